What follows belongs to an exercise in optimizing a design on an open flow for small area; a production flow would make more cautious choices. RTL that was checked went through simulation tests only; none was proved equivalent to the original. The runs stand in the order in which they began. Some may have run side by side, so a run need not build on the results above it, and the first need not be the original design. Some runs may be left out. An edit can pass the tests and still lose a function that they never use. Function not checked in runs 7 to 9: the RTL went through the layout flow alone. Power and IR drop assume default switching activity.

`flow/design.v`:
```
`timescale 1ns / 1ps
module clock_generator
    #(
        parameter half = 'd4
    )
    (
    input clk_in,
    input rst,
    output tick
    );
    localparam w = (half > 1) ? $clog2(half) : 1;
    reg [w-1:0] counter;
    reg clk_out;
    always @(posedge clk_in) begin
        if (rst) begin
            clk_out <= 1'b0;
            counter <= 'd0;
        end else if (counter == half - 'd1) begin
            clk_out <= ~clk_out;
            counter <= 'd0;
        end else begin
            counter <= counter + 'd1;
        end
    end
    assign tick = (counter == half - 'd1) && !clk_out;
endmodule
`timescale 1ns / 1ps
module frame_clock_gen
    #(
        parameter count = 'd128
    )
    (
        input clk_in,
        input rst,
        output tick
    );
    localparam w = ((count >> 1) > 1) ? $clog2(count >> 1) : 1;
    reg [w-1:0] counter;
    reg clk_r;
    always @(posedge clk_in) begin
        if (rst) begin
            clk_r <= 1'b1;
            counter <= 'd0;
        end else if (counter == ((count >> 1) - 'd1)) begin
            clk_r <= ~clk_r;
            counter <= 'd0;
        end else begin
            counter <= counter + 'd1;
        end
    end
    assign tick = (counter == ((count >> 1) - 'd1)) && !clk_r;
endmodule
`timescale 1ns / 1ps
module debouncer (
    input clk,
    input rst,
    input en,
    input switch_input,
    output reg button_press
);
	reg sync_0, sync_1;
	always @(posedge clk) begin
		if (rst) begin
			sync_0 <= 1'b0;
			sync_1 <= 1'b0;
		end else if (en) begin
			sync_0 <= switch_input;
			sync_1 <= sync_0;
		end
	end
	reg [3:0] count;
	wire finished = &count; 
	always @(posedge clk) begin
		if (rst) begin
			count <= 'd0;
			button_press <= 1'b0;
		end else if (en) begin
			if (sync_1) begin
				count <= count + 'd1;
			end else begin
				count <= 'd0;
				button_press <= 1'b0;
			end
			if (finished) begin
				button_press <= 1'b1;
			end
		end
	end
endmodule
`timescale 1ns / 1ps
module button_sync(
    input clk,
    input rst,
    input en_in,
    input en_out,
    input [3:0] buttons_in,   
    output reg [3:0] buttons_out  
);
    reg [3:0] btn_request; 
    reg [3:0] sync_ack_1, sync_ack_2; 
    reg [3:0] btn_ack; 
    reg [3:0] btn_latched; 
    always @(posedge clk) begin
        if (rst) begin
            btn_request <= 4'b0000;
        end else if (en_in) begin
            if (buttons_in & ~btn_request) begin
                btn_request <= buttons_in; 
            end else if (sync_ack_2) begin
                btn_request <= 4'b0000;  
            end
        end
    end
    always @(posedge clk) begin
        if (rst) begin
            btn_latched <= 4'b0000;
        end else if (en_out) begin
            btn_latched <= btn_request; 
        end
    end
    always @(posedge clk) begin
        if (rst) begin
            buttons_out <= 4'b0000;
            btn_ack <= 4'b0000;
        end else if (en_out) begin
            buttons_out <= btn_latched & ~btn_ack; 
            btn_ack <= btn_latched; 
        end
    end
    always @(posedge clk) begin
        if (rst) begin
            sync_ack_1 <= 4'b0000;
            sync_ack_2 <= 4'b0000;
        end else if (en_in) begin
            sync_ack_1 <= btn_ack;
            sync_ack_2 <= sync_ack_1;
        end
    end
endmodule
`timescale 1ns / 1ps
module frame_gen
#(
	parameter width = 'd800,
	parameter height = 'd600, 
	parameter ball_size = 'd5,
	parameter paddle_length = 'd30, 
	parameter paddle_width = 'd5,
	parameter fph = 'd56, 
	parameter sph = 'd120,
	parameter bph = 'd64,
	parameter fpv = 'd37,
	parameter spv = 'd6,
	parameter bpv = 'd23
	)(
	input clk, 
	input rst,
	input [9:0] ball_x,
	input [9:0] ball_y,
	input [9:0] paddle_r,
	input [9:0] paddle_l,
	output [2:0] red,
	output [2:0] green,
	output [1:0] blue,
	output HS,
	output VS
);
	reg [11:0] ih;
	reg [9:0] iv;
	wire left_paddle, right_paddle, ball, border;
	always @(posedge clk) begin
		if (rst) begin
			ih <= width + fph;
			iv <= height + fpv;
		end else if (ih >= (width + fph + sph + bph - 'd1)) begin
			if (iv >= (height + fpv + spv + bpv - 'd1)) begin
				iv <= 'd0;
			end else begin
				iv <= iv + 'd1;
			end
			ih <= 'd0;
		end else begin
			ih <= ih + 'd1;
		end
	end
	assign red = {3{((ih < width) && (iv < height) && (ball || left_paddle || right_paddle || border))}};
	assign green = {3{((ih < width) && (iv < height) && (ball || left_paddle || right_paddle || border))}};
	assign blue = {2{((ih < width) && (iv < height) && (ball || left_paddle || right_paddle || border))}};
	assign VS = !((iv >= (height + fpv)) && (iv < (height + fpv + spv)));
	assign HS = !((ih >= (width + fph)) && (ih < (width + fph + sph)));
	assign ball = (((iv >= ball_y) && (iv <= (ball_y + ball_size))) &&
					  ((ih >= ball_x) && (ih <= (ball_x + ball_size))));
	assign left_paddle = (((iv >= paddle_l) && (iv <= (paddle_l + paddle_length))) &&
								((ih >= 'd0) && (ih <= (paddle_width - 'd1))));
	assign right_paddle = (((iv >= paddle_r) && (iv <= (paddle_r + paddle_length))) &&
								 ((ih >= (width - paddle_width - 'd1)) && (ih <= (width - 'd1))));
	assign border = (((ih <= 'd0) || (ih == (width - 'd1)) || (iv <= 'd0) || (iv == (height - 'd1))));
endmodule
`timescale 1ns / 1ps
module pong 
	#(
	  parameter width = 'd800,
	  parameter height = 'd600, 
	  parameter ball_size = 'd10,
	  parameter paddle_length = 'd30, 
	  parameter paddle_width = 'd10,
	  parameter paddle_travel = 'd10,
	  parameter front_porch_h = 'd56, 
	  parameter sync_pulse_h = 'd120,
	  parameter back_porch_h = 'd64,
	  parameter front_porch_v = 'd37,
	  parameter sync_pulse_v = 'd6,
	  parameter back_porch_v = 'd23,
	  parameter debounce_half = 'd4,
	  parameter frame_count = 'd128
	)
	(
	  input clk,
	  input rst,
	  input sw_r_u,
	  input sw_r_d,
	  input sw_l_u,
	  input sw_l_d,
	  output reg [9:0] ball_x, 
	  output reg [9:0] ball_y,
	  output reg [9:0] paddle_r, 
	  output reg [9:0] paddle_l,
	  output [2:0] Red,
	  output [2:0] Green,
	  output [1:0] Blue,
	  output HS,
	  output VS
	);
	localparam up_l = 2'b00, dw_l = 2'b01, dw_r = 2'b10, up_r = 2'b11;
	reg [1:0] ball_dir;
	wire frm_clk, clk_debounce;
	wire collision_paddle, collision_side; 
	wire [3:0] buttons_out;
	wire sw_0, sw_1, sw_2, sw_3;
	always @(posedge clk) begin
		if (rst) begin
			paddle_r <= (height >> 1);
			paddle_l <= (height >> 1);
		end else if (frm_clk) begin
		if ((buttons_out[0]) && ((paddle_r <= (height - paddle_length - 'd2)))) begin
			if ((paddle_r + paddle_travel) > (height - paddle_length - 'd1)) begin
				paddle_r <= (height - paddle_length - 'd1);
			end else begin
				paddle_r <= paddle_r + paddle_travel;
			end
		end else if ((buttons_out[1]) && (paddle_r >= 'd1)) begin
			if (paddle_r < paddle_travel) begin
				paddle_r <= 'd0;
			end else begin
				paddle_r <= paddle_r - paddle_travel;
			end
		end
		if ((buttons_out[2]) && (paddle_l <= (height - paddle_length - 'd2))) begin
			if ((paddle_l + paddle_travel) > (height - paddle_length - 'd1)) begin
				paddle_l <= (height - paddle_length - 'd1);
			end else begin
				paddle_l <= paddle_l + paddle_travel;
			end
		end else if ((buttons_out[3]) && (paddle_l >= 'd1)) begin
			if (paddle_l < paddle_travel) begin
				paddle_l <= 'd0;
			end else begin
				paddle_l <= paddle_l - paddle_travel;
			end
		end
		end
	end
	always @(posedge clk) begin
		if (rst) begin
			ball_x <= (width >> 1);
			ball_y <= (height >> 1);
			ball_dir <= 'd2;
		end else if (frm_clk) begin
		if(collision_paddle) begin
			case (ball_dir)
				up_l: begin
					ball_dir <= up_r;
					ball_x <= ball_x + 'd1;
					ball_y <= ball_y - 'd2;
				end
				up_r: begin
					ball_dir <= up_l;
					ball_x <= ball_x - 'd1;
					ball_y <= ball_y - 'd2;
				end
				dw_l: begin
					ball_dir <= dw_r;
					ball_x <= ball_x + 'd1;
					ball_y <= ball_y + 'd2;
				end
				dw_r: begin
					ball_dir <= dw_l;
					ball_x <= ball_x - 'd1;
					ball_y <= ball_y + 'd2;
				end
			endcase
		end else if (collision_side) begin
			case (ball_dir)
				up_l: begin
					ball_dir <= dw_l;
					ball_x <= ball_x - 'd1;
					ball_y <= ball_y + 'd2;
				end
				up_r: begin
					ball_dir <= dw_r;
					ball_x <= ball_x + 'd1;
					ball_y <= ball_y + 'd2;
				end
				dw_l: begin
					ball_dir <= up_l;
					ball_x <= ball_x - 'd1;
					ball_y <= ball_y - 'd2;
				end
				dw_r: begin
					ball_dir <= up_r;
					ball_x <= ball_x + 'd1;
					ball_y <= ball_y - 'd2;
				end
			endcase
		end
		else begin 
			case (ball_dir)
				up_l: begin
					 ball_x <= ball_x - 'd1;
					 ball_y <= ball_y - 'd2;
				end
				dw_l: begin
					 ball_x <= ball_x - 'd1;
					 ball_y <= ball_y + 'd2;
				end
				dw_r: begin
					 ball_x <= ball_x + 'd1;
					 ball_y <= ball_y + 'd2;
				end
				up_r: begin
					 ball_x <= ball_x + 'd1;
					 ball_y <= ball_y - 'd2;
				end
			endcase
		end
		if ((ball_x == 'd0) || (ball_x > (width - ball_size + 'd2))) begin
			ball_x <= width >> 1;
			ball_y <= height >> 1;
			ball_dir <= up_r;
		end
		end
	end
   assign collision_paddle =  ((
								(ball_x == paddle_width - 'd1) && 
                        (ball_y <= (paddle_l + paddle_length)) &&
                        ((ball_y + ball_size) >= paddle_l) &&
								((ball_dir == up_l) || (ball_dir == dw_l))
                        ) || (
                        ((ball_x + ball_size) == (width - paddle_width - 'd1)) && 
                        (ball_y <= (paddle_r + paddle_length)) &&
                        ((ball_y + ball_size) >= paddle_r) &&
								((ball_dir == up_r) || (ball_dir == dw_r))));
	assign collision_side = ((
                        (ball_y <= 'd1) && ((ball_dir == up_r) || (ball_dir == up_l))
                        ) || (
                        (ball_y >= (height - ball_size - 'd1)) && ((ball_dir == dw_r) || (ball_dir == dw_l))));
	frame_clock_gen
	#(
		.count(frame_count)
	)
	frame_clk
	(
		.clk_in(clk),
		.rst(rst),
		.tick(frm_clk)
	);
	clock_generator
	#(
		.half(debounce_half)
	)
	clk_deb
	(
		.clk_in(clk),
		.rst(rst),
		.tick(clk_debounce)
	);
	debouncer d0
	(
		.clk(clk),
		.rst(rst),
		.en(clk_debounce),
		.switch_input(sw_r_u),
		.button_press(sw_0)
	);
	debouncer d1
	(
		.clk(clk),
		.rst(rst),
		.en(clk_debounce),
		.switch_input(sw_r_d),
		.button_press(sw_1)
	);
	debouncer d2
	(
		.clk(clk),
		.rst(rst),
		.en(clk_debounce),
		.switch_input(sw_l_u),
		.button_press(sw_2)
	);
	debouncer d3
	(
		.clk(clk),
		.rst(rst),
		.en(clk_debounce),
		.switch_input(sw_l_d),
		.button_press(sw_3)
	);
	button_sync btn_sync(
		.clk(clk),
		.rst(rst),
		.en_in(clk_debounce),
		.en_out(frm_clk),
		.buttons_in({sw_0, sw_1, sw_2, sw_3}),
		.buttons_out(buttons_out)
	);
	frame_gen
   #(
		.width(width),
		.height(height), 
		.ball_size(ball_size),
		.paddle_length(paddle_length), 
		.paddle_width(paddle_width),
		.fph(front_porch_h), 
		.sph(sync_pulse_h),
		.bph(back_porch_h),
		.fpv(front_porch_v),
		.spv(sync_pulse_v),
		.bpv(back_porch_v)
	) 
	frm 
	(
		.clk(clk), 
		.rst(rst),
		.ball_x(ball_x), 
		.ball_y(ball_y),
		.paddle_r(paddle_r),
		.paddle_l(paddle_l), 
		.red(Red),
		.green(Green),
		.blue(Blue),
		.HS(HS),
		.VS(VS)
	);
endmodule
```
`flow/run.sh`:
```
#!/bin/bash
# synth_recipe.tcl (not shown) runs the flow's synth.tcl, then flattens the netlist and writes it again
# the make line also repeats each setting of config.mk as NAME=value (left out here)
make -C /OpenROAD-flow-scripts/flow DESIGN_CONFIG=/design/flow/config.mk WORK_HOME=/design/flow/orfs CLKGATE_MAP_FILE= SYNTH_SCRIPT=/design/flow/synth_recipe.tcl finish
```
`flow/config.mk`:
```
export PLATFORM = sky130hd
export DESIGN_NAME = pong
export DESIGN_NICKNAME = pong
export VERILOG_FILES = /design/flow/design.v
export SDC_FILE = /design/flow/constraint.sdc
export NUM_CORES = 4
export LEC_CHECK = 0
export CAP_MARGIN = 20
export CORE_MARGIN = 2
export CORE_UTILIZATION = 40
export SLEW_MARGIN = 20
```
`flow/constraint.sdc`:
```
create_clock -name core_clock -period 20.0 [get_ports {clk}]
set_input_delay 4.0000 -clock core_clock [delete_from_list [all_inputs] [get_ports {clk}]]
set_output_delay 4.0000 -clock core_clock [all_outputs]
set_load 0.01 [all_outputs]
```
==> metrics.yaml, run 1 <==
global_routing:
  antenna_found_initial: 0
  grt_pass1_wl_um: 49000
  first_global_vias: 9406
  grt_overflow_total: 0
  grt_usage_pct: 21.5
  grt_max_degree: 74
timing:
  clock.fmax_mhz: 109
  drv_slew: 0
  rsz0062_at_grt: "no"
  hold_viol_final: 0
  setup_viol: 0
  period_share_pct: 46.0
  setup_tns_ns: 0
  finalClockSkew_ns: 0.0125
  min_period_ns: 9.20
  tightest_slew_ns: 1.08
  slew_headroom_pct: 27.7
clocking:
  clock_path_buffers: 2
  tritoncts: "done"
  clkTransAtPathRegs_ns: 0.07
  clock-root-buffer: "clkbuf_16"
  cts_resized: 0
  cts_max_level: 4
  cts_sinks: 125
  postCtsSetupRepairBufs: 0
  cts_inserted_buffers: 17
  insertion_delay_ns: 0.44
  hold_buffers: 0
worst_setup_path:
  cp.arrival_ns: 5.20
  crit_type: "register to output pin"
  startpoint_type: "register"
  max_stage_delay_ns: 0.66
  cp_cell_sequence: "inv_1 > ha_1 > xor2_1 > inv_1 > ha_1 > a21o_1 > maj3_1 > maj3_1 > maj3_1 > o21ai_0 > a21oi_1 > a211o_1 > a31oi_1 > clkdlybuf4s50_1"
  cp_top_family: "adder cells"
  worstPathRequired_ns: 16.00
  worstRegToRegCells: 16
  path_depth: 14
  crit_top_cell: "maj3_1"
  worstSetupEndpointType: "output pin"
  reg2reg_slack_ns: 15.40
  crit_buf_inv: 3
  cpMaxStageDelayCell: "clkdlybuf4s50_1"
  cp_max_fo: 13
logic_synthesis:
  syn_area_um2: 10500
  synth.distinct_cells: 84
  synth_warnings: 6
  postSynthAreaPerCell_um2: 7.61
  synth_seq_cells: 125
  yosysTopAreaCellShare_pct: 23.9
  ys_top_cells_by_area: "dfxtp_1, ha_1, nand2_1"
  synthArstFlopShare_pct: 0
  yosysSeqAreaShare_pct: 23.9
  synth_edf_count: 0
  yosys.area.top_type: "dfxtp_1"
  synth_flop_cell: "dfxtp_1"
  syn_inst: 1376
route:
  drc: 0
  wirelength_um: 29600
  vias_per_cell: 5.80
  drt_iter0_drc: 786
  drtAntennaViolNets: 0
  vias: 9996
  wl_per_cell_um: 17.2
  drtPass1Iterations: 5
final_layout:
  fin_nets: 1505
  antennaDiodeCount: 0
  areaGrowthSynthToFinish_pct: 12.3
  layout_common_cells: "nand2_1, nor2_1, dfxtp_1"
  layout_commonest_cell: "nand2_1"
  drive_gt1_share_pct: 4.54
  post-route-cell-area_um2: 11700
floorplan:
  die-width_um: 166
  core-area_um2: 25800
  die_h_um: 166
  start_util_pct: 40.5
  fp-row-count: 59
  ioPinCount: 56
  dieArea_um2: 27500
pwr:
  leakagePower_uw: 0.00445
  power_density_nw_per_um2: 56.0
  peakVddDrop_v: 0.0000369
placed_design:
  place_area_um2: 11100
  port_buffers: 54
  gp_congestion: 0.906
  post-dp-hpwl_um: 21100
run_status:
  run_status: "finished clean"
worst_hold_path:
  hold_class: "register to register"
  whs_path_depth: 1
run:
  drv_cap: 0
layer usage:
layer	track usage [%]	vias to the layer above	wire, um	share of wire, %
met5	0	-	0	0
met1	29.4	4680	14000	47
met4	7.52	0	743	2.5
met3	3.41	53	1630	5.5
met2	34.4	308	13200	45
li1	-	4955	-	-
registers in the layout, indices dropped and copies added, names as in the netlist, 4 cells and up:
name and flops:
btn_sync.sync_ack_2 4, d3.count 4, d2.count 4, paddle_r 10
d0.count 4, ball_y 9, frame_clk.counter 6, paddle_l 10
btn_sync.sync_ack_1 4, d1.count 4, btn_sync.btn_request 4, frm.ih 12
btn_sync.btn_latched 4, btn_sync.buttons_out 4, ball_x 10, frm.iv 10
btn_sync.btn_ack 4
final timing paths:
path | startpoint | endpoint
hold / removal | clk_deb.counter[0] | clk_deb.counter[0]
setup reg to reg | paddle_r[1] | ball_y[5]
hold reg to reg | clk_deb.counter[0] | clk_deb.counter[0]
setup / recovery | paddle_r[1] | Red[2]
worst reg2reg max path, cell delays in order (launching register included):
cell and delay (ns):
dfxtp_1 0.65, inv_1 0.24, ha_1 0.30, nor3b_1 0.19, nor2_1 0.13, nand2_1 0.08, xnor2_1 0.16, ha_1 0.31
nand2_1 0.07, a21o_1 0.17, a32oi_1 0.31, mux2i_1 0.23, o21a_1 0.29, o31ai_1 0.74, nand4_1 0.24, a311o_1 0.35
o21ai_0 0.07
area by class of cell:
| type | count | area (um^2) |
|---|---|---|
| inverter | 69 | 259 |
| clock inverter | 15 | 194 |
| multi-input combinational | 1100 | 7340 |
| tap | 335 | 419 |
| clock buffer | 17 | 425 |
| sequential | 125 | 2500 |
| timing repair buffer | 63 | 606 |
| fill | 2612 | 14100 |
logic make-up (layout without fill, tap and decap cells):
logic type,count (synthesis),count (layout),share of synthesized area (%)
and+or+nand+nor,493,493,22.3
adders and majority gates,129,129,15.3
buffers and inverters,152,164,5.98
AOI/OAI and AO/OA,394,394,25.3
DFF,125,125,23.9
xor gates and xnor gates,70,70,5.99
other,1,2,0.0358
muxes,12,12,1.17
Yosys cell counts, types with 7 or more instances:
cell type  count
nand2_1      147
nor2_1       132
dfxtp_1      125
ha_1         123
a21oi_1      109
o21ai_0       84
inv_1         65
clkbuf_1      63
nand3_1       54
xnor2_1       50
nor3_1        39
a21o_1        35
nand4_1       28
nand2b_1      20
xor2_1        19
a211oi_1      14
o21a_1        14
nor2b_1       12
o21bai_1      12
a31oi_1       11
a211o_1       10
mux2i_1       10
buf_4          9
nor4_1         9
o22ai_1        9
a22oi_1        8
a311oi_1       8
or3_1          8
and3_1         7
o31ai_1        7
power breakdown:
part	internal (uW)	switching, uW	total (uW)
combinational	29.2	36.7	66.0
clock	181	147	327
sequential	254	10.8	265
total	463	194	658
metrics by stage:
stage / util (%) / setup WS [ns] / hold slack [ns] / total power (uW) / instances
4_1_cts: 45.5 / 10.77 / 0.433 / 665 / 1724
3_5_place_dp: 43.1 / 11.25 / 0.420 / 336 / 1692
6_report: 45.5 / 10.80 / 0.433 / 658 / 1724
2_1_floorplan: - / 12.01 / 0.404 / 315 / 1377
3_3_place_gp: 43.1 / 11.37 / 0.418 / 334 / 1692
5_1_grt: 45.5 / 10.54 / 0.443 / 685 / 1724
==> run 2: changes to the inputs <==
==> flow/design.v (replaced) <==
`timescale 1ns / 1ps
module debouncer (
    input clk,
    input rst,
    input en,
    input switch_input,
    output reg button_press
);
	reg sync_0, sync_1;
	reg [3:0] count;
	always @(posedge clk) begin
		if (rst) begin
			sync_0 <= 1'b0;
			sync_1 <= 1'b0;
			count <= 4'd0;
			button_press <= 1'b0;
		end else if (en) begin
			sync_0 <= switch_input;
			sync_1 <= sync_0;
			count <= sync_1 ? count + 4'd1 : 4'd0;
			button_press <= (&count) | (sync_1 & button_press);
		end
	end
endmodule
`timescale 1ns / 1ps
module button_sync(
    input clk,
    input rst,
    input en_in,
    input en_out,
    input early,
    input [3:0] buttons_in,
    output reg [3:0] buttons_out
);
    reg [3:0] btn_request;
    reg [3:0] btn_ack;
    reg [3:0] btn_latched;
    reg ack_prev;
    wire ack_seen = early ? ack_prev : |btn_ack;
    always @(posedge clk) begin
        if (rst) begin
            btn_request <= 4'b0000;
        end else if (en_in) begin
            if (|(buttons_in & ~btn_request))
                btn_request <= buttons_in;
            else if (ack_seen)
                btn_request <= 4'b0000;
        end
    end
    always @(posedge clk) begin
        if (rst) begin
            btn_latched <= 4'b0000;
            buttons_out <= 4'b0000;
            btn_ack <= 4'b0000;
            ack_prev <= 1'b0;
        end else if (en_out) begin
            btn_latched <= btn_request;
            buttons_out <= btn_latched & ~btn_ack;
            btn_ack <= btn_latched;
            ack_prev <= |btn_ack;
        end
    end
endmodule
`timescale 1ns / 1ps
module frame_gen (
	input [10:0] ih,
	input [9:0] iv,
	input [9:0] ball_x,
	input [9:0] ball_y,
	input [9:0] paddle_r,
	input [9:0] paddle_l,
	output lit,
	output HS,
	output VS
);
	wire vis = (ih < 11'd800) && (iv < 10'd600);
	wire [9:0] pad = ih[9] ? paddle_r : paddle_l;
	wire [10:0] dp = {1'b0, iv} - {1'b0, pad};
	wire pad_row = !dp[10] && (dp[9:0] <= 10'd30);
	wire pad_col = (ih <= 11'd9) || (ih >= 11'd789);
	wire [10:0] dby = {1'b0, iv} - {1'b0, ball_y};
	wire [11:0] dbx = {1'b0, ih} - {2'b0, ball_x};
	wire ball = !dby[10] && (dby[9:0] <= 10'd10) && !dbx[11] && (dbx[10:0] <= 11'd10);
	wire border = (ih == 11'd0) || (ih == 11'd799) || (iv == 10'd0) || (iv == 10'd599);
	assign lit = vis && (ball || (pad_row && pad_col) || border);
	assign VS = !((iv >= 10'd637) && (iv < 10'd643));
	assign HS = !((ih >= 11'd856) && (ih < 11'd976));
endmodule
`timescale 1ns / 1ps
module pong (
	input clk,
	input rst,
	input sw_r_u,
	input sw_r_d,
	input sw_l_u,
	input sw_l_d,
	output reg [9:0] ball_x,
	output [9:0] ball_y,
	output reg [9:0] paddle_r,
	output reg [9:0] paddle_l,
	output [2:0] Red,
	output [2:0] Green,
	output [1:0] Blue,
	output HS,
	output VS
);
	reg [10:0] ih;
	reg [9:0] iv;
	reg [2:0] tq;
	wire line_end = ih[10] & (&ih[3:0]);                   
	wire frame_end = iv[9] & iv[7] & iv[4] & iv[3] & iv[0];  
	wire t15 = (ih[3:0] == 4'b0111);                         
	always @(posedge clk) begin
		if (rst) begin
			ih <= 11'd856;
			iv <= 10'd637;
			tq <= 3'd0;
		end else begin
			if (line_end) begin
				ih <= 11'd0;
				iv <= frame_end ? 10'd0 : iv + 10'd1;
			end else begin
				ih <= ih + 11'd1;
			end
			if (t15)
				tq <= tq + 3'd1;
		end
	end
	wire deb_tick = (ih[2:0] == 3'd3);    
	wire frm_tick = t15 & (&tq);          
	wire sw_0, sw_1, sw_2, sw_3;
	wire [3:0] buttons_out;
	debouncer d0 (.clk(clk), .rst(rst), .en(deb_tick), .switch_input(sw_r_u), .button_press(sw_0));
	debouncer d1 (.clk(clk), .rst(rst), .en(deb_tick), .switch_input(sw_r_d), .button_press(sw_1));
	debouncer d2 (.clk(clk), .rst(rst), .en(deb_tick), .switch_input(sw_l_u), .button_press(sw_2));
	debouncer d3 (.clk(clk), .rst(rst), .en(deb_tick), .switch_input(sw_l_d), .button_press(sw_3));
	button_sync btn_sync (
		.clk(clk), .rst(rst),
		.en_in(deb_tick), .en_out(frm_tick), .early(tq == 3'd0),
		.buttons_in({sw_0, sw_1, sw_2, sw_3}),
		.buttons_out(buttons_out)
	);
	wire r_up = buttons_out[0] && (paddle_r <= 10'd568);
	wire r_dn = buttons_out[1] && (paddle_r != 10'd0);
	wire [9:0] r_sum = paddle_r + (r_up ? 10'd10 : 10'd1014);
	wire l_up = buttons_out[2] && (paddle_l <= 10'd568);
	wire l_dn = buttons_out[3] && (paddle_l != 10'd0);
	wire [9:0] l_sum = paddle_l + (l_up ? 10'd10 : 10'd1014);
	always @(posedge clk) begin
		if (rst) begin
			paddle_r <= 10'd300;
			paddle_l <= 10'd300;
		end else if (frm_tick) begin
			if (r_up)
				paddle_r <= (paddle_r >= 10'd560) ? 10'd569 : r_sum;
			else if (r_dn)
				paddle_r <= (paddle_r < 10'd10) ? 10'd0 : r_sum;
			if (l_up)
				paddle_l <= (paddle_l >= 10'd560) ? 10'd569 : l_sum;
			else if (l_dn)
				paddle_l <= (paddle_l < 10'd10) ? 10'd0 : l_sum;
		end
	end
	reg [9:1] by;
	reg right, up;
	assign ball_y = {by, 1'b0};
	wire [9:0] pad = right ? paddle_r : paddle_l;
	wire [10:0] dcol = {1'b0, ball_y} + 11'd10 - {1'b0, pad};   
	wire col_x = right ? (ball_x == 10'd779) : (ball_x == 10'd9);
	wire hit_paddle = col_x && !dcol[10] && (dcol[9:0] <= 10'd40);
	wire hit_side = up ? (by == 9'd0) : (by >= 9'd295);     
	wire miss = (ball_x == 10'd0) || (ball_x > 10'd792);
	wire nright = right ^ hit_paddle;
	wire nup = up ^ (hit_side & !hit_paddle);
	always @(posedge clk) begin
		if (rst) begin
			ball_x <= 10'd400;
			by <= 9'd150;
			right <= 1'b1;
			up <= 1'b0;
		end else if (frm_tick) begin
			if (miss) begin
				ball_x <= 10'd400;
				by <= 9'd150;
				right <= 1'b1;
				up <= 1'b1;
			end else begin
				ball_x <= nright ? ball_x + 10'd1 : ball_x - 10'd1;
				by <= nup ? by - 9'd1 : by + 9'd1;
				right <= nright;
				up <= nup;
			end
		end
	end
	wire lit;
	frame_gen frm (
		.ih(ih), .iv(iv),
		.ball_x(ball_x), .ball_y(ball_y),
		.paddle_r(paddle_r), .paddle_l(paddle_l),
		.lit(lit), .HS(HS), .VS(VS)
	);
	assign Red = {3{lit}};
	assign Green = {3{lit}};
	assign Blue = {2{lit}};
endmodule
--- a/flow/config.mk
+++ b/flow/config.mk
@@ -9,3 +9,5 @@
 export CORE_MARGIN = 2
 export CORE_UTILIZATION = 40
+export CTS_BUF_LIST = sky130_fd_sc_hd__clkbuf_2 sky130_fd_sc_hd__clkbuf_4 sky130_fd_sc_hd__clkbuf_8
+export CTS_CLUSTER_SIZE = 20
 export SLEW_MARGIN = 20
==> run 2 against run 1 <==
Net effect: register-to-register slack worse by 1.2 ns; total power down 42%; global-route usage down 2.5 points; largest cell class unchanged; highest routed layer unchanged.
==> metrics.yaml, run 2 <==
final_layout:
  layout_commonest_cell: "dfxtp_1"
  antennaDiodeCount: 0  # unchanged
  layout_common_cells: "dfxtp_1, nor2_1, ha_1"
  multi_input_area_um2: 5470  # -26%
  top_register: "ih"
  fin_nets: 1151  # -24%
  drive_gt1_share_pct: 4.09  # -0.45 points
  largest_reg_flops: 11  # -1
  areaGrowthSynthToFinish_pct: 10.7
  regArea_um2: 2200  # -12%
  fillCellCount: 2039  # -22%
clocking:
  tritoncts: "done"
  postCtsSetupRepairBufs: 0  # unchanged
  cts_sinks: 110  # -12%
  hold_buffers: 0  # unchanged
  cts_resized: 0  # unchanged
  clock_path_buffers: 2  # unchanged
  clkTransAtPathRegs_ns: 0.11  # +0.04 ns
  cts_inserted_buffers: 9  # -8
  cts_max_level: 3  # -1
  insertion_delay_ns: 0.41  # -0.03 ns
  clock-root-buffer: "clkbuf_8"
logic_synthesis:
  synth_flop_cell: "dfxtp_1"
  synth_seq_cells: 110  # -12%
  synthTopCellsByCount: "dfxtp_1, nor2_1, ha_1, a21oi_1, inv_1"
  yosys.area.top_type: "dfxtp_1"
  synth.most_common_cell: "dfxtp_1"
  synth.distinct_cells: 73  # -13%
  synth_warnings: 3  # -3
  postSynthAreaPerCell_um2: 8.04  # +5.7%
  ys_top_cells_by_area: "dfxtp_1, ha_1, a21oi_1"
  syn_inst: 1021  # -26%
  synth_edf_count: 0  # unchanged
  synthArstFlopShare_pct: 0  # unchanged
  yosysTopAreaCellShare_pct: 26.8  # +2.9 points
  yosysSeqAreaShare_pct: 26.8  # +2.9 points
  syn_area_um2: 8210  # -22%
timing:
  setup_viol: 0  # unchanged
  min_period_ns: 8.40  # -0.800 ns
  setup_tns_ns: 0  # unchanged
  drv_slew: 0  # unchanged
  whs_ns: 0.467  # +0.0344 ns
  tightest_slew_ns: 0.926  # -0.154 ns
  rsz0062_at_grt: "no"
  hold_viol_final: 0  # unchanged
  slew_headroom_pct: 37.8  # +10 points
  period_share_pct: 42.0  # -4.0 points
  finalClockSkew_ns: 0.0167  # +0.00412 ns
  clock.fmax_mhz: 119  # +9.5%
worst_setup_path:
  worstPathRequired_ns: 16.00  # about the same
  cpMaxStageDelayCell: "clkdlybuf4s50_1"
  cp_cell_sequence: "ha_1 > inv_1 > fa_1 > a21o_1 > a21oi_1 > o21bai_1 > a21oi_1 > xnor2_1 > nor4_1 > nand4_1 > or4_1 > o221ai_1 > clkdlybuf4s50_1"
  cp_max_fo: 9  # -4
  cp.arrival_ns: 4.40  # -0.80 ns
  max_stage_delay_ns: 0.65  # about the same
  crit_top_cell: "a21oi_1"
  crit_type: "register to output pin"
  worstSetupEndpointType: "output pin"
  startpoint_type: "register"
route:
  drt_iter0_drc: 415  # -47%
  wirelength_um: 20300  # -31%
  drtPass1Iterations: 5  # unchanged
  drtAntennaViolNets: 0  # unchanged
  vias: 7181  # -28%
  wl_per_cell_um: 15.4  # -11%
  vias_per_cell: 5.43  # -6.3%
  drc: 0  # unchanged
floorplan:
  ioPinCount: 56  # unchanged
  fp-row-count: 52  # -12%
  core-area_um2: 20200  # -22%
  die_h_um: 147  # -11%
  start_util_pct: 40.7  # +0.20 points
  dieArea_um2: 21700  # -21%
  die-width_um: 147  # -11%
worst_hold_path:
  hold_class: "register to register"
pwr:
  power_density_nw_per_um2: 42.2  # -25%
  leakagePower_uw: 0.00367  # -18%
  peakVddDrop_v: 0.0000449  # +22%
run_status:
  run_status: "finished clean"
placed_design:
  port_buffers: 54  # unchanged
  post-dp-hpwl_um: 14900  # -30%
  gp_congestion: 0.878  # -3.0%
global_routing:
  grt_max_degree: 78  # +5.4%
  grt_overflow_total: 0  # unchanged
  grt_pass1_wl_um: 33700  # -31%
  first_global_vias: 6727  # -28%
  grt_usage_pct: 19.0  # -2.5 points
  antenna_found_initial: 0  # unchanged
run:
  drv_cap: 0  # unchanged
-- run 2: cell type report --
type	count	share of cell area [%]
multi-input combinational	788	60.1
clock inverter	6	0.881
sequential	110	24.2
timing repair buffer	60	6.42
clock buffer	9	1.36
tap	270	3.72
inverter	79	3.26
-- run 2: cells by family (layout without fill, tap and decap cells) --
family / after synthesis / count (layout) / share of synthesized area [%]
simple gates: 343 / 343 / 20.3
compound gates: 247 / 247 / 19.2
buf+inv: 123 / 154 / 6.60
flops: 110 / 110 / 26.8
fa+ha+maj: 97 / 97 / 15.5
xor+xnor: 57 / 57 / 6.17
mux: 43 / 43 / 5.35
other cells: 1 / 1 / 0.0457
-- run 2: per-stage QoR --
| step | setup WS [ns] | cell area, um^2 | power (uW) | utilization [%] | instances |
|---|---|---|---|---|---|
| 2_1_floorplan | 12.75 | 8210 | 239 | - | 1021 |
| 3_3_place_gp | 12.12 | 8880 | 243 | 44.1 | 1307 |
| 3_5_place_dp | 12.01 | 8880 | 243 | 44.1 | 1307 |
| 4_1_cts | 11.56 | 9090 | 388 | 45.1 | 1322 |
| 5_1_grt | 11.25 | 9090 | 398 | 45.1 | 1322 |
| 6_report | 11.60 | 9090 | 383 | 45.1 | 1322 |
-- run 2: path summary, 6_finish.rpt --
path / startpoint / slack (ns) / cells past startpoint / end
worst max-delay path: by[1] / 11.60 / 13 / Green[0]
worst max register to register: right / 14.21 / 19 / ball_x[9]
worst min-delay path: btn_sync.btn_ack[0] / 0.47 / 2 / btn_sync.btn_ack[0]
worst min register to register: btn_sync.btn_ack[0] / 0.47 / 2 / btn_sync.btn_ack[0]
-- run 2: report_power, final --
group | internal, uW | switching (uW)
Clock | 59.5 | 85.8
Combinational | 6.07 | 10.4
Sequential | 220 | 1.59
Total | 286 | 97.8
-- run 2: critical path, delay by kind of cell (launching register included) --
kind                     cells  cell delay [ns]
XOR/XNOR                     1             0.10
buffers and inverters        2             0.71
AND/OR/NAND/NOR              3             0.78
AO/OA/AOI/OAI                5             1.22
flip-flops                   1             0.53
adder cells (fa/ha/maj)      2             0.64
-- run 2: routing by layer --
layer | part of all wire (%) | track usage, % | up-vias
met5 | 0 | 0 | -
met4 | 1.4 | 4.47 | 0
met3 | 4.0 | 3.04 | 20
met2 | 46 | 31.4 | 146
met1 | 48 | 26.0 | 3359
li1 | - | - | 3656
==> run 3: changes to the inputs <==
==> flow/flow/run.sh (new file) <==
#!/bin/bash
# Own layout flow: the standard synthesis, then the combinational logic
# re-mapped by ABC for area (registers kept as synthesis named and typed
# them), then the standard ORFS steps with smaller port buffers.
set -euo pipefail
W=$(pwd)
R=$W/orfs/results/sky130hd/pong/base
bash standard.sh synth > $W/1_synth_make.log 2>&1
cp $R/1_2_yosys.v $W/1_2_yosys.std.v
yosys -c $W/flow/reabc.tcl > $W/1_reabc_yosys.log 2>&1
cp $W/1_2_yosys.reabc.v $R/1_2_yosys.v
bash standard.sh finish BUFFER_PORTS_ARGS="-buffer_cell sky130_fd_sc_hd__buf_1" > $W/2_finish_make.log 2>&1
==> flow/flow/area.abc (new file) <==
strash
&get -n
&st
&deepsyn -T 20
&dch -f
&nf -a -R 1000
&put
==> flow/flow/comb_cells.awk (new file) <==
# keep only modules without state (no always block)
/^module /{buf=""; inmod=1; seq=0}
inmod{buf=buf $0 "\n"; if ($0 ~ /always|reg /) seq=1}
/^endmodule/{if (!seq && buf !~ /conb/) printf "%s\n", buf; inmod=0}
==> flow/flow/dont_use.txt (new file) <==
-dont_use sky130_fd_sc_hd__lpflow_bleeder_1 -dont_use sky130_fd_sc_hd__lpflow_clkbufkapwr_1 -dont_use sky130_fd_sc_hd__lpflow_clkbufkapwr_16 -dont_use sky130_fd_sc_hd__lpflow_clkbufkapwr_2 -dont_use sky130_fd_sc_hd__lpflow_clkbufkapwr_4 -dont_use sky130_fd_sc_hd__lpflow_clkbufkapwr_8 -dont_use sky130_fd_sc_hd__lpflow_clkinvkapwr_1 -dont_use sky130_fd_sc_hd__lpflow_clkinvkapwr_16 -dont_use sky130_fd_sc_hd__lpflow_clkinvkapwr_2 -dont_use sky130_fd_sc_hd__lpflow_clkinvkapwr_4 -dont_use sky130_fd_sc_hd__lpflow_clkinvkapwr_8 -dont_use sky130_fd_sc_hd__lpflow_decapkapwr_12 -dont_use sky130_fd_sc_hd__lpflow_decapkapwr_3 -dont_use sky130_fd_sc_hd__lpflow_decapkapwr_4 -dont_use sky130_fd_sc_hd__lpflow_decapkapwr_6 -dont_use sky130_fd_sc_hd__lpflow_decapkapwr_8 -dont_use sky130_fd_sc_hd__lpflow_inputiso0n_1 -dont_use sky130_fd_sc_hd__lpflow_inputiso0p_1 -dont_use sky130_fd_sc_hd__lpflow_inputiso1n_1 -dont_use sky130_fd_sc_hd__lpflow_inputiso1p_1 -dont_use sky130_fd_sc_hd__lpflow_inputisolatch_1 -dont_use sky130_fd_sc_hd__lpflow_isobufsrc_1 -dont_use sky130_fd_sc_hd__lpflow_isobufsrc_16 -dont_use sky130_fd_sc_hd__lpflow_isobufsrc_2 -dont_use sky130_fd_sc_hd__lpflow_isobufsrc_4 -dont_use sky130_fd_sc_hd__lpflow_isobufsrc_8 -dont_use sky130_fd_sc_hd__lpflow_isobufsrckapwr_16 -dont_use sky130_fd_sc_hd__lpflow_lsbuf_lh_hl_isowell_tap_1 -dont_use sky130_fd_sc_hd__lpflow_lsbuf_lh_hl_isowell_tap_2 -dont_use sky130_fd_sc_hd__lpflow_lsbuf_lh_hl_isowell_tap_4 -dont_use sky130_fd_sc_hd__lpflow_lsbuf_lh_isowell_4 -dont_use sky130_fd_sc_hd__lpflow_lsbuf_lh_isowell_tap_1 -dont_use sky130_fd_sc_hd__lpflow_lsbuf_lh_isowell_tap_2 -dont_use sky130_fd_sc_hd__lpflow_lsbuf_lh_isowell_tap_4 -dont_use sky130_fd_sc_hd__probe_p_8 -dont_use sky130_fd_sc_hd__probec_p_8 
==> flow/flow/reabc.tcl (new file) <==
# Re-map the combinational part of the standard synthesis netlist for area.
# Registers (and tie cells) stay the cells and names synthesis gave them.
yosys -import
set lib $::env(FLOW_HOME)/platforms/sky130hd/lib/sky130_fd_sc_hd__tt_025C_1v80.lib
set w [pwd]
# logic models of the library's combinational cells, used as a techmap
read_liberty -ignore_miss_func $lib
write_verilog -noattr $w/cells_all.v
design -reset
exec awk -f $w/flow/comb_cells.awk $w/cells_all.v > $w/cells_comb.v
read_liberty -lib $lib
read_verilog $w/1_2_yosys.std.v
hierarchy -top pong
tee -o $w/reabc_stat_before.txt stat -liberty $lib
techmap -map $w/cells_comb.v
techmap
opt -fast
yosys rename -hide w:*.*
opt_clean -purge
abc -liberty $lib {*}[exec cat $w/flow/dont_use.txt] -script $w/flow/area.abc
opt_clean -purge
insbuf -buf sky130_fd_sc_hd__buf_1 A X
hilomap -singleton -hicell sky130_fd_sc_hd__conb_1 HI -locell sky130_fd_sc_hd__conb_1 LO
opt_clean -purge
tee -o $w/reabc_stat_after.txt stat -liberty $lib
check -assert -mapped
write_verilog -nohex -nodec $w/1_2_yosys.reabc.v
==> flow/standard.sh (new file) <==
#!/bin/bash
# synth_recipe.tcl (not shown) runs the flow's synth.tcl, then flattens the netlist and writes it again
# the make line also repeats each setting of config.mk as NAME=value (left out here)
make -C /OpenROAD-flow-scripts/flow DESIGN_CONFIG=/design/flow/config.mk WORK_HOME=/design/flow/orfs CLKGATE_MAP_FILE= SYNTH_SCRIPT=/design/flow/synth_recipe.tcl "${@:-finish}"
removed: flow/run.sh
==> run 3 against run 2 <==
Net effect: still clean on timing, DRC and antenna; total power shrank 2.0%; clock power is essentially flat; hold slack lost 0.0043 ns; global-route usage grew 1.4 points; worst setup slack gained 0.77 ns; sequential share of layout area grew 9.5 points; wire length shrank 21%; clock skew shrank 0.0084 ns; first-iteration DRC count shrank 17%; synthesized cell count shrank 26%; utilization grew 0.24 points; register-to-register slack gained 1.2 ns; largest cell class unchanged; largest power group unchanged; highest routed layer unchanged.
==> metrics.yaml, run 3 <==
logic_synthesis:
  syn_inst: 756  # -26%
  postSynthAreaPerCell_um2: 7.78  # -3.3%
  synth_warnings: 3  # unchanged
  syn_area_um2: 5880  # -28%
clocking:
  cts_resized: 0  # unchanged
  cts_inserted_buffers: 9  # unchanged
  cts_sinks: 110  # unchanged
  tritoncts: "done"
  postCtsSetupRepairBufs: 0  # unchanged
  insertion_delay_ns: 0.40  # about the same
  clock_path_buffers: 2  # unchanged
  cts_max_level: 3  # unchanged
  clkTransAtPathRegs_ns: 0.12  # about the same
  clock-root-buffer: "clkbuf_8"
  hold_buffers: 0  # unchanged
pwr:
  clockPowerShare_pct: 38.1  # +0.2 points
  leakagePower_uw: 0.00241  # -34%
  power_switching_uw: 99.9  # +2.2%
  sw_frac_of_total_pct: 26.6  # +1.1 points
  power_density_nw_per_um2: 57.5  # +36%
  power_frac_seq_pct: 59.0  # +1.2 points
  intPower_uw: 276  # -3.5%
  p_comb_share_pct: 2.9  # -1.4 points
  peakVddDrop_v: 0.0000532  # +19%
floorplan:
  die-width_um: 125  # -15%
  core-area_um2: 14400  # -28%
  start_util_pct: 40.8  # +0.061 points
  dieArea_um2: 15700  # -28%
  fp-row-count: 44  # -15%
  ioPinCount: 56  # unchanged
  die_h_um: 125  # -15%
final_layout:
  layout_commonest_cell: "dfxtp_1"
  largest_reg_flops: 11  # unchanged
  fin_nets: 823  # -28%
  layout_common_cells: "dfxtp_1, nand2_1, o21ai_0"
  antennaDiodeCount: 0  # unchanged
  fin_util_pct: 45.3  # +0.24 points
  drive_gt1_share_pct: 2.55  # -1.5 points
  top_register: "ih"
  areaGrowthSynthToFinish_pct: 11.1
timing:
  setup_tns_ns: 0  # unchanged
  finalClockSkew_ns: 0.00826  # -0.00841 ns
  rsz0062_at_grt: "no"
  tightest_slew_ns: 1.03  # +0.0990 ns
  clock.fmax_mhz: 131  # +10%
  setup_viol: 0  # unchanged
  drv_slew: 0  # unchanged
  hold_viol_final: 0  # unchanged
  min_period_ns: 7.63  # -0.772 ns
  period_share_pct: 38.1  # -3.9 points
  slew_headroom_pct: 31.4  # -6.4 points
worst_hold_path:
  hold_class: "register to register"
  whs_path_depth: 2  # unchanged
worst_setup_path:
  cp_top_family: "compound AO/OA/AOI/OAI gates"
  path_depth: 10  # -3
  worstSetupEndpointType: "output pin"
  cp_cell_sequence: "mux2i_1 > a22oi_1 > nor3_1 > o221ai_1 > a41oi_1 > nand2_1 > o21ai_0 > a31oi_1 > a2111oi_2 > buf_1"
  cpMaxStageDelayCell: "dfxtp_1"
  worstRegToRegCells: 16  # -3
  startpoint_type: "register"
  max_stage_delay_ns: 0.94  # +0.29 ns
  cp_max_fo: 21  # +12
  crit_type: "register to output pin"
  cp.arrival_ns: 3.63  # -0.77 ns
  crit_buf_inv: 1  # -1
  reg2reg_slack_ns: 15.37  # +1.16 ns
  worstPathRequired_ns: 16.00  # about the same
global_routing:
  grt_max_degree: 33  # -58%
  grt_overflow_total: 0  # unchanged
  grt_pass1_wl_um: 26400  # -22%
  grt_usage_pct: 20.3  # +1.4 points
  first_global_vias: 5234  # -22%
  antenna_found_initial: 0  # unchanged
route:
  drtPass1Iterations: 4  # -1
  drc: 0  # unchanged
  drtAntennaViolNets: 0  # unchanged
  vias_per_cell: 5.73  # +5.4%
  wl_per_cell_um: 16.0  # +4.1%
  wirelength_um: 16100  # -21%
  vias: 5761  # -20%
  drt_iter0_drc: 343  # -17%
run_status:
  run_status: "finished clean"
run:
  drv_cap: 0  # unchanged
placed_design:
  post-dp-hpwl_um: 11700  # -21%
  port_buffers: 54  # unchanged
  gp_congestion: 0.936  # +6.6%
run 3: final timing paths:
check | startpoint | to
setup / recovery | ih[9] | Blue[0]
hold / removal | btn_sync.ack_prev | btn_sync.ack_prev
setup reg to reg | right | ball_x[8]
hold reg to reg | btn_sync.ack_prev | btn_sync.ack_prev
run 3: layer usage:
layer  share of wire [%]  GRT usage [%]
met3                 5.2           4.28
met1                  46           27.5
met2                  48           33.2
met5                   0              0
met4                 1.4           5.29
run 3: power groups by stage:
stage | registers [uW] | logic [uW] | clock network (uW)
3_5_place_dp | 227 | 10.9 | 0
5_1_grt | 222 | 12.0 | 156
4_1_cts | 222 | 10.9 | 149
2_1_floorplan | 226 | 6.54 | 0
3_3_place_gp | 227 | 10.6 | 0
6_report | 222 | 10.7 | 143
run 3: worst register-to-register path, stage by stage, from the launching register on:
cell,delay [ns]
dfxtp_1,0.84
mux2i_1,0.38
or2_0,0.27
nand2_1,0.16
xor2_1,0.18
or4_1,0.40
o21ai_0,0.11
o2111ai_1,0.30
a21o_1,0.29
o21ai_0,0.48
nor2_1,0.25
a32oi_1,0.29
nand2_1,0.10
nor3_1,0.15
a21oi_1,0.08
a21oi_1,0.15
o21ai_0,0.08
run 3: metrics by stage:
step | std cells | setup slack [ns] | instance area, um^2 | total power, uW | hold slack, ns
floorplan | 756 | 12.56 | 5880 | 233 | 0.417
global placement | 990 | 12.64 | 6310 | 237 | 0.431
detailed placement | 990 | 12.52 | 6310 | 238 | 0.441
CTS | 1006 | 12.04 | 6530 | 382 | 0.469
global route | 1006 | 12.05 | 6530 | 390 | 0.486
finish | 1006 | 12.37 | 6530 | 376 | 0.463
run 3: cell type report:
cell class	count	area, um^2
Fill cell	1474	7890
Multi-Input combinational cell	617	3570
Sequential cell	110	2200
Timing Repair Buffer	58	233
Tap cell	184	230
Clock buffer	9	124
Clock inverter	7	91.3
Inverter	21	78.8
==> run 4: changes to the inputs <==
--- a/flow/flow/run.sh
+++ b/flow/flow/run.sh
@@ -10,3 +10,3 @@
 yosys -c $W/flow/reabc.tcl > $W/1_reabc_yosys.log 2>&1
 cp $W/1_2_yosys.reabc.v $R/1_2_yosys.v
-bash standard.sh finish BUFFER_PORTS_ARGS="-buffer_cell sky130_fd_sc_hd__buf_1" > $W/2_finish_make.log 2>&1
+bash standard.sh finish BUFFER_PORTS_ARGS="-buffer_cell sky130_fd_sc_hd__buf_1" CTS_ARGS="-sink_clustering_enable -repair_clock_nets -dont_use_dummy_load -buf_list {sky130_fd_sc_hd__clkbuf_4 sky130_fd_sc_hd__clkbuf_8 sky130_fd_sc_hd__clkbuf_16} -sink_clustering_size 30 -sink_clustering_max_diameter 60" > $W/2_finish_make.log 2>&1
==> run 4 against run 3 <==
Net effect: die area stayed put; hold slack worse by 0.013 ns; final area rose by 0.15%; critical endpoint unchanged; largest cell class unchanged; highest routed layer unchanged.
==> metrics.yaml, run 4 <==
timing:
  period_share_pct: 37.5  # -0.59 points
  whs_ns: 0.450  # -0.0131 ns
  drv_slew: 0  # unchanged
  min_period_ns: 7.51  # -0.118 ns
  clock.fmax_mhz: 133  # +1.6%
  setup_tns_ns: 0  # unchanged
  tightest_slew_ns: 1.01  # -0.0138 ns
  finalClockSkew_ns: 0.0225  # +0.0143 ns
  hold_viol_final: 0  # unchanged
  rsz0062_at_grt: "no"
  slew_headroom_pct: 32.3  # +0.92 points
  setup_viol: 0  # unchanged
final_layout:
  fillCellCount: 1480  # +0.41%
  areaGrowthSynthToFinish_pct: 11.3
  fin_util_pct: 45.4  # +0.069 points
  drive_gt1_share_pct: 1.72  # -0.84 points
  multi_input_area_um2: 3570  # unchanged
  largest_reg_flops: 11  # unchanged
  fin_nets: 823  # unchanged
  antennaDiodeCount: 0  # unchanged
  layout_common_cells: "dfxtp_1, nand2_1, o21ai_0"
  layout_commonest_cell: "dfxtp_1"
  regArea_um2: 2200  # unchanged
  top_register: "ih"
global_routing:
  first_global_vias: 5221  # -0.25%
  grt_pass1_wl_um: 26400  # +0.28%
  grt_overflow_total: 0  # unchanged
  grt_usage_pct: 20.4  # +0.072 points
  grt_max_degree: 33  # unchanged
  antenna_found_initial: 0  # unchanged
pwr:
  p_comb_share_pct: 2.8  # about the same
  clockPowerShare_pct: 39.7  # +1.6 points
  power_density_nw_per_um2: 59.0  # +2.6%
  power.total_uw: 386  # +2.8%
  leakagePower_uw: 0.00242  # +0.10%
  power_switching_uw: 82.8  # -17%
  peakVddDrop_v: 0.0000578  # +8.5%
  sw_frac_of_total_pct: 21.5  # -5.1 points
  intPower_uw: 303  # +10%
  power_frac_seq_pct: 57.5  # -1.5 points
logic_synthesis:
  syn_inst: 756  # unchanged
  postSynthAreaPerCell_um2: 7.78  # unchanged
  syn_area_um2: 5880  # unchanged
  synth_warnings: 3  # unchanged
floorplan:
  fp-row-count: 44  # unchanged
  die-width_um: 125  # unchanged
  ioPinCount: 56  # unchanged
  core-area_um2: 14400  # unchanged
  dieArea_um2: 15700  # unchanged
  start_util_pct: 40.8  # unchanged
  die_h_um: 125  # unchanged
clocking:
  tritoncts: "done"
  cts_resized: 0  # unchanged
  clkTransAtPathRegs_ns: 0.07  # -0.05 ns
  clock_path_buffers: 2  # unchanged
  cts_inserted_buffers: 9  # unchanged
  postCtsSetupRepairBufs: 0  # unchanged
  insertion_delay_ns: 0.36  # -0.04 ns
  clock-root-buffer: "clkbuf_16"
  cts_sinks: 110  # unchanged
  hold_buffers: 0  # unchanged
  cts_max_level: 3  # unchanged
route:
  vias_per_cell: 5.77  # +0.81%
  drt_iter0_drc: 268  # -22%
  vias: 5767  # +0.10%
  wl_per_cell_um: 16.1  # +0.39%
  drtAntennaViolNets: 0  # unchanged
  drc: 0  # unchanged
  drtPass1Iterations: 6  # +2
  wirelength_um: 16000  # -0.31%
worst_setup_path:
  worstPathRequired_ns: 16.00  # about the same
  startpoint_type: "register"
  cp.arrival_ns: 3.51  # -0.12 ns
  worstSetupEndpointType: "output pin"
  crit_type: "register to output pin"
  cp_max_fo: 21  # unchanged
placed_design:
  post-dp-hpwl_um: 11700  # unchanged
  gp_congestion: 0.936  # unchanged
  port_buffers: 54  # unchanged
run:
  drv_cap: 0  # unchanged
worst_hold_path:
  hold_class: "register to register"
run_status:
  run_status: "finished clean"
[run 4: final cells by class]
| class | instances | share of cell area (%) |
|---|---|---|
| multi-input cells | 617 | 54.6 |
| well taps | 184 | 3.52 |
| inverters | 21 | 1.20 |
| flip-flops and latches | 110 | 33.7 |
| clock buffers | 9 | 3.44 |
| repair buffers | 58 | 3.56 |
[run 4: routing by layer]
metal	vias to the layer above	track usage (%)	share of wire, %
met4	0	6.27	1.7
met2	135	33.3	48
met3	24	3.77	4.7
met1	2722	27.5	46
met5	-	0	0
li1	2886	-	-
[run 4: final timing paths]
kind                                         from                 to  slack, ns  cells after the start
worst max-delay path                        ih[9]            Blue[0]      12.49                     10
worst min-delay path            btn_sync.ack_prev  btn_sync.ack_prev       0.45                      2
worst max register to register              right          ball_x[8]      15.38                     16
worst min register to register  btn_sync.ack_prev  btn_sync.ack_prev       0.45                      2
[run 4: critical path, stage by stage, from the launching register on]
cell and delay, ns:
dfxtp_1 0.91, mux2i_1 0.40, a22oi_1 0.11, nor3_1 0.15, o221ai_1 0.16, a41oi_1 0.19
nand2_1 0.07, o21ai_0 0.16, a31oi_1 0.08, a2111oi_2 0.71, buf_1 0.22
[run 4: power groups by stage]
stage / Clock, uW / Combinational [uW] / Sequential (uW)
2_1_floorplan: 0 / 6.54 / 226
3_3_place_gp: 0 / 10.6 / 227
3_5_place_dp: 0 / 10.9 / 227
4_1_cts: 160 / 10.9 / 222
5_1_grt: 166 / 12.0 / 222
6_report: 153 / 10.8 / 222
[run 4: metrics by stage]
step / instance area (um^2) / setup WS (ns) / cells
detailed placement: 6310 / 12.52 / 990
global route: 6540 / 12.12 / 999
finish: 6540 / 12.49 / 999
floorplan: 5880 / 12.56 / 756
CTS: 6540 / 12.12 / 999
global placement: 6310 / 12.64 / 990
==> run 5: changes to the inputs <==
==> flow/flow/run.sh (replaced) <==
#!/bin/bash
# Own layout flow: the standard synthesis, then the combinational logic
# re-mapped by ABC for area (registers kept as synthesis named and typed
# them), then the standard ORFS steps with smaller port buffers.
set -euo pipefail
W=$(pwd)
R=$W/orfs/results/sky130hd/pong/base
bash standard.sh synth > $W/1_synth_make.log 2>&1
cp $R/1_2_yosys.v $W/1_2_yosys.std.v
yosys -c $W/flow/reabc.tcl > $W/1_reabc_yosys.log 2>&1
cp $W/1_2_yosys.reabc.v $R/1_2_yosys.v
bash standard.sh finish BUFFER_PORTS_ARGS="-buffer_cell sky130_fd_sc_hd__buf_1" CTS_ARGS="-sink_clustering_enable -repair_clock_nets -dont_use_dummy_load -buf_list {sky130_fd_sc_hd__clkbuf_2 sky130_fd_sc_hd__clkbuf_4 sky130_fd_sc_hd__clkbuf_8} -sink_clustering_size 20" > $W/2_finish_make.log 2>&1
==> run 5 against run 4 <==
Net effect: die area unchanged; hold slack better by 0.0054 ns; count of clock-buffer cells in the layout unchanged; clock power down 29%; worst setup slack worse by 0.048 ns; sequential power about the same; critical path depth unchanged; total power down 11%; critical endpoint unchanged; highest routed layer unchanged.
==> metrics.yaml, run 5 <==
clocking:
  clock-root-buffer: "clkbuf_8"
  clock_path_buffers: 2  # unchanged
  cts_resized: 0  # unchanged
  tritoncts: "done"
  cts_max_level: 3  # unchanged
  cts_sinks: 110  # unchanged
  clkTransAtPathRegs_ns: 0.12  # +0.05 ns
  hold_buffers: 0  # unchanged
  insertion_delay_ns: 0.40  # +0.04 ns
  cts_inserted_buffers: 9  # unchanged
  postCtsSetupRepairBufs: 0  # unchanged
final_layout:
  multi_input_area_um2: 3570  # unchanged
  top_register: "ih"
  layout_common_cells: "dfxtp_1, nand2_1, o21ai_0"
  layout_commonest_cell: "dfxtp_1"
  largest_reg_flops: 11  # unchanged
  regArea_um2: 2200  # unchanged
  instances_no_fill: 999  # unchanged
  fillCellCount: 1485  # +0.34%
  antennaDiodeCount: 0  # unchanged
  fin_nets: 823  # unchanged
  drive_gt1_share_pct: 1.72  # unchanged
  areaGrowthSynthToFinish_pct: 9.58
placed_design:
  place_inst: 990  # unchanged
  port_buffers: 54  # unchanged
  post-dp-hpwl_um: 11700  # unchanged
  gp_congestion: 0.936  # unchanged
pwr:
  power_density_nw_per_um2: 53.0  # -10%
  leakagePower_uw: 0.00237  # -1.9%
  peakVddDrop_v: 0.0000531  # -8.0%
route:
  wirelength_um: 16000  # about the same
  vias_per_cell: 5.76  # -0.28%
  drtPass1Iterations: 7  # +1
  vias: 5751  # -0.28%
  drtAntennaViolNets: 0  # unchanged
  drt_iter0_drc: 301  # +12%
  drc: 0  # unchanged
  wl_per_cell_um: 16.1  # about the same
worst_setup_path:
  r2r_end: "ball_x[8]"
  crit_start: "ih[9]"
  max_stage_delay_ns: 0.93  # +0.02 ns
  cp_cell_sequence: "mux2i_1 > a22oi_1 > nor3_1 > o221ai_1 > a41oi_1 > nand2_1 > o21ai_0 > a31oi_1 > a2111oi_2 > buf_1"
  worstPathRequired_ns: 16.00  # about the same
  cp.arrival_ns: 3.56  # +0.05 ns
  worstSetupEndpointType: "output pin"
  startpoint_type: "register"
  crit_end: "Blue[0]"
  crit_type: "register to output pin"
  worstRegToRegCells: 16  # unchanged
  reg2reg_slack_ns: 15.37  # about the same
  r2r_start: "right"
  cp_max_fo: 21  # unchanged
  cpMaxStageDelayCell: "dfxtp_1"
logic_synthesis:
  synth_warnings: 3  # unchanged
  postSynthAreaPerCell_um2: 7.78  # unchanged
  syn_inst: 756  # unchanged
  syn_area_um2: 5880  # unchanged
timing:
  tightest_slew_ns: 1.02  # +0.00358 ns
  finalClockSkew_ns: 0.0350  # +0.0125 ns
  min_period_ns: 7.56  # +0.0478 ns
  period_share_pct: 37.8  # +0.24 points
  hold_viol_final: 0  # unchanged
  whs_ns: 0.455  # +0.00540 ns
  setup_viol: 0  # unchanged
  setup_tns_ns: 0  # unchanged
  drv_slew: 0  # unchanged
  rsz0062_at_grt: "no"
  clock.fmax_mhz: 132  # -0.63%
  slew_headroom_pct: 32.1  # -0.24 points
global_routing:
  grt_max_degree: 33  # unchanged
  grt_usage_pct: 20.4  # -0.029 points
  antenna_found_initial: 0  # unchanged
  first_global_vias: 5218  # -0.057%
  grt_pass1_wl_um: 26400  # -0.23%
  grt_overflow_total: 0  # unchanged
floorplan:
  ioPinCount: 56  # unchanged
  start_util_pct: 40.8  # unchanged
  fp-row-count: 44  # unchanged
  die-width_um: 125  # unchanged
  core-area_um2: 14400  # unchanged
  die_h_um: 125  # unchanged
  dieArea_um2: 15700  # unchanged
worst_hold_path:
  whs_path_depth: 1  # -1
  hold_class: "register to register"
run:
  drv_cap: 0  # unchanged
run_status:
  run_status: "finished clean"
## run 5: cell count changes in the layout (fill, tap and decap cells not counted)
| cell | change |
|---|---|
| clkbuf_16 | -9 |
| clkbuf_8 | +9 |
## run 5: final cells by class
cell class,count,area share [%]
sequential,110,34.2
multi-input combinational,617,55.5
tap,184,3.57
inverter,21,1.22
timing repair buffer,58,3.61
clock buffer,9,1.92
## run 5: worst min path at each step
stage,start,slack [ns],end
final,d0.sync_0,0.46,d0.sync_1
after global routing,d0.sync_0,0.48,d0.sync_1
after CTS,d0.sync_0,0.45,d0.sync_1
after detailed placement,btn_sync.ack_prev,0.44,btn_sync.ack_prev
after global placement,btn_sync.ack_prev,0.43,btn_sync.ack_prev
after floorplan,btn_sync.ack_prev,0.42,btn_sync.ack_prev
## run 5: metal layers
layer | wire length [um] | up-vias | global-route usage [%]
li1 | - | 2887 | -
met1 | 7390 | 2715 | 27.6
met2 | 7640 | 124 | 33.3
met3 | 724 | 25 | 4.28
met4 | 280 | 0 | 5.29
met5 | 0 | - | 0
## run 5: critical path, delay by kind of cell, from the launching register on
family,cells,cell delay [ns]
AO/OA/AOI/OAI,6,1.40
flip-flops,1,0.93
buffers and inverters,1,0.22
multiplexers,1,0.40
AND/OR/NAND/NOR,2,0.22
## run 5: per-stage QoR
stage	area [um^2]	setup slack (ns)	util, %	total power [uW]
floorplan	5880	12.56	-	233
global placement	6310	12.64	43.8	237
detailed placement	6310	12.52	43.8	238
CTS	6440	12.07	44.6	348
global route	6440	12.08	44.7	355
finish	6440	12.45	44.7	342
## run 5: power breakdown
group | leakage (uW) | switching, uW | internal, uW
Clock | 0.0000647 | 68.7 | 40.6
Sequential | 0.000888 | 1.53 | 220
Combinational | 0.00142 | 7.58 | 3.22
==> run 6: changes to the inputs <==
--- a/flow/design.v
+++ b/flow/design.v
@@ -36,6 +36,6 @@
     reg [3:0] btn_ack;
     reg [3:0] btn_latched;
-    reg ack_prev;
-    wire ack_seen = early ? ack_prev : |btn_ack;
+    reg [3:0] ack_prev;    
+    wire ack_seen = early ? |ack_prev : |btn_ack;
     always @(posedge clk) begin
         if (rst) begin
@@ -51,14 +51,13 @@
         if (rst) begin
             btn_latched <= 4'b0000;
-            buttons_out <= 4'b0000;
             btn_ack <= 4'b0000;
-            ack_prev <= 1'b0;
+            ack_prev <= 4'b0000;
         end else if (en_out) begin
             btn_latched <= btn_request;
-            buttons_out <= btn_latched & ~btn_ack;
             btn_ack <= btn_latched;
-            ack_prev <= |btn_ack;
+            ack_prev <= btn_ack;
         end
     end
+    always @* buttons_out = btn_ack & ~ack_prev;
 endmodule
 `timescale 1ns / 1ps
@@ -95,5 +94,5 @@
 	input sw_l_u,
 	input sw_l_d,
-	output reg [9:0] ball_x,
+	output [9:0] ball_x,
 	output [9:0] ball_y,
 	output reg [9:0] paddle_r,
@@ -163,6 +162,8 @@
 	end
 	reg [9:1] by;
+	reg [9:1] bx;
 	reg right, up;
 	assign ball_y = {by, 1'b0};
+	assign ball_x = {bx, by[1]};
 	wire [9:0] pad = right ? paddle_r : paddle_l;
 	wire [10:0] dcol = {1'b0, ball_y} + 11'd10 - {1'b0, pad};   
@@ -175,5 +176,5 @@
 	always @(posedge clk) begin
 		if (rst) begin
-			ball_x <= 10'd400;
+			bx <= 9'd200;
 			by <= 9'd150;
 			right <= 1'b1;
@@ -181,10 +182,10 @@
 		end else if (frm_tick) begin
 			if (miss) begin
-				ball_x <= 10'd400;
+				bx <= 9'd200;
 				by <= 9'd150;
 				right <= 1'b1;
 				up <= 1'b1;
 			end else begin
-				ball_x <= nright ? ball_x + 10'd1 : ball_x - 10'd1;
+				bx <= nright ? bx + {8'd0, ball_x[0]} : bx - {8'd0, !ball_x[0]};
 				by <= nup ? by - 9'd1 : by + 9'd1;
 				right <= nright;
==> run 6 against run 5 <==
Net effect: total power increased by 2.0%; synthesized area decreased by 0.32%; non-clock buffer count increased by 2; sequential power about the same; critical endpoint is now Blue[1]; largest power group unchanged.
==> metrics.yaml, run 6 <==
pwr:
  peakVddDrop_v: 0.0000354  # -33%
  power_density_nw_per_um2: 54.4  # +2.6%
  power.total_uw: 349  # +2.0%
  leakagePower_uw: 0.00234  # -1.2%
logic_synthesis:
  postSynthAreaPerCell_um2: 7.79  # +0.21%
  syn_area_um2: 5860  # -0.32%
  syn_inst: 752  # -0.53%
  synth_warnings: 3  # unchanged
final_layout:
  areaGrowthSynthToFinish_pct: 9.33
  layout_commonest_cell: "dfxtp_1"
  layout_common_cells: "dfxtp_1, nor2_1, o21ai_0"
  largest_reg_flops: 11  # unchanged
  drive_gt1_share_pct: 1.86  # +0.14 points
  antennaDiodeCount: 0  # unchanged
  top_register: "ih"
  fin_nets: 814  # -1.1%
global_routing:
  grt_overflow_total: 0  # unchanged
  first_global_vias: 5542  # +6.2%
  grt_usage_pct: 21.0  # +0.58 points
  grt_pass1_wl_um: 27100  # +2.7%
  antenna_found_initial: 0  # unchanged
  grt_max_degree: 31  # -6.1%
floorplan:
  start_util_pct: 40.6  # -0.13 points
  die-width_um: 125  # -0.15%
  ioPinCount: 56  # unchanged
  die_h_um: 125  # -0.15%
  dieArea_um2: 15600  # -0.30%
  core-area_um2: 14400  # unchanged
  fp-row-count: 44  # unchanged
clocking:
  clock_path_buffers: 2  # unchanged
  clock-root-buffer: "clkbuf_8"
  cts_resized: 0  # unchanged
  hold_buffers: 0  # unchanged
  insertion_delay_ns: 0.40  # about the same
  tritoncts: "done"
  cts_inserted_buffers: 9  # unchanged
  clkTransAtPathRegs_ns: 0.11  # about the same
  postCtsSetupRepairBufs: 0  # unchanged
  cts_max_level: 3  # unchanged
  cts_sinks: 108  # -1.8%
placed_design:
  post-dp-hpwl_um: 11800  # +1.1%
  gp_congestion: 0.889  # -5.1%
  port_buffers: 54  # unchanged
route:
  drc: 0  # unchanged
  vias_per_cell: 5.87  # +1.9%
  vias: 5810  # +1.0%
  wl_per_cell_um: 16.8  # +4.5%
  drtAntennaViolNets: 0  # unchanged
  wirelength_um: 16600  # +3.6%
  drt_iter0_drc: 356  # +18%
  drtPass1Iterations: 7  # unchanged
timing:
  tightest_slew_ns: 0.975  # -0.0405 ns
  drv_slew: 0  # unchanged
  rsz0062_at_grt: "no"
  setup_viol: 0  # unchanged
  min_period_ns: 7.66  # +0.107 ns
  finalClockSkew_ns: 0.0234  # -0.0116 ns
  setup_tns_ns: 0  # unchanged
  clock.fmax_mhz: 131  # -1.4%
  period_share_pct: 38.3  # +0.53 points
  slew_headroom_pct: 34.8  # +2.7 points
  hold_viol_final: 0  # unchanged
worst_setup_path:
  max_stage_delay_ns: 0.86  # -0.07 ns
  cp_max_fo: 17  # -19%
  cpMaxStageDelayCell: "dfxtp_1"
  cp.arrival_ns: 3.66  # +0.10 ns
  crit_buf_inv: 2  # +1
  cp_top_family: "compound AO/OA/AOI/OAI gates"
  crit_type: "register to output pin"
  worstSetupEndpointType: "output pin"
  cp_cell_sequence: "mux2i_1 > xnor2_1 > a211oi_1 > nor2_1 > nand2_1 > nand2_1 > o2111ai_1 > a21oi_1 > nor4_1 > a21oi_1 > a2111oi_1 > buf_4 > buf_1"
  startpoint_type: "register"
  worstPathRequired_ns: 16.00  # about the same
run:
  drv_cap: 0  # unchanged
worst_hold_path:
  hold_class: "register to register"
run_status:
  run_status: "finished clean"
-- run 6: layer usage --
| metal | global-route usage [%] | wire length [um] | vias up |
|---|---|---|---|
| li1 | - | - | 2861 |
| met1 | 27.3 | 7750 | 2756 |
| met2 | 35.6 | 7780 | 164 |
| met3 | 2.74 | 774 | 29 |
| met4 | 7.71 | 303 | 0 |
| met5 | 0 | 0 | - |
-- run 6: area by class of cell --
type / instances / area [um^2]
repair buffers: 60 / 248
inverters: 25 / 93.8
fillers: 1472 / 8020
clock buffers: 9 / 124
flip-flops and latches: 108 / 2160
well taps: 184 / 230
multi-input cells: 604 / 3550
-- run 6: report_power, final --
| part | internal (uW) | leakage (uW) | switching [uW] |
|---|---|---|---|
| Sequential | 217 | 0.000872 | 4.20 |
| Clock | 40.6 | 0.0000647 | 69.4 |
| Combinational | 6.38 | 0.00140 | 11.3 |
| Total | 264 | 0.00234 | 84.9 |
-- run 6: worst reg2reg max path, cell delays in order (launching register included) --
cell	delay, ns
dfxtp_1	0.32
buf_4	0.26
mux2i_1	0.42
xnor2_1	0.14
a21o_1	0.22
nor2_1	0.13
nand2_1	0.07
a22oi_1	0.15
o211ai_1	0.12
nor4_1	0.48
xor2_1	0.38
nand2_1	0.13
nor2_1	0.18
nand2_1	0.11
nor3_1	0.34
o21ai_0	0.20
nor2_1	0.23
o21ai_0	0.14
a21oi_1	0.14
o21ai_0	0.08
-- run 6: per-stage QoR --
stage                     worst slack [ns]  instance area [um^2]  hold WS (ns)  util, %  cells
after floorplan                      12.51                  5860         0.432        -    752
after global placement               12.83                  6280         0.452     43.6    981
after detailed placement             12.69                  6280         0.454     43.6    981
after CTS                            12.28                  6410         0.474     44.4    990
after global routing                 12.10                  6410         0.498     44.4    990
final                                12.34                  6410         0.470     44.4    990
-- run 6: final timing paths --
check / from / endpoint / slack, ns / cells past startpoint
max: ih[9] / Blue[1] / 12.34 / 13
min: d2.button_press / d2.button_press / 0.47 / 2
min reg2reg: d2.button_press / d2.button_press / 0.47 / 2
max reg2reg: right / bx[8] / 15.63 / 19
==> run 7: changes to the inputs <==
--- a/flow/design.v
+++ b/flow/design.v
@@ -106,7 +106,8 @@
 	reg [10:0] ih;
 	reg [9:0] iv;
-	reg [2:0] tq;
+	reg [1:0] tq;
 	wire line_end = ih[10] & (&ih[3:0]);                   
 	wire frame_end = iv[9] & iv[7] & iv[4] & iv[3] & iv[0];  
+	wire t4 = iv[0] ^ ih[4] ^ !ih[3];
 	wire t15 = (ih[3:0] == 4'b0111);                         
 	always @(posedge clk) begin
@@ -114,5 +115,5 @@
 			ih <= 11'd856;
 			iv <= 10'd637;
-			tq <= 3'd0;
+			tq <= 2'd0;
 		end else begin
 			if (line_end) begin
@@ -122,10 +123,10 @@
 				ih <= ih + 11'd1;
 			end
-			if (t15)
-				tq <= tq + 3'd1;
+			if (t15 & t4)
+				tq <= tq + 2'd1;
 		end
 	end
 	wire deb_tick = (ih[2:0] == 3'd3);    
-	wire frm_tick = t15 & (&tq);          
+	wire frm_tick = t15 & t4 & (&tq);     
 	wire sw_0, sw_1, sw_2, sw_3;
 	wire [3:0] buttons_out;
@@ -136,5 +137,5 @@
 	button_sync btn_sync (
 		.clk(clk), .rst(rst),
-		.en_in(deb_tick), .en_out(frm_tick), .early(tq == 3'd0),
+		.en_in(deb_tick), .en_out(frm_tick), .early(!t4 && tq == 2'd0),
 		.buttons_in({sw_0, sw_1, sw_2, sw_3}),
 		.buttons_out(buttons_out)
--- a/flow/flow/reabc.tcl
+++ b/flow/flow/reabc.tcl
@@ -20,5 +20,5 @@
 abc -liberty $lib {*}[exec cat $w/flow/dont_use.txt] -script $w/flow/area.abc
 opt_clean -purge
-insbuf -buf sky130_fd_sc_hd__buf_1 A X
+
 hilomap -singleton -hicell sky130_fd_sc_hd__conb_1 HI -locell sky130_fd_sc_hd__conb_1 LO
 opt_clean -purge
--- a/flow/config.mk
+++ b/flow/config.mk
@@ -11,3 +11,4 @@
 export CTS_BUF_LIST = sky130_fd_sc_hd__clkbuf_2 sky130_fd_sc_hd__clkbuf_4 sky130_fd_sc_hd__clkbuf_8
 export CTS_CLUSTER_SIZE = 20
+export GPL_TIMING_DRIVEN = 0
 export SLEW_MARGIN = 20
==> run 7 against run 6 <==
Net effect: first-iteration DRC count increased by 5.9%; global-route usage grew 0.22 points; largest cell class unchanged; still clean on timing, DRC and antenna; synthesized cell count fell by 2.1%; synthesized area decreased by 2.1%; hold slack worse by 0.0084 ns; flip-flop and latch count is 1 lower; clock power about the same; count of clock-buffer cells in the layout is the same; final area fell by 1.7%.
==> metrics.yaml, run 7 <==
run_status:
  run_status: "finished clean"
clocking:
  cts_max_level: 3  # unchanged
  tritoncts: "done"
  postCtsSetupRepairBufs: 0  # unchanged
  cts_sinks: 107  # -0.93%
  hold_buffers: 0  # unchanged
  insertion_delay_ns: 0.40  # about the same
  cts_resized: 0  # unchanged
  clock_path_buffers: 2  # unchanged
  cts_inserted_buffers: 9  # unchanged
  clkTransAtPathRegs_ns: 0.12  # about the same
  clock-root-buffer: "clkbuf_8"
global_routing:
  grt_usage_pct: 21.2  # +0.22 points
  first_global_vias: 5097  # -8.0%
  grt_pass1_wl_um: 25600  # -5.5%
  grt_max_degree: 33  # +6.5%
  antenna_found_initial: 0  # unchanged
  grt_overflow_total: 0  # unchanged
placed_design:
  post-dp-hpwl_um: 11400  # -3.4%
  port_buffers: 54  # unchanged
  pre_cts_ws_ns: 12.67  # -0.0112 ns
  place_area_um2: 6170  # -1.8%
  gp_congestion: 0.856  # -3.7%
floorplan:
  die_h_um: 124  # -1.0%
  fp-row-count: 43  # -2.3%
  dieArea_um2: 15300  # -2.1%
  ioPinCount: 56  # unchanged
  die-width_um: 124  # -1.0%
  core-area_um2: 13900  # -3.4%
  start_util_pct: 41.2  # +0.54 points
final_layout:
  antennaDiodeCount: 0  # unchanged
  fin_util_pct: 45.2  # +0.77 points
  top_register: "ih"
  largest_reg_flops: 11  # unchanged
  areaGrowthSynthToFinish_pct: 9.77
  post-route-cell-area_um2: 6300  # -1.7%
  layout_commonest_cell: "dfxtp_1"
  fillCellCount: 1391  # -5.5%
  layout_common_cells: "dfxtp_1, nor2_1, o21ai_0"
  drive_gt1_share_pct: 1.63  # -0.23 points
  fin_nets: 807  # -0.86%
route:
  drc: 0  # unchanged
  drtPass1Iterations: 5  # -2
  drtAntennaViolNets: 0  # unchanged
  wirelength_um: 15800  # -4.9%
  vias_per_cell: 5.82  # -0.88%
  drt_iter0_drc: 377  # +5.9%
  vias: 5695  # -2.0%
  wl_per_cell_um: 16.1  # -3.9%
logic_synthesis:
  postSynthAreaPerCell_um2: 7.79  # about the same
  syn_area_um2: 5740  # -2.1%
  syn_inst: 736  # -2.1%
  synth_warnings: 3  # unchanged
run:
  drv_cap: 0  # unchanged
worst_setup_path:
  crit_type: "register to output pin"
  cp_max_fo: 20  # +3
  worstPathRequired_ns: 16.00  # about the same
  worstSetupEndpointType: "output pin"
  cp.arrival_ns: 3.80  # +0.14 ns
  startpoint_type: "register"
timing:
  period_share_pct: 39.0  # +0.68 points
  min_period_ns: 7.80  # +0.136 ns
  setup_tns_ns: 0  # unchanged
  hold_viol_final: 0  # unchanged
  finalClockSkew_ns: 0.0454  # +0.0220 ns
  slew_headroom_pct: 31.8  # -3.0 points
  whs_ns: 0.462  # -0.00841 ns
  tightest_slew_ns: 1.02  # +0.0420 ns
  drv_slew: 0  # unchanged
  rsz0062_at_grt: "no"
  timing.final.ws_setup_ns: 12.20  # -0.136 ns
  setup_viol: 0  # unchanged
  clock.fmax_mhz: 128  # -1.7%
pwr:
  peakVddDrop_v: 0.0000718  # +100%
  leakagePower_uw: 0.00230  # -1.9%
  power_density_nw_per_um2: 52.9  # -2.9%
worst_hold_path:
  hold_class: "register to register"
-- run 7: final cells by class --
type	count	area, um^2	share of cell area (%)
clock buffers	9	124	1.97
inverters	23	86.3	1.37
multi-input cells	606	3520	55.8
flip-flops and latches	107	2140	34.0
well taps	180	225	3.58
repair buffers	54	204	3.24
-- run 7: routing by layer --
metal	global-route usage (%)	routed length (um)
met1	28.2	7440
met2	34.9	7390
met3	3.75	724
met4	6.46	235
met5	0	0
-- run 7: critical path, stage by stage, from the launching register on --
cell	delay, ns
dfxtp_1	0.97
o21ai_0	0.30
a2111oi_0	0.62
nand4_1	0.18
nor3_1	0.17
nand3_1	0.11
a32oi_1	0.17
a21oi_1	0.06
a211oi_1	0.64
buf_1	0.22
-- run 7: final timing paths --
kind | from | end | slack [ns] | cells after the start
min reg2reg | btn_sync.btn_latched[3] | btn_sync.btn_ack[3] | 0.46 | 1
max | ih[9] | Green[0] | 12.20 | 9
min | btn_sync.btn_latched[3] | btn_sync.btn_ack[3] | 0.46 | 1
max reg2reg | right | by[9] | 15.52 | 19
-- run 7: stage by stage --
step,total power [uW],std cells
2_1_floorplan,226,736
3_3_place_gp,230,970
3_5_place_dp,231,970
4_1_cts,338,979
5_1_grt,347,979
6_report,333,979
-- run 7: where the power goes --
group          switching (uW)  leakage (uW)  internal [uW]  total, uW
Combinational            7.23       0.00137           2.61       9.84
Sequential               1.57      0.000864            214        216
Clock                    66.7     0.0000647           40.6        107
Total                    75.5       0.00230            257        333
==> run 8: changes to the inputs <==
==> flow/flow/area.abc (replaced) <==
strash
&get -n
&st
&deepsyn -T 120
&dch -f
&nf -a -R 1000
&put
--- a/flow/config.mk
+++ b/flow/config.mk
@@ -8,5 +8,5 @@
 export CAP_MARGIN = 20
 export CORE_MARGIN = 2
-export CORE_UTILIZATION = 40
+export CORE_UTILIZATION = 60
 export CTS_BUF_LIST = sky130_fd_sc_hd__clkbuf_2 sky130_fd_sc_hd__clkbuf_4 sky130_fd_sc_hd__clkbuf_8
 export CTS_CLUSTER_SIZE = 20
==> run 8 against run 7 <==
Net effect: non-clock buffer count is the same; register-to-register slack worse by 0.15 ns; final area shrank 1.1%; synthesized cell count grew 0.54%; critical path depth unchanged; hold slack improved by 0.021 ns; fmax rose by 3.8%; sequential share of layout area increased by 0.37 points; utilization increased by 22 points; critical path type unchanged; critical endpoint is now Red[1]; highest routed layer unchanged.
==> metrics.yaml, run 8 <==
global_routing:
  first_global_vias: 5132  # +0.69%
  grt_max_degree: 26  # -21%
  antenna_found_initial: 0  # unchanged
  grt_usage_pct: 29.0  # +7.8 points
  grt_pass1_wl_um: 24100  # -5.8%
  grt_overflow_total: 0  # unchanged
route:
  wirelength_um: 14900  # -5.4%
  route.met3.wl_um: 647  # -11%
  drc: 0  # unchanged
  drt_iter0_drc: 349  # -7.4%
  top_layer_used: "met4"
  vias_per_cell: 6.19  # +6.4%
  drtPass1Iterations: 5  # unchanged
  wl_met2_um: 7250  # -1.8%
  wl_met1_um: 6680  # -10%
  drtAntennaViolNets: 0  # unchanged
  vias: 5768  # +1.3%
  wl_per_cell_um: 16.0  # -0.58%
worst_setup_path:
  reg2reg_slack_ns: 15.37  # -0.15 ns
  crit_top_cell: "a21oi_1"
  cp_max_fo: 19  # -5.0%
  worstSetupEndpointType: "output pin"
  cp_cell_sequence: "mux2i_1 > or2_0 > a21oi_1 > a311oi_1 > nand4_1 > a211oi_1 > o21ai_0 > a21oi_1 > buf_1"
  cpMaxStageDelayCell: "dfxtp_1"
  startpoint_type: "register"
  max_stage_delay_ns: 0.96  # about the same
  crit_buf_inv: 1  # unchanged
  worstPathRequired_ns: 16.00  # about the same
  crit_type: "register to output pin"
  cp.arrival_ns: 3.51  # -0.29 ns
  cp_top_family: "compound AO/OA/AOI/OAI gates"
clocking:
  cts_inserted_buffers: 9  # unchanged
  cts_max_level: 3  # unchanged
  hold_buffers: 0  # unchanged
  clock_path_buffers: 2  # unchanged
  cts_sinks: 107  # unchanged
  cts_resized: 0  # unchanged
  postCtsSetupRepairBufs: 0  # unchanged
  clkTransAtPathRegs_ns: 0.09  # -0.03 ns
  insertion_delay_ns: 0.37  # -0.03 ns
  tritoncts: "done"
  clock-root-buffer: "clkbuf_8"
floorplan:
  fp-row-count: 35  # -19%
  die-width_um: 102  # -18%
  start_util_pct: 62.0  # +21 points
  dieArea_um2: 10400  # -32%
  die_h_um: 102  # -18%
  core-area_um2: 9240  # -34%
  ioPinCount: 56  # unchanged
placed_design:
  post-dp-hpwl_um: 10800  # -5.7%
  place_inst: 923  # -4.8%
  port_buffers: 54  # unchanged
  pre_cts_ws_ns: 12.97  # +0.297 ns
  gp_congestion: 0.963  # +13%
final_layout:
  layout_common_cells: "dfxtp_1, nand2_1, nor2_1"
  antennaDiodeCount: 0  # unchanged
  top_register: "ih"
  multi_input_area_um2: 3500  # -0.53%
  instances_no_fill: 932  # -4.8%
  fin_nets: 811  # +0.50%
  areaGrowthSynthToFinish_pct: 8.66
  regArea_um2: 2140  # unchanged
  drive_gt1_share_pct: 1.49  # -0.13 points
  largest_reg_flops: 11  # unchanged
  fillCellCount: 820  # -41%
  layout_commonest_cell: "dfxtp_1"
pwr:
  power_density_nw_per_um2: 53.0  # +0.19%
  power.total_uw: 330  # -0.89%
  peakVddDrop_v: 0.0000661  # -8.0%
  leakagePower_uw: 0.00227  # -1.2%
run_status:
  run_status: "finished clean"
timing:
  timing.final.ws_setup_ns: 12.49  # +0.288 ns
  finalClockSkew_ns: 0.0236  # -0.0218 ns
  rsz0062_at_grt: "no"
  slew_headroom_pct: 31.5  # -0.29 points
  min_period_ns: 7.51  # -0.288 ns
  setup_tns_ns: 0  # unchanged
  hold_viol_final: 0  # unchanged
  setup_viol: 0  # unchanged
  tightest_slew_ns: 1.02  # +0.00691 ns
  period_share_pct: 37.5  # -1.4 points
  drv_slew: 0  # unchanged
  clock.fmax_mhz: 133  # +3.8%
  whs_ns: 0.483  # +0.0209 ns
run:
  drv_cap: 0  # unchanged
logic_synthesis:
  postSynthAreaPerCell_um2: 7.75  # -0.61%
  syn_area_um2: 5730  # about the same
  synth_warnings: 3  # unchanged
  syn_inst: 740  # +0.54%
worst_hold_path:
  hold_class: "register to register"
run 8: cell type report:
class,instances,share of cell area [%]
inverter,27,1.63
tap,129,2.59
timing repair buffer,54,3.27
clock buffer,9,1.99
multi-input combinational,606,56.1
sequential,107,34.4
run 8: where the power goes:
part | internal [uW] | total (uW) | switching (uW)
Sequential | 214 | 216 | 1.92
Clock | 40.6 | 104 | 63.7
Combinational | 2.57 | 9.79 | 7.21
Total | 257 | 330 | 72.8
run 8: worst reg2reg max path, cell delays in order (launching register included):
cell and delay [ns]:
dfxtp_1 0.88, mux2i_1 0.48, or2_0 0.23, nand2_1 0.09, a2111oi_0 0.43, a311oi_1 0.11
nor4_1 0.55, o21ai_0 0.26, xnor2_1 0.23, nand2_1 0.14, a211oi_1 0.59, nand2b_1 0.20
nor2_1 0.17, o21ai_0 0.09, a21oi_1 0.12
run 8: worst paths after layout:
| check | startpoint | endpoint | cells after the start |
|---|---|---|---|
| max | ih[9] | Red[1] | 9 |
| min | up | up | 2 |
| max reg2reg | right | by[9] | 14 |
| min reg2reg | up | up | 2 |
run 8: routing by layer:
layer / GRT usage [%] / vias up
li1: - / 2853
met1: 38.0 / 2750
met2: 48.4 / 139
met3: 4.42 / 26
met4: 10.4 / 0
met5: 0 / -
run 8: stage by stage:
stage          util, %  instance area [um^2]
4_1_cts           67.4                  6230
6_report          67.4                  6230
5_1_grt           67.4                  6230
3_5_place_dp      66.1                  6110
2_1_floorplan        -                  5730
3_3_place_gp      66.0                  6100
==> run 9: changes to the inputs <==
--- a/flow/config.mk
+++ b/flow/config.mk
@@ -8,7 +8,8 @@
 export CAP_MARGIN = 20
 export CORE_MARGIN = 2
-export CORE_UTILIZATION = 60
+export CORE_UTILIZATION = 70
 export CTS_BUF_LIST = sky130_fd_sc_hd__clkbuf_2 sky130_fd_sc_hd__clkbuf_4 sky130_fd_sc_hd__clkbuf_8
 export CTS_CLUSTER_SIZE = 20
 export GPL_TIMING_DRIVEN = 0
+export PLACE_DENSITY = 0.8
 export SLEW_MARGIN = 20
==> run 9 against run 8 <==
Net effect: utilization grew 9.2 points; via count increased by 3.4%; hold slack lost 0.017 ns; fmax decreased by 0.33%; register-to-register slack improved by 0.09 ns; combinational power increased by 2%; final cell count fell by 2.6%; count of clock-buffer cells in the layout stayed put.
==> metrics.yaml, run 9 <==
clocking:
  cts_resized: 0  # unchanged
  clkTransAtPathRegs_ns: 0.10  # about the same
  hold_buffers: 0  # unchanged
  cts_inserted_buffers: 9  # unchanged
  clock-root-buffer: "clkbuf_8"
  clock_path_buffers: 2  # unchanged
  postCtsSetupRepairBufs: 0  # unchanged
  tritoncts: "done"
  cts_sinks: 107  # unchanged
  cts_max_level: 3  # unchanged
  insertion_delay_ns: 0.37  # about the same
logic_synthesis:
  postSynthAreaPerCell_um2: 7.75  # unchanged
  synth_warnings: 3  # unchanged
  syn_area_um2: 5730  # unchanged
  syn_inst: 740  # unchanged
floorplan:
  die-width_um: 94.5  # -7.1%
  die_h_um: 94.5  # -7.1%
  fp-row-count: 33  # -5.7%
  core-area_um2: 8090  # -12%
  dieArea_um2: 8930  # -14%
  start_util_pct: 70.8  # +8.8 points
  ioPinCount: 56  # unchanged
timing:
  setup_viol: 0  # unchanged
  finalClockSkew_ns: 0.0330  # +0.00944 ns
  slew_headroom_pct: 24.3  # -7.2 points
  setup_tns_ns: 0  # unchanged
  min_period_ns: 7.54  # +0.0252 ns
  timing.final.ws_setup_ns: 12.47  # -0.0252 ns
  tightest_slew_ns: 1.13  # +0.108 ns
  clock.fmax_mhz: 133  # -0.33%
  hold_viol_final: 0  # unchanged
  rsz0062_at_grt: "no"
  drv_slew: 0  # unchanged
  period_share_pct: 37.7  # +0.13 points
final_layout:
  antennaDiodeCount: 0  # unchanged
  fin_nets: 811  # unchanged
  largest_reg_flops: 11  # unchanged
  layout_commonest_cell: "dfxtp_1"
  drive_gt1_share_pct: 1.49  # unchanged
  areaGrowthSynthToFinish_pct: 8.14
  layout_common_cells: "dfxtp_1, nand2_1, nor2_1"
  top_register: "ih"
route:
  vias: 5963  # +3.4%
  wl_per_cell_um: 16.7  # +3.8%
  drc: 0  # unchanged
  drtAntennaViolNets: 0  # unchanged
  drtPass1Iterations: 6  # +1
  vias_per_cell: 6.57  # +6.1%
  wirelength_um: 15100  # +1.2%
  drt_iter0_drc: 548  # +57%
placed_design:
  port_buffers: 54  # unchanged
  gp_congestion: 0.923  # -4.2%
  pre_cts_ws_ns: 12.94  # -0.0309 ns
  post-dp-hpwl_um: 10600  # -1.6%
run:
  drv_cap: 0  # unchanged
worst_setup_path:
  startpoint_type: "register"
  worstPathRequired_ns: 16.00  # about the same
  cp_max_fo: 19  # unchanged
  crit_type: "register to output pin"
  worstSetupEndpointType: "output pin"
  cp.arrival_ns: 3.53  # +0.02 ns
global_routing:
  antenna_found_initial: 0  # unchanged
  grt_max_degree: 26  # unchanged
  grt_pass1_wl_um: 24300  # +0.63%
  grt_overflow_total: 0  # unchanged
  grt_usage_pct: 33.8  # +4.8 points
  first_global_vias: 5297  # +3.2%
pwr:
  leakagePower_uw: 0.00227  # unchanged
  power_density_nw_per_um2: 53.6  # +1.3%
  peakVddDrop_v: 0.0000459  # -30%
run_status:
  run_status: "finished clean"
worst_hold_path:
  hold_class: "register to register"
## run 9: worst max-delay path, stage by stage, from the launching register on
cell and delay [ns]:
dfxtp_1 0.97, mux2i_1 0.31, and2_0 0.23, nor3_1 0.08, o311ai_0 0.35, nand2_1 0.13
a211oi_1 0.31, o21ai_0 0.14, a21oi_1 0.43, buf_1 0.22
## run 9: final timing paths
path	startpoint	endpoint	slack [ns]	depth (start not counted)
setup / recovery	ih[9]	Red[0]	12.47	9
hold / removal	btn_sync.btn_latched[1]	btn_sync.btn_ack[1]	0.47	2
setup reg to reg	right	by[6]	15.46	13
hold reg to reg	btn_sync.btn_latched[1]	btn_sync.btn_ack[1]	0.47	2
## run 9: final cells by class
| cell class | count | area [um^2] |
|---|---|---|
| multi-input cells | 606 | 3500 |
| flip-flops and latches | 107 | 2140 |
| repair buffers | 54 | 204 |
| fillers | 630 | 1890 |
| clock buffers | 9 | 124 |
| well taps | 105 | 131 |
| inverters | 27 | 101 |
## run 9: per-layer routing
metal / wire length (um) / up-vias / share of wire, % / GRT usage (%)
met5: 0 / - / 0 / 0
li1: - / 2860 / - / -
met1: 6380 / 2794 / 42 / 42.6
met4: 546 / 0 / 3.6 / 17.9
met2: 7220 / 264 / 48 / 57.0
met3: 975 / 45 / 6.4 / 3.75
## run 9: report_power, final
group	switching, uW	internal, uW
sequential	1.90	214
combinational	7.37	2.58
clock	66.1	40.7
total	75.4	257
## run 9: per-stage QoR
step | instances | hold WS [ns] | total power, uW | instance area (um^2) | utilization (%)
after global routing | 908 | 0.491 | 341 | 6200 | 76.6
final | 908 | 0.466 | 333 | 6200 | 76.6
after CTS | 908 | 0.467 | 332 | 6200 | 76.6
after detailed placement | 899 | 0.455 | 230 | 6080 | 75.1
after floorplan | 740 | 0.426 | 226 | 5730 | -
after global placement | 899 | 0.449 | 230 | 6070 | 75.0
==> run 10: changes to the inputs <==
--- a/flow/design.v
+++ b/flow/design.v
@@ -18,5 +18,5 @@
 			sync_0 <= switch_input;
 			sync_1 <= sync_0;
-			count <= sync_1 ? count + 4'd1 : 4'd0;
+			count <= sync_1 ? {count[3] ^ (&count[2:0]), count[2] ^ (&count[1:0]), count[1] ^ count[0], !count[0]} : 4'd0;
 			button_press <= (&count) | (sync_1 & button_press);
 		end
@@ -75,10 +75,22 @@
 	wire vis = (ih < 11'd800) && (iv < 10'd600);
 	wire [9:0] pad = ih[9] ? paddle_r : paddle_l;
-	wire [10:0] dp = {1'b0, iv} - {1'b0, pad};
-	wire pad_row = !dp[10] && (dp[9:0] <= 10'd30);
+	reg [9:0] dp, dby, dbx;
+	reg bp, bby, bbx;
+	integer i;
+	always @* begin
+		bp = 1'b0; bby = 1'b0; bbx = 1'b0;
+		for (i = 0; i < 10; i = i + 1) begin
+			dp[i] = iv[i] ^ pad[i] ^ bp;
+			bp = (!iv[i] & pad[i]) | (!(iv[i] ^ pad[i]) & bp);
+			dby[i] = iv[i] ^ ball_y[i] ^ bby;
+			bby = (!iv[i] & ball_y[i]) | (!(iv[i] ^ ball_y[i]) & bby);
+			dbx[i] = ih[i] ^ ball_x[i] ^ bbx;
+			bbx = (!ih[i] & ball_x[i]) | (!(ih[i] ^ ball_x[i]) & bbx);
+		end
+	end
+	wire pad_row = !bp && (dp[9:5] == 5'd0) && (dp[4:0] != 5'd31);
 	wire pad_col = (ih <= 11'd9) || (ih >= 11'd789);
-	wire [10:0] dby = {1'b0, iv} - {1'b0, ball_y};
-	wire [11:0] dbx = {1'b0, ih} - {2'b0, ball_x};
-	wire ball = !dby[10] && (dby[9:0] <= 10'd10) && !dbx[11] && (dbx[10:0] <= 11'd10);
+	wire ball = !bby && (dby[9:4] == 6'd0) && (dby[3:0] <= 4'd10) &&
+	            !bbx && (dbx[9:4] == 6'd0) && (dbx[3:0] <= 4'd10);
 	wire border = (ih == 11'd0) || (ih == 11'd799) || (iv == 10'd0) || (iv == 10'd599);
 	assign lit = vis && (ball || (pad_row && pad_col) || border);
@@ -104,4 +116,29 @@
 	output VS
 );
+	function [10:0] step11;
+		input [10:0] a;
+		input en, dn;
+		integer k;
+		reg c;
+		begin
+			c = en;
+			for (k = 0; k < 11; k = k + 1) begin
+				step11[k] = a[k] ^ c;
+				c = c & (a[k] ^ dn);
+			end
+		end
+	endfunction
+	function [8:0] add9;
+		input [8:0] a, b;
+		integer k;
+		reg c;
+		begin
+			c = 1'b0;
+			for (k = 0; k < 9; k = k + 1) begin
+				add9[k] = a[k] ^ b[k] ^ c;
+				c = (a[k] & b[k]) | (a[k] & c) | (b[k] & c);
+			end
+		end
+	endfunction
 	reg [10:0] ih;
 	reg [9:0] iv;
@@ -119,7 +156,7 @@
 			if (line_end) begin
 				ih <= 11'd0;
-				iv <= frame_end ? 10'd0 : iv + 10'd1;
+				iv <= frame_end ? 10'd0 : step11({1'b0, iv}, 1'b1, 1'b0);
 			end else begin
-				ih <= ih + 11'd1;
+				ih <= step11(ih, 1'b1, 1'b0);
 			end
 			if (t15 & t4)
@@ -143,8 +180,8 @@
 	wire r_up = buttons_out[0] && (paddle_r <= 10'd568);
 	wire r_dn = buttons_out[1] && (paddle_r != 10'd0);
-	wire [9:0] r_sum = paddle_r + (r_up ? 10'd10 : 10'd1014);
+	wire [9:0] r_sum = {add9(paddle_r[9:1], r_up ? 9'd5 : 9'd507), paddle_r[0]};
 	wire l_up = buttons_out[2] && (paddle_l <= 10'd568);
 	wire l_dn = buttons_out[3] && (paddle_l != 10'd0);
-	wire [9:0] l_sum = paddle_l + (l_up ? 10'd10 : 10'd1014);
+	wire [9:0] l_sum = {add9(paddle_l[9:1], l_up ? 9'd5 : 9'd507), paddle_l[0]};
 	always @(posedge clk) begin
 		if (rst) begin
@@ -168,5 +205,22 @@
 	assign ball_x = {bx, by[1]};
 	wire [9:0] pad = right ? paddle_r : paddle_l;
-	wire [10:0] dcol = {1'b0, ball_y} + 11'd10 - {1'b0, pad};   
+	reg [10:0] dcol;
+	reg [9:0] byp;
+	reg cb, cc;
+	integer j;
+	always @* begin
+		cc = 1'b0;
+		byp[0] = 1'b0;
+		for (j = 1; j < 10; j = j + 1) begin
+			byp[j] = by[j] ^ (j == 1 || j == 3) ^ cc;
+			cc = (by[j] & ((j == 1) || (j == 3))) | (by[j] & cc) | (((j == 1) || (j == 3)) & cc);
+		end
+		cb = 1'b0;
+		for (j = 0; j < 10; j = j + 1) begin
+			dcol[j] = byp[j] ^ pad[j] ^ cb;
+			cb = (!byp[j] & pad[j]) | (!(byp[j] ^ pad[j]) & cb);
+		end
+		dcol[10] = cb ^ cc;
+	end
 	wire col_x = right ? (ball_x == 10'd779) : (ball_x == 10'd9);
 	wire hit_paddle = col_x && !dcol[10] && (dcol[9:0] <= 10'd40);
@@ -188,6 +242,6 @@
 				up <= 1'b1;
 			end else begin
-				bx <= nright ? bx + {8'd0, ball_x[0]} : bx - {8'd0, !ball_x[0]};
-				by <= nup ? by - 9'd1 : by + 9'd1;
+				bx <= step11({2'b0, bx}, nright ? ball_x[0] : !ball_x[0], !nright);
+				by <= step11({2'b0, by}, 1'b1, nup);
 				right <= nright;
 				up <= nup;
--- a/flow/config.mk
+++ b/flow/config.mk
@@ -8,8 +8,7 @@
 export CAP_MARGIN = 20
 export CORE_MARGIN = 2
-export CORE_UTILIZATION = 70
+export CORE_UTILIZATION = 60
 export CTS_BUF_LIST = sky130_fd_sc_hd__clkbuf_2 sky130_fd_sc_hd__clkbuf_4 sky130_fd_sc_hd__clkbuf_8
 export CTS_CLUSTER_SIZE = 20
 export GPL_TIMING_DRIVEN = 0
-export PLACE_DENSITY = 0.8
 export SLEW_MARGIN = 20
==> run 10 against run 9 <==
Net effect: synthesized area shrank 1.1%; via count shrank 4.5%; sequential share of layout area grew 0.30 points; combinational power grew 67%.
==> metrics.yaml, run 10 <==
worst_setup_path:
  crit_buf_inv: 2  # +1
  path_depth: 11  # +2
  crit_type: "register to output pin"
  worstPathRequired_ns: 16.00  # about the same
  cp_cell_sequence: "mux2i_1 > o22ai_1 > a311oi_1 > nor3_1 > nor2_1 > xnor2_1 > nor4_1 > nor4_1 > a2111oi_1 > buf_1 > buf_1"
  reg2reg_slack_ns: 15.62  # +0.16 ns
  cp.arrival_ns: 4.02  # +0.49 ns
  startpoint_type: "register"
  worstSetupEndpointType: "output pin"
  max_stage_delay_ns: 0.93  # -0.04 ns
  r2r_start: "right"
  cpMaxStageDelayCell: "dfxtp_1"
  worstRegToRegCells: 16  # +3
  cp_top_family: "compound AO/OA/AOI/OAI gates"
  cp_max_fo: 19  # unchanged
  r2r_end: "by[9]"
clocking:
  tritoncts: "done"
  cts_inserted_buffers: 9  # unchanged
  clock_path_buffers: 2  # unchanged
  clock-root-buffer: "clkbuf_8"
  postCtsSetupRepairBufs: 0  # unchanged
  insertion_delay_ns: 0.38  # about the same
  hold_buffers: 0  # unchanged
  clkTransAtPathRegs_ns: 0.10  # about the same
  cts_resized: 0  # unchanged
  cts_max_level: 3  # unchanged
  cts_sinks: 107  # unchanged
timing:
  finalClockSkew_ns: 0.0388  # +0.00579 ns
  hold_viol_final: 0  # unchanged
  setup_viol: 0  # unchanged
  slew_headroom_pct: 38.7  # +14 points
  drv_slew: 0  # unchanged
  whs_ns: 0.473  # +0.00755 ns
  period_share_pct: 40.1  # +2.4 points
  rsz0062_at_grt: "no"
  setup_tns_ns: 0  # unchanged
  tightest_slew_ns: 0.919  # -0.213 ns
  min_period_ns: 8.02  # +0.487 ns
  clock.fmax_mhz: 125  # -6.1%
worst_hold_path:
  hold_start: "d1.button_press"
  holdPathEnd: "d1.button_press"
  hold_class: "register to register"
  whs_path_depth: 2  # unchanged
route:
  vias: 5693  # -4.5%
  wl_per_cell_um: 16.5  # -0.75%
  drt_iter0_drc: 315  # -43%
  drtPass1Iterations: 5  # -1
  drtAntennaViolNets: 0  # unchanged
  wirelength_um: 14600  # -3.2%
  vias_per_cell: 6.43  # -2.2%
  drc: 0  # unchanged
logic_synthesis:
  postSynthAreaPerCell_um2: 7.98  # +3.0%
  syn_inst: 711  # -3.9%
  syn_area_um2: 5670  # -1.1%
  synth_warnings: 4  # +1
placed_design:
  post-dp-hpwl_um: 10300  # -2.6%
  port_buffers: 54  # unchanged
  gp_congestion: 0.932  # +0.96%
final_layout:
  layout_commonest_cell: "dfxtp_1"
  drive_gt1_share_pct: 1.42  # -0.075 points
  antennaDiodeCount: 0  # unchanged
  fin_nets: 783  # -3.5%
  layout_common_cells: "dfxtp_1, nor2_1, o21ai_0"
  top_register: "ih"
  largest_reg_flops: 11  # unchanged
  areaGrowthSynthToFinish_pct: 8.36
  fillCellCount: 811  # +29%
floorplan:
  dieArea_um2: 10200  # +15%
  die_h_um: 101  # +7.1%
  die-width_um: 101  # +7.1%
  fp-row-count: 35  # +6.1%
  start_util_pct: 61.7  # -9.2 points
  ioPinCount: 56  # unchanged
  core-area_um2: 9200  # +14%
global_routing:
  grt_overflow_total: 0  # unchanged
  grt_usage_pct: 28.8  # -5.0 points
  grt_pass1_wl_um: 23900  # -1.5%
  antenna_found_initial: 0  # unchanged
  grt_max_degree: 35  # +35%
  first_global_vias: 5185  # -2.1%
pwr:
  peakVddDrop_v: 0.0000488  # +6.1%
  power_density_nw_per_um2: 56.0  # +4.4%
  leakagePower_uw: 0.00232  # +2.3%
run:
  drv_cap: 0  # unchanged
run_status:
  run_status: "finished clean"
run 10: stage by stage:
stage               power (uW)  setup slack [ns]  utilization, %  instances  area [um^2]
global placement           240             12.15            65.4        876         6010
CTS                        346             12.02            66.8        886         6140
detailed placement         241             12.43            65.5        877         6020
floorplan                  234             10.26               -        711         5670
finish                     344             11.98            66.8        886         6150
global route               356             11.69            66.8        886         6150
run 10: routing by layer:
layer | track usage (%) | part of all wire, % | routed length [um] | vias up
li1 | - | - | - | 2778
met1 | 37.1 | 45 | 6530 | 2698
met2 | 49.3 | 47 | 6950 | 180
met3 | 4.07 | 5.3 | 769 | 37
met4 | 10.8 | 2.7 | 395 | 0
met5 | 0 | 0 | 0 | -
run 10: cell type report:
class / instances / area (um^2) / area share (%)
clock buffer: 9 / 124 / 2.02
inverter: 22 / 82.6 / 1.34
multi-input combinational: 582 / 3450 / 56.1
timing repair buffer: 55 / 208 / 3.38
tap: 111 / 139 / 2.26
sequential: 107 / 2140 / 34.9
run 10: worst max path at each step:
stage                      from      end
after detailed placement  ih[9]   Red[0]
after CTS                 ih[9]   Red[0]
after global placement    ih[9]  Blue[0]
after floorplan           ih[9]  Blue[0]
after global routing      ih[9]   Red[0]
final                     ih[9]   Red[0]
run 10: worst reg2reg max path, delay by kind of cell, from the launching register on:
| kind | cells | cell delay [ns] |
|---|---|---|
| buffers and inverters | 1 | 0.12 |
| AND/OR/NAND/NOR | 7 | 1.65 |
| flip-flops | 1 | 0.79 |
| AO/OA/AOI/OAI | 7 | 1.48 |
| multiplexers | 1 | 0.27 |
run 10: power breakdown:
part           total (uW)  internal (uW)  switching [uW]  leakage [uW]
clock network         108           40.7            67.6     0.0000647
registers             219            215            4.06      0.000864
logic                16.6           5.26            11.3       0.00139
==> run 11: changes to the inputs <==
==> flow/flow/run.sh (replaced) <==
#!/bin/bash
# Own layout flow: the standard synthesis, then the combinational logic
# re-mapped by ABC for area (registers kept as synthesis named and typed
# them; the best of four ABC seeds is kept), then the standard ORFS steps
# with the smallest port buffers and a clock tree without dummy loads.
set -euo pipefail
W=$(pwd)
R=$W/orfs/results/sky130hd/pong/base
bash standard.sh synth > $W/1_synth_make.log 2>&1
cp $R/1_2_yosys.v $W/1_2_yosys.std.v

# logic models of the library's combinational cells, for the re-mapping
LIB=$FLOW_HOME/platforms/sky130hd/lib/sky130_fd_sc_hd__tt_025C_1v80.lib
yosys -p "read_liberty -ignore_miss_func $LIB; write_verilog -noattr $W/cells_all.v" > $W/1_cells_yosys.log 2>&1
awk -f $W/flow/comb_cells.awk $W/cells_all.v > $W/cells_comb.v

for s in 1 2 3 4; do
  sed "s/@SEED@/$s/" $W/flow/area.abc > $W/reabc_s$s.abc
  REABC_TAG=s$s yosys -c $W/flow/reabc.tcl > $W/1_reabc_s$s.log 2>&1 &
done
wait
best=""; best_area=""
for s in 1 2 3 4; do
  f=$W/reabc_stat_s$s.txt
  [[ -f $f && -f $W/1_2_yosys.reabc_s$s.v ]] || continue
  a=$(awk '/Chip area/ {print $NF}' $f)
  echo "seed $s: $a" >> $W/reabc_choice.txt
  if [[ -z "$best" ]] || awk -v a=$a -v b=$best_area 'BEGIN{exit !(a < b)}'; then best=s$s; best_area=$a; fi
done
echo "chosen: $best ($best_area)" >> $W/reabc_choice.txt
cp $W/1_2_yosys.reabc_$best.v $R/1_2_yosys.v

bash standard.sh finish BUFFER_PORTS_ARGS="-buffer_cell sky130_fd_sc_hd__buf_1" CTS_ARGS="-sink_clustering_enable -repair_clock_nets -dont_use_dummy_load -buf_list {sky130_fd_sc_hd__clkbuf_2 sky130_fd_sc_hd__clkbuf_4 sky130_fd_sc_hd__clkbuf_8} -sink_clustering_size 20" > $W/2_finish_make.log 2>&1
==> flow/flow/area.abc (replaced) <==
strash
&get -n
&st
&deepsyn -T 60 -S @SEED@
&dch -f
&nf -a -R 1000
&put
==> flow/flow/reabc.tcl (replaced) <==
# Re-map the combinational part of the standard synthesis netlist for area.
# Registers (and tie cells) stay the cells and names synthesis gave them.
# REABC_TAG names this run's files; its ABC script is reabc_<tag>.abc.
yosys -import
set lib $::env(FLOW_HOME)/platforms/sky130hd/lib/sky130_fd_sc_hd__tt_025C_1v80.lib
set w [pwd]
set tag $::env(REABC_TAG)
read_liberty -lib $lib
read_verilog $w/1_2_yosys.std.v
hierarchy -top $::env(FLOW_TOP)
tee -o $w/reabc_stat_before.txt stat -liberty $lib
# logic models of the library's combinational cells (cells_comb.v)
techmap -map $w/cells_comb.v
techmap
opt -fast
yosys rename -hide w:*.*
opt_clean -purge
abc -liberty $lib {*}[exec cat $w/flow/dont_use.txt] -script $w/reabc_$tag.abc
opt_clean -purge
hilomap -singleton -hicell sky130_fd_sc_hd__conb_1 HI -locell sky130_fd_sc_hd__conb_1 LO
opt_clean -purge
tee -o $w/reabc_stat_$tag.txt stat -liberty $lib
check -assert -mapped
write_verilog -nohex -nodec $w/1_2_yosys.reabc_$tag.v
==> run 11 against run 10 <==
Net effect: clock skew rose by 0.0024 ns; critical path depth down 1; critical endpoint is now Green[2]; hold slack got worse by 0.014 ns; sequential share of layout area grew 0.13 points.
==> metrics.yaml, run 11 <==
timing:
  tightest_slew_ns: 1.06  # +0.146 ns
  hold_viol_final: 0  # unchanged
  setup_viol: 0  # unchanged
  finalClockSkew_ns: 0.0412  # +0.00244 ns
  period_share_pct: 37.2  # -2.9 points
  clock.fmax_mhz: 134  # +7.7%
  slew_headroom_pct: 28.8  # -9.9 points
  whs_ns: 0.459  # -0.0139 ns
  timing.final.ws_setup_ns: 12.55  # +0.573 ns
  min_period_ns: 7.45  # -0.573 ns
  setup_tns_ns: 0  # unchanged
  rsz0062_at_grt: "no"
  drv_slew: 0  # unchanged
floorplan:
  die_h_um: 101  # -0.30%
  dieArea_um2: 10200  # -0.59%
  ioPinCount: 56  # unchanged
  start_util_pct: 61.3  # -0.38 points
  die-width_um: 101  # -0.30%
  fp-row-count: 35  # unchanged
  core-area_um2: 9200  # unchanged
worst_setup_path:
  reg2reg_slack_ns: 14.94  # -0.68 ns
  startpoint_type: "register"
  worstSetupEndpointType: "output pin"
  cp_max_fo: 15  # -4
  worstPathRequired_ns: 16.00  # about the same
  cp.arrival_ns: 3.45  # -0.57 ns
  crit_buf_inv: 1  # -1
  worstRegToRegCells: 18  # +2
  max_stage_delay_ns: 0.83  # -0.10 ns
  r2r_start: "right"
  r2r_end: "bx[9]"
  crit_top_cell: "nor3_1"
  cp_cell_sequence: "mux2i_1 > and2_0 > nor3_1 > nor3_1 > o31ai_1 > nand2_1 > xnor2_1 > a21oi_1 > nor3_1 > buf_1"
  cp_top_family: "simple AND/OR/NAND/NOR gates"
  cpMaxStageDelayCell: "dfxtp_1"
  crit_type: "register to output pin"
worst_hold_path:
  hold_class: "register to register"
  holdPathEnd: "d1.sync_1"
  hold_start: "d1.sync_0"
  whs_path_depth: 1  # -1
clocking:
  insertion_delay_ns: 0.39  # about the same
  tritoncts: "done"
  cts_sinks: 107  # unchanged
  clock-root-buffer: "clkbuf_8"
  hold_buffers: 0  # unchanged
  cts_inserted_buffers: 9  # unchanged
  cts_max_level: 3  # unchanged
  clkTransAtPathRegs_ns: 0.10  # about the same
  postCtsSetupRepairBufs: 0  # unchanged
  clock_path_buffers: 2  # unchanged
  cts_resized: 0  # unchanged
route:
  drc: 0  # unchanged
  vias: 5526  # -2.9%
  vias_per_cell: 6.24  # -2.9%
  drtPass1Iterations: 6  # +1
  wirelength_um: 14200  # -3.0%
  drt_iter0_drc: 345  # +9.5%
  wl_per_cell_um: 16.0  # -3.0%
  drtAntennaViolNets: 0  # unchanged
global_routing:
  grt_overflow_total: 0  # unchanged
  antenna_found_initial: 0  # unchanged
  first_global_vias: 4998  # -3.6%
  grt_pass1_wl_um: 23300  # -2.7%
  grt_max_degree: 31  # -11%
  grt_usage_pct: 28.3  # -0.57 points
final_layout:
  instances_no_fill: 886  # unchanged
  drive_gt1_share_pct: 1.42  # unchanged
  layout_common_cells: "dfxtp_1, nor2_1, a21oi_1"
  areaGrowthSynthToFinish_pct: 8.63
  fin_nets: 783  # unchanged
  antennaDiodeCount: 0  # unchanged
  top_register: "ih"
  largest_reg_flops: 11  # unchanged
  post-route-cell-area_um2: 6120  # -0.37%
  layout_commonest_cell: "dfxtp_1"
placed_design:
  gp_congestion: 0.951  # +2.1%
  port_buffers: 54  # unchanged
  place_area_um2: 6000  # -0.33%
  post-dp-hpwl_um: 10300  # about the same
  place_inst: 877  # unchanged
  pre_cts_ws_ns: 13.02  # +0.587 ns
pwr:
  peakVddDrop_v: 0.0000330  # -32%
  power_density_nw_per_um2: 54.5  # -2.7%
  leakagePower_uw: 0.00233  # +0.11%
run_status:
  run_status: "finished clean"
logic_synthesis:
  syn_inst: 711  # unchanged
  syn_area_um2: 5640  # -0.62%
  postSynthAreaPerCell_um2: 7.93  # -0.62%
  synth_warnings: 4  # unchanged
run:
  drv_cap: 0  # unchanged
-- run 11: power breakdown --
part | internal, uW | total (uW) | switching (uW) | leakage (uW)
Sequential | 214 | 216 | 1.67 | 0.000864
Clock | 40.6 | 108 | 67.2 | 0.0000647
Combinational | 3.11 | 10.1 | 7.02 | 0.00140
Total | 258 | 334 | 75.9 | 0.00233
-- run 11: worst max-delay path by stage --
stage	from	endpoint	slack, ns	cells after the start
2_1_floorplan	by[1]	Blue[0]	12.43	10
3_3_place_gp	rst	d1.count[3]	12.36	5
3_5_place_dp	ih[9]	Green[0]	13.02	10
4_1_cts	ih[9]	Green[0]	12.58	10
5_1_grt	by[1]	Green[2]	12.35	11
6_report	ih[9]	Green[2]	12.55	10
-- run 11: routing by layer --
| metal | part of all wire, % | vias to the layer above | track usage, % |
|---|---|---|---|
| li1 | - | 2756 | - |
| met1 | 46 | 2585 | 38.2 |
| met2 | 47 | 166 | 46.2 |
| met3 | 5.5 | 19 | 4.72 |
| met4 | 1.4 | 0 | 9.15 |
| met5 | 0 | - | 0 |
-- run 11: final cells by class --
class,instances,area [um^2]
clock buffer,9,124
timing repair buffer,55,224
multi-input combinational,580,3400
fill,811,3070
sequential,107,2140
inverter,24,90.1
tap,111,139
-- run 11: stage by stage --
step / utilization [%] / power, uW
2_1_floorplan: - / 226
3_3_place_gp: 65.0 / 230
3_5_place_dp: 65.2 / 231
4_1_cts: 66.6 / 335
5_1_grt: 66.6 / 345
6_report: 66.6 / 334

==> afterwards: timing with drivers on the ports <==
No port has a modelled driver above. Below, the same layouts with a new extraction and two added sets of constraints.
Step 1 assumes that a clkbuf_16 drives the clock port and a buf_2 every other input.
Step 2 also shifts input and output timing later by t, the mid clock arrival at the registers, as if the neighbouring blocks saw the same clock.
Three values: ideal, step 1, step 2; two values: the first two.
| run | t, ns | slack for setup (ns) | worst setup path after step 2 | latest minus earliest clock arrival (ns) | worst data-port slew with drivers (ns) |
|---|---|---|---|---|---|
| run 1 | 0.481 | 10.802 / 10.756 / 11.237 | register to output | 0.012 / 0.013 | 0.03 |
| run 2 | 0.441 | 11.602 / 11.560 / 12.001 | register to output | 0.017 / 0.018 | 0.03 |
| run 3 | 0.429 | 12.375 / 12.338 / 12.767 | register to output | 0.010 / 0.010 | 0.03 |
| run 4 | 0.390 | 12.493 / 12.452 / 12.842 | register to output | 0.026 / 0.026 | 0.03 |
| run 5 | 0.419 | 12.445 / 12.408 / 12.828 | register to output | 0.041 / 0.041 | 0.03 |
| run 6 | 0.418 | 12.338 / 12.301 / 12.719 | register to output | 0.032 / 0.032 | 0.03 |
| run 7 | 0.414 | 12.202 / 12.166 / 12.580 | register to output | 0.046 / 0.047 | 0.03 |
| run 8 | 0.392 | 12.490 / 12.456 / 12.848 | register to output | 0.029 / 0.029 | 0.03 |
| run 9 | 0.388 | 12.465 / 12.432 / 12.820 | register to output | 0.035 / 0.035 | 0.03 |
| run 10 | 0.397 | 11.978 / 11.943 / 12.341 | register to output | 0.040 / 0.039 | 0.03 |
| run 11 | 0.402 | 12.551 / 12.516 / 12.918 | register to output | 0.044 / 0.044 | 0.03 |
After both steps every run listed still meets setup and hold.
